This is an optimization exercise on Yosys and OpenROAD, whose aim is small area and few clock cycles, not a production implementation. RTL that was checked went through simulation tests only; none was proved equivalent to the original. The runs stand in the order in which they began. Some may have run side by side, so a run need not build on the results above it, and the first need not be the original design. Not every run is shown, and edits may drop behaviour that the tests do not exercise. Only the layout flow was run in run 1; the RTL was not checked for function there. Power is estimated from default activity; no workload was simulated.

==> design/flow/design.v <==
`timescale 1ns/1ps
module Data_Road (
  input               clk,
  input               rst,
  output     [63:0]   pc,
  input      [31:0]   instruction,
  output     [63:0]   dmem_addr,
  output     [63:0]   dmem_wdata,
  output     [7:0]    dmem_wmask,
  output              dmem_we,
  input      [63:0]   dmem_rdata
);
  wire       [31:0]   inst;
  wire       [63:0]   inst_fetcher_pc_debug;
  wire       [3:0]    controller_1_aluCtr;
  wire                controller_1_aluSrc;
  wire                controller_1_shiftCtr;
  wire                controller_1_strip32;
  wire       [1:0]    controller_1_exRes;
  wire                controller_1_regWriteEnable;
  wire       [2:0]    controller_1_branch;
  wire                controller_1_jump;
  wire                controller_1_jalr;
  wire       [2:0]    controller_1_load;
  wire       [2:0]    controller_1_store;
  wire                controller_1_memWriteEnable;
  wire       [4:0]    controller_1_rs1;
  wire       [4:0]    controller_1_rs2;
  wire       [4:0]    controller_1_rd;
  wire       [63:0]   reg_1_readData1;
  wire       [63:0]   reg_1_readData2;
  wire       [63:0]   reg_1_writeData;
  wire                alu_1_Zero;
  wire                alu_1_Less;
  wire                alu_1_LessU;
  wire       [63:0]   alu_1_aluResult;
  wire       [11:0]   branchAddr;
  wire       [19:0]   jumpAddr;
  reg                 branch;
  reg        [63:0]   data1;
  reg        [63:0]   immediate;
  reg        [63:0]   data2;
  wire       [63:0]   exResult;
  wire       [63:0]   upper_immediate;
  reg        [63:0]   write_data;
  wire       [2:0]    byteOffset;
  wire       [63:0]   load_lane;
  reg        [63:0]   load_data;
  reg        [7:0]    store_mask;
  Instruction_Fetcher inst_fetcher (
    .clk           (clk                   ),  
    .rst           (rst                   ),  
    .branch        (branch                ),  
    .jump          (controller_1_jump     ),  
    .jalr          (controller_1_jalr     ),  
    .enable        (1'b1                  ),  
    .branchAddr    (branchAddr            ),  
    .jumpAddr      (jumpAddr              ),  
    .jalrAddr      (alu_1_aluResult       ),  
    .romData       (instruction           ),  
    .instruction   (inst                  ),  
    .pc_debug      (inst_fetcher_pc_debug )   
  );
  Controller controller_1 (
    .instruction    (inst                       ),  
    .aluCtr         (controller_1_aluCtr        ),  
    .aluSrc         (controller_1_aluSrc        ),  
    .shiftCtr       (controller_1_shiftCtr      ),  
    .strip32        (controller_1_strip32       ),  
    .exRes          (controller_1_exRes         ),  
    .regWriteEnable (controller_1_regWriteEnable),  
    .branch         (controller_1_branch        ),  
    .jump           (controller_1_jump          ),  
    .jalr           (controller_1_jalr          ),  
    .load           (controller_1_load          ),  
    .store          (controller_1_store         ),  
    .memWriteEnable (controller_1_memWriteEnable),  
    .rs1            (controller_1_rs1           ),  
    .rs2            (controller_1_rs2           ),  
    .rd             (controller_1_rd            )   
  );
  Register_file reg_1 (
    .clk       (clk                        ),  
    .rst       (rst                        ),  
    .RegWrite  (controller_1_regWriteEnable),  
    .readReg1  (controller_1_rs1           ),  
    .readReg2  (controller_1_rs2           ),  
    .writeReg  (controller_1_rd            ),  
    .writeData (reg_1_writeData            ),  
    .readData1 (reg_1_readData1            ),  
    .readData2 (reg_1_readData2            )   
  );
  ALU alu_1 (
    .aluOp     (controller_1_aluCtr  ),  
    .word      (controller_1_strip32 ),  
    .data1     (data1                ),  
    .data2     (data2                ),  
    .Zero      (alu_1_Zero           ),  
    .Less      (alu_1_Less           ),  
    .LessU     (alu_1_LessU          ),  
    .aluResult (alu_1_aluResult      )   
  );
  assign pc = inst_fetcher_pc_debug;
  always @(*) begin
    if(controller_1_store != 3'b000) begin
      immediate = {{52{inst[31]}},inst[31 : 25],inst[11 : 7]};
    end else begin
      immediate = {{52{inst[31]}},inst[31 : 20]};
    end
  end
  assign branchAddr = {inst[31],inst[7],inst[30 : 25],inst[11 : 8]};
  assign jumpAddr = {inst[31],inst[19 : 12],inst[20],inst[30 : 21]};
  always @(*) begin
    data1 = reg_1_readData1;
    if(controller_1_strip32) begin
      data1[63 : 32] = (controller_1_aluCtr == 4'b1001) ? {32{reg_1_readData1[31]}} : 32'h0;
    end
  end
  always @(*) begin
    data2 = (controller_1_aluSrc ? reg_1_readData2 : immediate);
    if(controller_1_strip32) begin
      data2[63 : 32] = 32'h0;
    end
  end
  always @(*) begin
    case(controller_1_branch)
      3'b001 : branch = alu_1_Zero;
      3'b010 : branch = (! alu_1_Zero);
      3'b011 : branch = alu_1_Less;
      3'b100 : branch = (! alu_1_Less);
      3'b101 : branch = alu_1_LessU;
      3'b110 : branch = (! alu_1_LessU);
      default : branch = 1'b0;
    endcase
  end
  assign exResult = (controller_1_strip32 ? {{32{alu_1_aluResult[31]}},alu_1_aluResult[31 : 0]} : alu_1_aluResult);
  assign upper_immediate = {{32{inst[31]}},inst[31 : 12],12'h0};
  always @(*) begin
    case(controller_1_exRes)
      2'b00 : write_data = exResult;
      2'b01 : write_data = (inst_fetcher_pc_debug + 64'h0000000000000004);
      2'b10 : write_data = upper_immediate;
      default : write_data = (upper_immediate + inst_fetcher_pc_debug);
    endcase
  end
  assign byteOffset = alu_1_aluResult[2 : 0];
  assign load_lane = (dmem_rdata >> {byteOffset,3'b000});
  always @(*) begin
    case(controller_1_load)
      3'b001 : load_data = {{56{load_lane[7]}},load_lane[7 : 0]};
      3'b010 : load_data = {{48{load_lane[15]}},load_lane[15 : 0]};
      3'b011 : load_data = {{32{load_lane[31]}},load_lane[31 : 0]};
      3'b101 : load_data = {56'h0,load_lane[7 : 0]};
      3'b110 : load_data = {48'h0,load_lane[15 : 0]};
      3'b111 : load_data = {32'h0,load_lane[31 : 0]};
      default : load_data = load_lane;
    endcase
  end
  assign reg_1_writeData = ((controller_1_load == 3'b000) ? write_data : load_data);
  always @(*) begin
    case(controller_1_store)
      3'b001 : store_mask = 8'h01;
      3'b010 : store_mask = 8'h03;
      3'b011 : store_mask = 8'h0f;
      default : store_mask = 8'hff;
    endcase
  end
  assign dmem_addr = alu_1_aluResult;
  assign dmem_wdata = (reg_1_readData2 << {byteOffset,3'b000});
  assign dmem_wmask = (store_mask << byteOffset);
  assign dmem_we = controller_1_memWriteEnable;
endmodule
module ALU (
  input      [3:0]    aluOp,
  input               word,
  input      [63:0]   data1,
  input      [63:0]   data2,
  output              Zero,
  output              Less,
  output              LessU,
  output     [63:0]   aluResult
);
  wire       [63:0]   adder_1_data2;
  wire                adder_1_carryOut;
  wire                adder_1_overflow;
  wire                adder_1_sign;
  wire                adder_1_zero;
  wire       [63:0]   adder_1_adderResult;
  wire       [63:0]   shifter_1_shiftResult;
  wire       [5:0]    shamt;
  reg        [1:0]    opCtr;
  reg                 signCtr;
  reg                 subCtr;
  reg        [1:0]    shiftCtr;
  reg        [1:0]    logicCtr;
  wire                sltLess;
  wire                sltuLess;
  wire       [63:0]   sltResult;
  reg        [63:0]   logicResult;
  reg        [63:0]   _zz_aluResult;
  Adder adder_1 (
    .data1       (data1              ),  
    .data2       (adder_1_data2      ),  
    .subCtr      (subCtr             ),  
    .carryOut    (adder_1_carryOut   ),  
    .overflow    (adder_1_overflow   ),  
    .sign        (adder_1_sign       ),  
    .zero        (adder_1_zero       ),  
    .adderResult (adder_1_adderResult)   
  );
  Shifter shifter_1 (
    .data        (data1                ),  
    .shamt       (shamt                ),  
    .shiftCtr    (shiftCtr             ),  
    .shiftResult (shifter_1_shiftResult)   
  );
  always @(*) begin
    case(aluOp)
      4'b0000, 4'b1000 : opCtr = 2'b00;
      4'b0001, 4'b0010 : opCtr = 2'b01;
      4'b0110, 4'b0111, 4'b1001 : opCtr = 2'b10;
      4'b0011, 4'b0100, 4'b0101 : opCtr = 2'b11;
      default : opCtr = 2'b00;
    endcase
  end
  always @(*) begin
    case(aluOp)
      4'b0010 : signCtr = 1'b0;
      default : signCtr = 1'b1;
    endcase
  end
  always @(*) begin
    case(aluOp)
      4'b0001, 4'b0010, 4'b1000 : subCtr = 1'b1;
      default : subCtr = 1'b0;
    endcase
  end
  always @(*) begin
    case(aluOp)
      4'b0110 : shiftCtr = 2'b00;
      4'b0111 : shiftCtr = 2'b10;
      4'b1001 : shiftCtr = 2'b01;
      default : shiftCtr = 2'b00;
    endcase
  end
  always @(*) begin
    case(aluOp)
      4'b0011 : logicCtr = 2'b00;
      4'b0100 : logicCtr = 2'b01;
      4'b0101 : logicCtr = 2'b10;
      default : logicCtr = 2'b00;
    endcase
  end
  assign shamt = {(data2[5] && (! word)),data2[4 : 0]};
  assign adder_1_data2 = (subCtr ? (~ data2) : data2);
  assign Zero = adder_1_zero;
  assign sltLess = (adder_1_sign ^ adder_1_overflow);
  assign sltuLess = (! adder_1_carryOut);
  assign Less = sltLess;
  assign LessU = sltuLess;
  assign sltResult = {63'h0,(signCtr ? sltLess : sltuLess)};
  always @(*) begin
    case(logicCtr)
      2'b00 : logicResult = (data1 & data2);
      2'b01 : logicResult = (data1 | data2);
      2'b10 : logicResult = (data1 ^ data2);
      default : logicResult = 64'h0;
    endcase
  end
  always @(*) begin
    case(opCtr)
      2'b00 : _zz_aluResult = adder_1_adderResult;
      2'b01 : _zz_aluResult = sltResult;
      2'b10 : _zz_aluResult = shifter_1_shiftResult;
      default : _zz_aluResult = logicResult;
    endcase
  end
  assign aluResult = _zz_aluResult;
endmodule
module Adder (
  input      [63:0]   data1,
  input      [63:0]   data2,
  input               subCtr,
  output              carryOut,
  output              overflow,
  output              sign,
  output              zero,
  output     [63:0]   adderResult
);
  wire       [64:0]   tempResult;
  assign tempResult = (({1'b0,data1} + {1'b0,data2}) + {64'h0,subCtr});
  assign zero = (tempResult[63 : 0] == 64'h0);
  assign overflow = (((data1[63] && data2[63]) && (! tempResult[63])) || (((! data1[63]) && (! data2[63])) && tempResult[63]));
  assign sign = tempResult[63];
  assign carryOut = tempResult[64];
  assign adderResult = tempResult[63 : 0];
endmodule
module Shifter (
  input      [63:0]   data,
  input      [5:0]    shamt,
  input      [1:0]    shiftCtr,
  output     [63:0]   shiftResult
);
  reg        [63:0]   reversed;
  wire       [63:0]   tempShift;
  reg        [63:0]   leftShiftResult;
  wire       [63:0]   sraMask;
  reg        [63:0]   _zz_shiftResult;
  integer             i;
  always @(*) begin
    for(i = 0; i < 64; i = i + 1) begin
      reversed[i] = data[63 - i];
    end
  end
  assign tempShift = (((shiftCtr == 2'b00) ? reversed : data) >> shamt);
  always @(*) begin
    for(i = 0; i < 64; i = i + 1) begin
      leftShiftResult[i] = tempShift[63 - i];
    end
  end
  assign sraMask = (~ (64'hffffffffffffffff >> shamt));
  always @(*) begin
    case(shiftCtr)
      2'b00 : _zz_shiftResult = leftShiftResult;
      2'b01 : _zz_shiftResult = (tempShift | (sraMask & {64{data[63]}}));
      2'b10 : _zz_shiftResult = tempShift;
      default : _zz_shiftResult = 64'h0;
    endcase
  end
  assign shiftResult = _zz_shiftResult;
endmodule
module Register_file (
  input               clk,
  input               rst,
  input               RegWrite,
  input      [4:0]    readReg1,
  input      [4:0]    readReg2,
  input      [4:0]    writeReg,
  input      [63:0]   writeData,
  output     [63:0]   readData1,
  output     [63:0]   readData2
);
  reg        [63:0]   coreArea_Regs [1:31];
  integer             i;
  assign readData1 = ((readReg1 == 5'b00000) ? 64'h0 : coreArea_Regs[readReg1]);
  assign readData2 = ((readReg2 == 5'b00000) ? 64'h0 : coreArea_Regs[readReg2]);
  always @(posedge clk or posedge rst) begin
    if(rst) begin
      for(i = 1; i < 32; i = i + 1) begin
        coreArea_Regs[i] <= 64'h0;
      end
    end else begin
      if(RegWrite && (writeReg != 5'b00000)) begin
        coreArea_Regs[writeReg] <= writeData;
      end
    end
  end
endmodule
module Instruction_Fetcher (
  input               clk,
  input               rst,
  input               branch,
  input               jump,
  input               jalr,
  input               enable,
  input      [11:0]   branchAddr,
  input      [19:0]   jumpAddr,
  input      [63:0]   jalrAddr,
  input      [31:0]   romData,
  output     [31:0]   instruction,
  output     [63:0]   pc_debug
);
  reg        [63:0]   coreArea_pc;
  reg        [63:0]   coreArea_pc_reg;
  wire       [63:0]   coreArea_pc_add_4;
  wire       [63:0]   coreArea_jumpAddr;
  wire       [63:0]   coreArea_branchAddr;
  reg        [63:0]   coreArea_next_pc;
  assign pc_debug = coreArea_pc;
  assign coreArea_pc_add_4 = (coreArea_pc + 64'h0000000000000004);
  assign coreArea_jumpAddr = (coreArea_pc + {{43{jumpAddr[19]}},jumpAddr,1'b0});
  assign coreArea_branchAddr = (coreArea_pc + {{51{branchAddr[11]}},branchAddr,1'b0});
  always @(*) begin
    if(jalr) begin
      coreArea_next_pc = {jalrAddr[63 : 1],1'b0};
    end else if(jump) begin
      coreArea_next_pc = coreArea_jumpAddr;
    end else if(branch) begin
      coreArea_next_pc = coreArea_branchAddr;
    end else begin
      coreArea_next_pc = coreArea_pc_add_4;
    end
    if(rst) begin
      coreArea_next_pc = 64'h0;
    end
  end
  assign instruction = (rst ? 32'h0 : romData);
  always @(*) begin
    coreArea_pc = coreArea_pc_reg;
    if(rst) begin
      coreArea_pc = 64'h0;
    end
  end
  always @(posedge clk or posedge rst) begin
    if(rst) begin
      coreArea_pc_reg <= 64'h0;
    end else begin
      if(enable) begin
        coreArea_pc_reg <= coreArea_next_pc;
      end
    end
  end
endmodule
module Controller (
  input      [31:0]   instruction,
  output reg [3:0]    aluCtr,
  output reg          aluSrc,
  output reg          shiftCtr,
  output reg          strip32,
  output reg [1:0]    exRes,
  output reg          regWriteEnable,
  output reg [2:0]    branch,
  output reg          jump,
  output reg          jalr,
  output reg [2:0]    load,
  output reg [2:0]    store,
  output reg          memWriteEnable,
  output     [4:0]    rs1,
  output     [4:0]    rs2,
  output     [4:0]    rd
);
  wire       [6:0]    funct7;
  wire       [2:0]    funct3;
  wire       [6:0]    opcode;
  assign funct7 = instruction[31 : 25];
  assign funct3 = instruction[14 : 12];
  assign opcode = instruction[6 : 0];
  assign rs2 = instruction[24 : 20];
  assign rs1 = instruction[19 : 15];
  assign rd = instruction[11 : 7];
  always @(*) begin
    aluCtr = 4'b0000;
    aluSrc = 1'b0;
    shiftCtr = 1'b0;
    strip32 = 1'b0;
    exRes = 2'b00;
    regWriteEnable = 1'b0;
    branch = 3'b000;
    jump = 1'b0;
    jalr = 1'b0;
    load = 3'b000;
    store = 3'b000;
    memWriteEnable = 1'b0;
    case(opcode)
      7'b0000011 : begin
        regWriteEnable = 1'b1;
        case(funct3)
          3'b000 : load = 3'b001;
          3'b001 : load = 3'b010;
          3'b010 : load = 3'b011;
          3'b011 : load = 3'b100;
          3'b100 : load = 3'b101;
          3'b101 : load = 3'b110;
          3'b110 : load = 3'b111;
          default : load = 3'b100;
        endcase
      end
      7'b0010011, 7'b0011011, 7'b0110011, 7'b0111011 : begin
        regWriteEnable = 1'b1;
        aluSrc = opcode[5];
        strip32 = opcode[3];
        case(funct3)
          3'b000 : aluCtr = ((opcode[5] && funct7[5]) ? 4'b1000 : 4'b0000);
          3'b010 : aluCtr = 4'b0001;
          3'b011 : aluCtr = 4'b0010;
          3'b111 : aluCtr = 4'b0011;
          3'b110 : aluCtr = 4'b0100;
          3'b100 : aluCtr = 4'b0101;
          3'b001 : begin
            aluCtr = 4'b0110;
            shiftCtr = 1'b1;
          end
          default : begin
            aluCtr = (funct7[5] ? 4'b1001 : 4'b0111);
            shiftCtr = 1'b1;
          end
        endcase
      end
      7'b0100011 : begin
        memWriteEnable = 1'b1;
        case(funct3)
          3'b000 : store = 3'b001;
          3'b001 : store = 3'b010;
          3'b010 : store = 3'b011;
          default : store = 3'b100;
        endcase
      end
      7'b0110111 : begin
        regWriteEnable = 1'b1;
        exRes = 2'b10;
      end
      7'b0010111 : begin
        regWriteEnable = 1'b1;
        exRes = 2'b11;
      end
      7'b1100011 : begin
        aluCtr = 4'b1000;
        aluSrc = 1'b1;
        case(funct3)
          3'b000 : branch = 3'b001;
          3'b001 : branch = 3'b010;
          3'b100 : branch = 3'b011;
          3'b101 : branch = 3'b100;
          3'b110 : branch = 3'b101;
          3'b111 : branch = 3'b110;
          default : branch = 3'b000;
        endcase
      end
      7'b1100111 : begin
        regWriteEnable = 1'b1;
        jump = 1'b1;
        jalr = 1'b1;
        exRes = 2'b01;
      end
      7'b1101111 : begin
        regWriteEnable = 1'b1;
        jump = 1'b1;
        exRes = 2'b01;
      end
      default : begin
      end
    endcase
  end
endmodule
==> design/flow/run.sh <==
#!/bin/bash
# synth_recipe.tcl (not shown) runs the flow's synth.tcl, then flattens the netlist and writes it again
# the make line also repeats each setting of config.mk as NAME=value (left out here)
make -C /OpenROAD-flow-scripts/flow DESIGN_CONFIG=/design/flow/config.mk WORK_HOME=/design/flow/orfs CLKGATE_MAP_FILE= SYNTH_SCRIPT=/design/flow/synth_recipe.tcl finish
==> design/flow/config.mk <==
export PLATFORM = sky130hd
export DESIGN_NAME = Data_Road
export DESIGN_NICKNAME = Data_Road
export VERILOG_FILES = /design/flow/design.v
export SDC_FILE = /design/flow/constraint.sdc
export NUM_CORES = 8
export LEC_CHECK = 0
export CAP_MARGIN = 20
export CORE_MARGIN = 2
export CORE_UTILIZATION = 35
export MAX_ROUTING_LAYER = met4
export PLACE_DENSITY = 0.5
export SLEW_MARGIN = 20
==> design/flow/constraint.sdc <==
create_clock -name core_clock -period 18.0 [get_ports {clk}]
set_input_delay 3.6000 -clock core_clock [delete_from_list [all_inputs] [get_ports {clk}]]
set_output_delay 3.6000 -clock core_clock [all_outputs]
set_load 0.01 [all_outputs]
==> results.txt, run 1 <==
- The flow ran to the end and the layout has no timing, DRC or antenna violations.
- Clock-pin slew was measured on the worst setup and hold paths at about 60 ps.
- The filler cells instantiated in the layout total between 30000 and 40000.
- Yosys mapped a number of flops with a built-in enable equal to 0.
- The number of setup violations in the final report is 0.
- The top cell types in the final layout, fill and taps aside, are sky130_fd_sc_hd__nand2_1, sky130_fd_sc_hd__o21ai_0, sky130_fd_sc_hd__dfrtp_1.
- The number of H-tree branching levels is 4.
- The total number of vias is roughly 150k.
- The number of buffers inserted during clock tree synthesis is around 240.
- Data arrives at the worst endpoint at ~14000 ps.
- The register with the most flip-flops in the layout has between 1500 and 2000 of them.
- Once the clock tree was built, the resizer swapped 0 gates to a different size.
- STA classifies the critical path endpoint as a primary output.
- The starting DRC count in detailed routing is about 29000.
- The congestion estimate from routability-driven global placement came to ~1.1.
- Dividing the detail-routed wire length by the instance count gives 44.5 µm.
- The clock reaches the later pin of the worst-skew pair after around 1100 ps.
- In this run, synthesis produced a sequential element count of 2048.
- The final critical delay including setup and external delays is between 15000 and 20000 ps.
- After synthesis, flip-flops and latches occupy just under 40% of the total area.
- The initial utilization of the core area, before any placement, comes to 35.1%.
- The die covers 384000 µm².
- The most common library cell in the layout ignoring fill and taps is sky130_fd_sc_hd__nand2_1.
- IR analysis of the VDD net gives a maximum drop of around 0.092 mV.
- The top cell type by area accounts for 38.7% of the synthesized area.
- The measured slew at the worst slew-check pin is approximately 1400 ps.
- The simple-gate share of the synthesized area is between 20% and 30%.
- The multiplexer share of the synthesized area is under 10%.
- The height of the die is 619 µm.
- STA puts the critical path data required time at around 14000 ps.
- The final sum of negative setup slack is 0 ps.
- The global-route wire length before repair is between 1000 and 1500 mm.
- The row count is around 230.
- The fraction of layout instances using a drive strength above 1 is around 11%.
- The number of buffers inserted by port buffering is between 200 and 300.
- The class of the tightest hold or removal check is reg -> reg.
- The most used flip-flop cell after synthesis is sky130_fd_sc_hd__dfrtp_1.
- Clock tree synthesis selected as its root buffer the cell sky130_fd_sc_hd__clkbuf_16.
- The first-pass iteration count of the detailed router is 14.
- The final net count is 16399.
- The clock drives roughly 2000 sinks.
- Across the run, the number of max-cap violations was 0.
- The category of the worst setup path launch point is a primary input.
- The area added between synthesis and finish is 15.8%.
- On the final layout, the worst hold slack is between 500 and 600 ps.
- The final clock skew is roughly 170 ps.
- The detailed-route vias per instance is approximately 7.0.
- The worst register-to-register path begins at reg_1.coreArea_Regs[29][0]$_DFFE_PP0P_.
- The total count of max-transition violations in the final report was 0.
- For this run the aggregate overflow at the end of global routing stands at 0.
- The critical path is of the in -> out type.
- For this run, the number of Yosys warnings is 7.
- The number of remaining DRC errors is 0.
- In the synthesized netlist the async set-or-reset flop fraction comes to 100%.
- After technology mapping, the gate count stands at 16254.
- For this run, the total global-route usage over all layers was measured as 49.6%.
- The worst pin sits at a relative slew slack of slightly below 6%.
- In this run the remaining antenna-violating nets after routing total 0.
- The count of endpoints failing hold in the final timing report was 0.
- The synthesized design spends more area on one cell type than any other, namely sky130_fd_sc_hd__dfrtp_1.
- The count of boundary I/O pins is roughly 300.
- Static timing analysis puts the maximum clock frequency at 56.8 MHz.
- The average footprint of a synthesized cell is between 8 and 9 µm².
- The start point of the worst hold path is reg_1.coreArea_Regs[28][46]$_DFFE_PP0P_.
- In this run the post-CTS setup repair buffer count came out at 0.
- In this run the worst path has a maximum fanout of 26.
- The routed design has ~950 mm of wire.
- Power spread over the standard cell area amounts to 80.3 nW/µm².
- Detailed placement ended at an HPWL of ~660 mm.
- Counting stages on the worst path, the most repeated cell is sky130_fd_sc_hd__nand2_1.
- The initial antenna violation count is about 150.
- The via count of the first global-routing pass was about 140k.
- Yosys attributes the largest share of cell area to sky130_fd_sc_hd__dfrtp_1, sky130_fd_sc_hd__nand2_1, sky130_fd_sc_hd__o21ai_0, sky130_fd_sc_hd__a22oi_1, sky130_fd_sc_hd__and3_1.
- The post-synthesis xor/xnor area fraction is a little under 2%.
- The worst setup path startpoint is instruction[24].
- The clock passes through at most 4 buffers.
- The synthesized netlist devotes roughly 2.6% of its cell area to adder and majority cells.
- The die boundary width is 619 µm.
- The netlist uses 109 different library cells.
- The static leakage is roughly 68 nW.
- The final critical path takes up 97.8% of the cycle.
- The share of the synthesized area in compound gates (AO/OA/AOI/OAI) is 26.9%.
- The largest single stage delay on the critical path is about 900 ps.
- Setup repair after global routing left no endpoint under its margin.
- The total area inside the core boundary comes to around 380000 µm².
- After synthesis the cells add up to about 130000 µm².
- The pin count of the biggest net entering global routing is between 150 and 200.
- After clock tree synthesis, the flow added hold-fix buffers numbering 0.
- The largest individual stage delay along the critical path comes from the cell sky130_fd_sc_hd__clkdlybuf4s50_1.
- TritonCTS built the clock tree.
- The combinational family with the most area after synthesis is compound AO/OA/AOI/OAI gates.
## layout make-up
cell class	count	area [µm²]	area share (%)
Timing Repair Buffer	1146	10600	6.88
Clock buffer	347	6920	4.50
Clock inverter	91	1220	0.798
Tap cell	5016	6280	4.09
Multi-Input combinational cell	12357	75900	49.4
Sequential cell	2048	51200	33.4
Antenna cell	203	508	0.331
Inverter	239	907	0.591
## routing by layer
metal | global-route usage [%] | up-vias | part of all wire (%)
met3 | 18.8 | 4036 | 14
met1 | 60.9 | 74067 | 38
li1 | - | 59475 | -
met2 | 65.9 | 13147 | 39
met4 | 35.1 | 0 | 8.9
met5 | - | - | 0
## path summary, 6_finish.rpt
check	endpoint	slack (ps)	cells after the start
max	dmem_wdata[57]	400	32
min in group asynchronous	inst_fetcher.coreArea_pc_reg[39]$_DFF_PP0_	3040	2
max reg2reg	inst_fetcher.coreArea_pc_reg[46]$_DFF_PP0_	7450	26
min	reg_1.coreArea_Regs[28][46]$_DFFE_PP0P_	500	2
max in group asynchronous	reg_1.coreArea_Regs[7][10]$_DFFE_PP0P_	7300	12
min reg2reg	reg_1.coreArea_Regs[28][46]$_DFFE_PP0P_	500	2
## worst max-delay path: cells and delay by family
kind                       cells  cell delay (ps)
AOI/OAI and AO/OA             12             3640
xor gates and xnor gates       1              210
adders and majority gates      1              450
buffers and inverters          7             3210
muxes                          2              280
and+or+nand+nor                9             2500
## power by group
group / internal [mW] / switching [mW] / total [mW] / leakage [nW]
logic: 0.560 / 1.77 / 2.33 / 35.9
clock network: 2.98 / 2.26 / 5.23 / 4.00
registers: 4.68 / 0.0837 / 4.76 / 28.5
total: 8.22 / 4.11 / 12.3 / 68.4
## cells in the mapped netlist (96+ instances only)
library cell	number
sky130_fd_sc_hd__mux2i_1	244
sky130_fd_sc_hd__nand4_1	210
sky130_fd_sc_hd__o22ai_1	136
sky130_fd_sc_hd__o31ai_1	131
sky130_fd_sc_hd__nand3_1	316
sky130_fd_sc_hd__nor2_1	596
sky130_fd_sc_hd__xnor2_1	205
sky130_fd_sc_hd__a211oi_1	128
sky130_fd_sc_hd__ha_1	270
sky130_fd_sc_hd__dfrtp_1	2048
sky130_fd_sc_hd__a22oi_1	955
sky130_fd_sc_hd__clkbuf_1	1333
sky130_fd_sc_hd__and3_1	980
sky130_fd_sc_hd__buf_2	174
sky130_fd_sc_hd__nor3_1	214
sky130_fd_sc_hd__nand2_1	2850
sky130_fd_sc_hd__o21ai_0	2108
sky130_fd_sc_hd__a221oi_1	161
sky130_fd_sc_hd__a2111oi_0	291
sky130_fd_sc_hd__nor2b_1	112
sky130_fd_sc_hd__inv_1	231
sky130_fd_sc_hd__a21oi_1	642
sky130_fd_sc_hd__xor2_1	96
sky130_fd_sc_hd__o21ai_1	163
sky130_fd_sc_hd__a21o_1	96
sky130_fd_sc_hd__mux2_2	206
## cells by family after synthesis
kind of cell	count (synthesis)
simple gates	5765
mux	460
compound gates	5554
fa+ha+maj	277
buf+inv	1849
flops	2048
xor+xnor	301
## through the flow
stage	total power [mW]	instance area (µm²)	std cells	setup slack (ps)	utilization, %
final	12.3	154000	21447	400	40.6
after global routing	12.5	153000	21402	283	40.6
after CTS	12.2	153000	21240	900	40.4
after detailed placement	7.03	145000	20802	922	38.3
after global placement	7.04	145000	20802	863	38.3
after floorplan	5.80	133000	16254	4.70	-
## Run 2: large edit since run 1, in outline
design/flow/design.v: 534 -> 2951 lines; modules unchanged: 0
  c_a222oi: new, 3 lines
  c_a22o: new, 3 lines
  c_o22ai: new, 3 lines
  c_a21o: new, 3 lines
  c_and2: new, 3 lines
  c_or2: new, 3 lines
  c_or3: new, 3 lines
  c_nand2: new, 3 lines
  c_nand3: new, 3 lines
  c_nand4: new, 3 lines
  c_inv: new, 3 lines
  c_xor2: new, 3 lines
  c_ha: new, 4 lines
  c_fa: new, 4 lines
  c_wmux: new, 3 lines
  c_o21ai: new, 3 lines
  mux32: new, 17 lines
  mux31: new, 16 lines
  Data_Road: edited, 171 -> 2867 lines, shown in part
  removed: ALU, Adder, Shifter, Register_file, Instruction_Fetcher, Controller
==> module c_a222oi as of run 2 <==
module c_a222oi(input a0, input s0, input a1, input s1, input a2, input s2, output y);
  assign y = ~((a0 & s0) | (a1 & s1) | (a2 & s2));
endmodule
==> module c_a22o as of run 2 <==
module c_a22o(input a0, input s0, input a1, input s1, output y);
  assign y = (a0 & s0) | (a1 & s1);
endmodule
==> module c_o22ai as of run 2 <==
module c_o22ai(input x, input sn, input z, input s, output y);
  assign y = ~((x | sn) & (z | s));
endmodule
==> module c_a21o as of run 2 <==
module c_a21o(input a1, input a2, input b1, output y);
  assign y = (a1 & a2) | b1;
endmodule
==> module c_and2 as of run 2 <==
module c_and2(input a, input b, output y);
  assign y = a & b;
endmodule
==> module c_or2 as of run 2 <==
module c_or2(input a, input b, output y);
  assign y = a | b;
endmodule
==> module c_or3 as of run 2 <==
module c_or3(input a, input b, input c, output y);
  assign y = a | b | c;
endmodule
==> module c_nand2 as of run 2 <==
module c_nand2(input a, input b, output y);
  assign y = ~(a & b);
endmodule
==> module c_nand3 as of run 2 <==
module c_nand3(input a, input b, input c, output y);
  assign y = ~(a & b & c);
endmodule
==> module c_nand4 as of run 2 <==
module c_nand4(input a, input b, input c, input d, output y);
  assign y = ~(a & b & c & d);
endmodule
==> module c_inv as of run 2 <==
module c_inv(input a, output y);
  assign y = ~a;
endmodule
==> module c_xor2 as of run 2 <==
module c_xor2(input a, input b, output y);
  assign y = a ^ b;
endmodule
==> module c_ha as of run 2 <==
module c_ha(input a, input b, output s, output c);
  assign s = a ^ b;
  assign c = a & b;
endmodule
==> module c_fa as of run 2 <==
module c_fa(input a, input b, input ci, output s, output co);
  assign s = a ^ b ^ ci;
  assign co = (a & b) | (ci & (a ^ b));
endmodule
==> module c_wmux as of run 2 <==
module c_wmux(input q, input wen, input wd, input we, output y);
  assign y = (q & wen) | (wd & we);
endmodule
==> module c_o21ai as of run 2 <==
module c_o21ai(input a1, input a2, input b1, output y);
  assign y = ~((a1 | a2) & b1);
endmodule
==> module mux32 as of run 2 <==
module mux32(input [31:0] d, input [31:0] s, output y);
  wire [11:0] l;
  wire h0, h1, h2;
  genvar j;
  generate
    for (j = 0; j < 10; j = j + 1) begin : t
      c_a222oi u(.a0(d[3*j]), .s0(s[3*j]), .a1(d[3*j+1]), .s1(s[3*j+1]),
                 .a2(d[3*j+2]), .s2(s[3*j+2]), .y(l[j]));
    end
  endgenerate
  c_nand2 u10(.a(d[30]), .b(s[30]), .y(l[10]));
  c_nand2 u11(.a(d[31]), .b(s[31]), .y(l[11]));
  c_nand4 n0(.a(l[0]), .b(l[1]), .c(l[2]), .d(l[3]), .y(h0));
  c_nand4 n1(.a(l[4]), .b(l[5]), .c(l[6]), .d(l[7]), .y(h1));
  c_nand4 n2(.a(l[8]), .b(l[9]), .c(l[10]), .d(l[11]), .y(h2));
  c_or3 o(.a(h0), .b(h1), .c(h2), .y(y));
endmodule
==> module mux31 as of run 2 <==
module mux31(input [30:0] d, input [30:0] s, output y);
  wire [10:0] l;
  wire h0, h1, h2;
  genvar j;
  generate
    for (j = 0; j < 10; j = j + 1) begin : t
      c_a222oi u(.a0(d[3*j]), .s0(s[3*j]), .a1(d[3*j+1]), .s1(s[3*j+1]),
                 .a2(d[3*j+2]), .s2(s[3*j+2]), .y(l[j]));
    end
  endgenerate
  c_nand2 u10(.a(d[30]), .b(s[30]), .y(l[10]));
  c_nand4 n0(.a(l[0]), .b(l[1]), .c(l[2]), .d(l[3]), .y(h0));
  c_nand4 n1(.a(l[4]), .b(l[5]), .c(l[6]), .d(l[7]), .y(h1));
  c_nand3 n2(.a(l[8]), .b(l[9]), .c(l[10]), .y(h2));
  c_or3 o(.a(h0), .b(h1), .c(h2), .y(y));
endmodule
==> module Data_Road as of run 2, first 57 of 2867 lines <==
module Data_Road (
  input               clk,
  input               rst,
  output     [63:0]   pc,
  input      [31:0]   instruction,
  output     [63:0]   dmem_addr,
  output     [63:0]   dmem_wdata,
  output     [7:0]    dmem_wmask,
  output              dmem_we,
  input      [63:0]   dmem_rdata
);
  wire [31:0] i = instruction;
  wire op2 = i[2];
  wire op3 = i[3];
  wire op4 = i[4];
  wire op5 = i[5];
  wire op6 = i[6];
  wire [2:0] f3 = i[14:12];
  wire is_load   = ~op6 & ~op5 & ~op4;
  wire is_store  = ~op6 &  op5 & ~op4;
  wire is_branch =  op6 & ~op2;
  wire is_jal    =  op6 &  op3;
  wire is_jump   =  op6 &  op2;           
  wire not_jump  = ~is_jump;
  wire is_lui    = ~op6 &  op5 & op4 & op2;
  wire is_auipc  = ~op6 & ~op5 & op4 & op2;
  wire is_alu    = ~op6 &  op4 & ~op2;    
  wire is_word   = is_alu & op3;
  wire use_rs2   = is_branch | (is_alu & op5);
  wire use_imm   = ~use_rs2;
  wire reg_wen   = ~is_store & ~is_branch;
  wire sub       = is_branch | (is_alu & ((op5 & i[30] & (f3 == 3'b000)) | (f3[2:1] == 2'b01)));
  wire [4:0] rs1 = i[19:15];
  wire [4:0] rs2 = i[24:20];
  wire [4:0] rd  = i[11:7];
  reg  [63:2] pc_q;
  assign pc = {pc_q, 2'b00};
  wire [63:0] wd;
  wire [63:0] a;
  wire [63:0] r2;
  wire [31:1] wsel;
  wire [31:1] wseln;
  wire [31:0] s1;
  wire [31:1] s2;
  wire use_pc = is_auipc | is_jal;
  wire rs1_en = ~use_pc & ~is_lui;
  assign s1[0] = use_pc;
  genvar gi, gb;
  generate
    for (gi = 1; gi < 32; gi = gi + 1) begin : regs
      reg  [63:0] q;
      wire [63:0] d;
      assign wsel[gi]  = rst | (reg_wen & (rd == gi));
      assign wseln[gi] = ~wsel[gi];
      assign s1[gi] = rs1_en & (rs1 == gi);
      assign s2[gi] = rs2 == gi;
      for (gb = 0; gb < 64; gb = gb + 1) begin : b
removed: design/flow/run.sh
==> design/flow/flow/run.sh (new file) <==
#!/bin/bash
# Layout flow: the standard ORFS flow (standard.sh, step by step), with
#  - port buffers made of the smallest buffer cell (buf_1), which repair
#    resizes where timing needs it
#  - a clock tree of clkbuf_8 cells with clusters of at most 16 sinks and
#    no dummy loads
# Each step's full output goes to its own log file in this folder.
set -euo pipefail
export BUFFER_PORTS_ARGS="-buffer_cell sky130_fd_sc_hd__buf_1"
export CTS_ARGS="-sink_clustering_enable -repair_clock_nets -dont_use_dummy_load -buf_list sky130_fd_sc_hd__clkbuf_8 -sink_clustering_size 16 -sink_clustering_max_diameter 50"
for step in synth floorplan place cts route finish; do
  bash standard.sh "$step" > "log_$step.txt" 2>&1
done
test -f out/final.def
==> design/flow/standard.sh (new file) <==
#!/bin/bash
# synth_recipe.tcl (not shown) runs the flow's synth.tcl, then flattens the netlist and writes it again
# the make line also repeats each setting of config.mk as NAME=value (left out here)
make -C /OpenROAD-flow-scripts/flow DESIGN_CONFIG=/design/flow/config.mk WORK_HOME=/design/flow/orfs CLKGATE_MAP_FILE= SYNTH_SCRIPT=/design/flow/synth_recipe.tcl "${@:-finish}"
--- a/design/flow/config.mk
+++ b/design/flow/config.mk
@@ -7,7 +7,8 @@
 export LEC_CHECK = 0
 export CAP_MARGIN = 20
 export CORE_MARGIN = 2
-export CORE_UTILIZATION = 35
-export MAX_ROUTING_LAYER = met4
+export CORE_UTILIZATION = 40
+export MAX_ROUTING_LAYER = met5
 export PLACE_DENSITY = 0.5
 export SLEW_MARGIN = 20
+export SYNTH_HIERARCHICAL = 1
==> run 2 against run 1 <==
  * Critical endpoint is now dmem_addr[55]
  * Register-to-register slack got worse by 3600 ps
  * Critical path depth decreased by 8
  * Worst setup slack improved by 1700 ps
  * First-iteration DRC count is 12% higher
  * Worst hold slack better by 12 ps
==> results.txt, run 2 <==
- The run finished with no timing, DRC or antenna violations.
- The fraction of layout instances using a drive strength above 1 is 9.24% (-2.1 points).
- The power per cell area is 138 nW/µm² (+72%).
- The quantity of gates resized following cts is 0 (unchanged).
- The length in cells of the worst reg-to-reg path came to 55 (+110%).
- The endpoint required time on the critical path is 14400 ps (about the same).
- The signal arrival time at the worst endpoint is 12300 ps (-1700 ps).
- The final wirelength is 665 mm (-30%).
- The number of remaining DRC errors is 0 (unchanged).
- The sequential cell area was 41300 µm² (-19%).
- The detailed-route vias per instance was 8.88 (+26%).
- The count of flip-flops with a built-in enable after synthesis is 0 (unchanged).
- The total global-route track usage is 54.6% (+5.0 points).
- Leaving out fill and tap cells, the most frequent cell in the layout is sky130_fd_sc_hd__a22o_1.
- The number of maximum-capacitance constraint violations came to 0 (unchanged).
- The global-route wire length before repair came to 867 mm (-32%).
- The average wire length per cell after detail routing was 54.9 µm (+23%).
- The total number of vias is 107557 (-29%).
- The final critical delay including setup and external delays is 15900 ps (-1700 ps).
- The worst hold path cell count was 1 (-1).
- The area occupied by multi-input gates was 49200 µm² (-35%).
- The static leakage was 39.5 nW (-42%).
- The post-synthesis instance area is 90500 µm² (-32%).
- The register area share after synthesis came to 45.6% (+6.9 points).
- The post-CTS repair timing setup buffer count is 0 (unchanged).
- The highest attainable clock frequency is 62.9 MHz (+11%).
- The post-detailed-route count of antenna-violating nets came to 0 (unchanged).
- The insertion delay to the later sink of the worst-skew pair came to 1100 ps (+50 ps).
- The highest ir drop seen on vdd came to 0.0732 mV (-20%).
- The height of the die is 480 µm (-23%).
- The total count of max-transition violations in the final report is 0 (unchanged).
- The signal on the critical path passes through buf_1 -> nand2b_1 -> nor2_4 -> buf_4 -> a222oi_1 -> nand4_1 -> or3_1 -> buf_4 -> xor2_1 -> a22o_1 -> ha_1 -> a21o_1 -> a21o_1 -> a21o_1 -> a21o_1 -> a21o_1 -> a21o_1 -> buf_4 -> a21o_1 -> a21o_1 -> a21o_1 -> a21o_1 -> xor2_1 -> buf_1.
- The number of buffers inserted during clock tree synthesis is 227 (-3.8%).
- The maximum root-to-sink buffer count was 3 (-1).
- The worst setup path is of the in -> out kind.
- The worst reg2reg path startpoint is pc_q[14]$_DFF_PP0_.
- The register ranked first by flip-flop count is regs.q.
- The die boundary width is 480 µm (-23%).
- The detailed placer's ending HPWL came to 415 mm (-38%).
- The via count of the first global-routing pass came to 97693 (-29%).
- The final net count is 9247 (-44%).
- The number of filler instances in the final layout is 21344 (-45%).
- The first-pass iteration count of the detailed router is 22 (+8).
- The count of endpoints failing hold in the final timing report is 0 (unchanged).
- The measured slew at the worst slew-check pin is 1390 ps (-23.5 ps).
- The fraction of registers with async set/reset is 3.03% (-97 points).
- The class of the tightest hold or removal check is reg -> reg.
- The initial antenna violation count was 91 (-40%).
- The fraction of post-synthesis cell area in the top cell type by area is 43.9% (+5.2 points).
- Setup repair after global routing left no endpoint under its margin.
- The average footprint of a synthesized cell was 11.0 µm² (+35%).
- The area added between synthesis and finish is 13.4%.
- The number of H-tree branching levels is 4 (unchanged).
- The die area is 230000 µm² (-40%).
- The number of synthesized register bits is 2046 (-0.098%).
- The top cell types in the final layout, fill and taps aside, are sky130_fd_sc_hd__a22o_1, sky130_fd_sc_hd__dfxtp_1, sky130_fd_sc_hd__a222oi_1.
- The flip-flop count of the largest register, all copies and words added is 1984 (unchanged).
- The distinct cell type count after synthesis came to 58 (-47%).
- The starting DRC count in detailed routing came to 32143 (+12%).
- The terminus of the critical flop-to-flop path is regs[25].q[63]$_DFF_P_.
- The slowest library cell on the worst path is sky130_fd_sc_hd__nor2_4.
- The count of boundary I/O pins is 299 (unchanged).
- Summed over all instances, the cell type with the most area after synthesis is sky130_fd_sc_hd__dfxtp_1.
- The post-route fraction of the period consumed by the critical path is 88.4% (-9.4 points).
- The number of clock sinks seen by CTS is 2046 (-0.098%).
- The critical-path maximum fanout is 20 (-23%).
- The type of element capturing the critical path is a primary output.
- Yosys attributes the largest share of cell area to sky130_fd_sc_hd__dfxtp_1, sky130_fd_sc_hd__a22o_1, sky130_fd_sc_hd__a222oi_1, sky130_fd_sc_hd__o22ai_1, sky130_fd_sc_hd__nand4_1.
- The most prevalent standard cell on the critical path is sky130_fd_sc_hd__a21o_1.
- The number of setup violations in the final report is 0 (unchanged).
- TritonCTS built the clock tree.
- The number of buffer and inverter stages on the critical path came to 5 (-2).
- The effective utilization at floorplan is 40.2% (+5.2 points).
- Sorting the synthesized cells by how often they occur yields sky130_fd_sc_hd__a22o_1, sky130_fd_sc_hd__dfxtp_1, sky130_fd_sc_hd__a222oi_1, sky130_fd_sc_hd__nand2_1, sky130_fd_sc_hd__o22ai_1.
- The clock transition at the registers of the reported paths came to 70 ps (about the same).
- The final global-route overflow total was 0 (unchanged).
- The cell at the root of the clock tree is sky130_fd_sc_hd__clkbuf_8.
- The kind of cell with the highest combined delay on the critical path is compound AO/OA/AOI/OAI gates.
- The final sum of negative setup slack is 0 ps (unchanged).
- The core box area is 225000 µm² (-41%).
- The number of buffers inserted by port buffering was 294 (-1.3%).
- The pin count of the biggest net entering global routing is 66 (-56%).
- The last weighted congestion value of the routability-driven placer is 1.16 (+6.5%).
- For this run, the leading register cell type out of synthesis is sky130_fd_sc_hd__dfxtp_1.
- The count of yosys warnings during synthesis is 8 (+1).
- The row count is 174 (-23%).
- The headroom to the max-slew limit is 7.23% (+1.3 points).
- The setup slack of the worst register-to-register path was 3900 ps (-3550 ps).
- The start point of the worst hold path is regs[31].q[6]$_DFF_P_.
- The hold buffer count at cts came to 0 (unchanged).
- The final clock skew was 168 ps (+1.38 ps).
- The largest incremental delay on the critical path was 1210 ps (+310 ps).
- The core utilization of the finished layout is 45.6% (+5.0 points).
- The most used standard cell by instance count after synthesis is sky130_fd_sc_hd__a22o_1.
- The worst setup path is launched from a primary input.
- The number of instances in the synthesized netlist is 8225 (-49%).
- The worst hold path terminates at regs[31].q[6]$_DFF_P_.
run 2: report_power, final:
part	total, mW	internal (mW)	switching [mW]	leakage (nW)
clock network	2.81	1.11	1.71	1.63
logic	4.88	1.51	3.37	20.9
registers	6.49	5.49	0.997	17.0
total	14.2	8.11	6.08	39.5
run 2: kinds of logic after synthesis:
group | after synthesis | synth area share, %
AOI/OAI and AO/OA | 4302 | 42.0
DFF | 2046 | 45.6
and+or+nand+nor | 1354 | 7.70
buffers and inverters | 217 | 1.26
xor gates and xnor gates | 195 | 1.89
adders and majority gates | 92 | 1.36
muxes | 17 | 0.194
other | 2 | 0.00830
run 2: layout make-up:
class,instances,share of cell area [%]
diodes,71,0.173
multi-input cells,5966,48.0
flip-flops and latches,2046,40.2
repair buffers,716,4.51
well taps,2992,3.65
clock buffers,227,3.04
inverters,101,0.433
run 2: how the worst max path moves through the flow:
| stage | start | slack [ps] | to | cells past startpoint |
|---|---|---|---|---|
| finish | instruction[23] | 2100 | dmem_addr[55] | 24 |
| global route | instruction[23] | 2540 | dmem_addr[55] | 24 |
| CTS | instruction[3] | 3100 | dmem_addr[55] | 23 |
| detailed placement | instruction[3] | 3130 | dmem_addr[55] | 23 |
| global placement | instruction[3] | 3190 | dmem_addr[55] | 23 |
| floorplan | instruction[20] | 660 | regs[29].q[32]$_DFF_P_ | 22 |
run 2: worst reg2reg max path: cells and delay by family, from the launching register on:
family	cells	cell delay (ps)
and+or+nand+nor	51	12600
DFF	1	590
AOI/OAI and AO/OA	2	350
buffers and inverters	1	350
xor gates and xnor gates	1	200
run 2: per-layer routing:
metal	share of wire, %	global-route usage (%)
met1	34	63.2
met2	38	73.0
met4	10	44.6
met5	0.22	3.40
met3	17	29.4
run 2: per-module statistics from Yosys (local to each module, per instance), a selection:
module     area [µm²]  cells inside  copies in the design  flip-flops and latches
c_o21ai          5.00             1                    50                       0
c_inv            3.75             1                    56                       0
c_and2           6.26             1                   112                       0
c_or3            6.26             1                   128                       0
c_or2            6.26             1                    50                       0
c_nand2          3.75             1                   419                       0
c_nand4          6.26             1                   352                       0
c_wmux           8.76             1                  1984                       0
Data_Road       44100          2550                     1                    2046
c_xor2           8.76             1                   179                       0
c_a222oi         10.0             1                  1503                       0
run 2: through the flow:
step | power [mW] | instances | setup slack [ps] | hold slack, ps | cell area, µm²
final | 14.2 | 12119 | 2100 | 514 | 103000
after global routing | 14.3 | 12058 | 2540 | 523 | 102000
after CTS | 13.7 | 12043 | 3100 | 510 | 102000
after detailed placement | 11.0 | 11816 | 3130 | 494 | 99200
after global placement | 10.9 | 11815 | 3190 | 489 | 99200
after floorplan | 8.72 | 8229 | 655 | 478 | 90500
Testbench counts for the RTL of run 2, summed over its fixed seeds: cycles 87,125.
## Run 3: large edit since run 2, in outline
design/flow/design.v: 2951 -> 2715 lines; modules unchanged: 18
  Data_Road: edited, 2867 -> 2631 lines, shown in part
==> module Data_Road, changes in run 3, first 96 of 3569 lines <==
@@ -106,6 +106,7 @@
   wire fillw  = arith & a[31];
   wire fill   = sright & arith & (op3 ? a[31] : a[63]);
   wire filln  = ~fill;
+  wire fwn    = ~(fillw & srw);
   wire [5:0] sh  = is_load ? {sum[2:0], 3'b000} : {bx[5] & ~op3, bx[4:0]};
   wire [5:0] shn = ~sh;
   wire [63:0] sl0, sl1, sl2, sl3, sl4, sl5, sl6;
@@ -139,6 +140,9 @@
                (sz == 2'd1) ? dmem_rdata[{off[2:1], 4'b1111}] :
                               dmem_rdata[{off[2], 5'b11111}];
   wire lext = ~f3[2] & lsign;
+  wire ext1n = ~(lext & lde1);
+  wire ext2n = ~(lext & lde2);
+  wire ext4n = ~(lext & lde4 | wsign & s_w);
   wire sz0   = (sz == 2'd0);
   wire sz1   = (sz == 2'd1);
   wire sz2   = (sz == 2'd2);
@@ -391,654 +395,534 @@
   wire l714;
   wire l717;
   wire l720;
-  wire l722;
-  wire h724;
-  wire l726;
+  wire h722;
+  wire l724;
+  wire h726;
   wire l728;
   wire h730;
   wire l732;
-  wire l734;
-  wire h736;
-  wire l738;
+  wire h734;
+  wire l736;
+  wire h738;
   wire l740;
   wire h742;
   wire l744;
-  wire l746;
-  wire h748;
-  wire l750;
+  wire h746;
+  wire l748;
+  wire h750;
   wire l752;
   wire h754;
   wire l756;
-  wire l758;
-  wire h760;
-  wire l762;
+  wire h758;
+  wire l760;
+  wire h762;
   wire l764;
   wire h766;
   wire l768;
-  wire l770;
-  wire h772;
-  wire l774;
+  wire h770;
+  wire l772;
+  wire h774;
   wire l776;
   wire h778;
   wire l780;
-  wire l782;
-  wire h784;
-  wire l786;
+  wire h782;
+  wire l784;
+  wire h786;
   wire l788;
   wire h790;
   wire l792;
-  wire l794;
-  wire h796;
-  wire l798;
+  wire h794;
+  wire l796;
+  wire h798;
   wire l800;
   wire h802;
   wire l804;
-  wire l806;
-  wire h808;
-  wire l810;
+  wire h806;
+  wire l808;
+  wire h810;
   wire l812;
   wire h814;
   wire l816;
-  wire l818;
-  wire h820;
==> run 3 against run 2 <==
  * Sequential power down 2%
  * Non-clock buffer count fell by 9
  * Routed wire length shrank 5.3%
  * Worst setup slack worse by 260 ps
  * Critical endpoint is now dmem_addr[63]
  * Worst hold slack lost 3.7 ps
  * Largest cell class unchanged
  * Synthesized area decreased by 0.38%
  * Clock power is essentially flat
  * First-iteration DRC count fell by 10%
  * Critical path depth did not move
==> results.txt, run 3 <==
- The core box area was 224000 µm² (-0.19%).
- The worst setup path is captured at a primary output.
- The critical-path maximum fanout is 27 (+35%).
- Yosys instantiated no cell more often than sky130_fd_sc_hd__a22o_1.
- The hold buffer count at cts is 0 (unchanged).
- In the layout the commonest cells are sky130_fd_sc_hd__a22o_1, sky130_fd_sc_hd__dfxtp_1, sky130_fd_sc_hd__a222oi_1.
- The number of maximum-capacitance constraint violations is 0 (unchanged).
- The insertion delay to the later sink of the worst-skew pair is 1090 ps (about the same).
- The cell type contributing the most total cell area after synthesis is sky130_fd_sc_hd__dfxtp_1.
- The signal arrival time at the worst endpoint was 12560 ps (+260 ps).
- The die area is 229000 µm² (-0.38%).
- The run finished with no timing, DRC or antenna violations.
- The final critical delay including setup and external delays came to 16160 ps (+258 ps).
- The highest ir drop seen on vdd is 0.0697 mV (-4.9%).
- The area occupied by multi-input gates was 49100 µm² (-0.29%).
- The final global-route overflow total was 0 (unchanged).
- The number of instances in the synthesized netlist is 8104 (-1.5%).
- Setup repair after global routing left no endpoint under its margin.
- The clock transition at the registers of the reported paths was 50 ps (-20 ps).
- The path class of the tightest hold or removal check is reg -> reg.
- The last weighted congestion value of the routability-driven placer came to 1.14 (-1.6%).
- The total number of vias is 103927 (-3.4%).
- The fraction of layout instances using a drive strength above 1 is 9.27% (+0.026 points).
- The most common library cell in the layout ignoring fill and taps is sky130_fd_sc_hd__a22o_1.
- The starting DRC count in detailed routing is 28810 (-10%).
- The total global-route track usage was 51.7% (-2.9 points).
- The number of synthesized register bits is 2046 (unchanged).
- After synthesis, the cell types taking the most area are sky130_fd_sc_hd__dfxtp_1, sky130_fd_sc_hd__a22o_1, sky130_fd_sc_hd__a222oi_1, sky130_fd_sc_hd__o22ai_1, sky130_fd_sc_hd__nand4_1.
- The flip-flop cell with the highest count after synthesis is sky130_fd_sc_hd__dfxtp_1.
- The final clock skew is 183 ps (+15.7 ps).
- The count of endpoints failing hold in the final timing report is 0 (unchanged).
- The core utilization of the finished layout is 45.4% (-0.19 points).
- The row count came to 174 (unchanged).
- The post-route fraction of the period consumed by the critical path was 89.8% (+1.4 points).
- The detailed placer's ending HPWL came to 400 mm (-3.5%).
- The CTS tree is built.
- The final net count is 9102 (-1.6%).
- The pin count of the biggest net entering global routing is 71 (+7.6%).
- The average wire length per cell after detail routing came to 52.8 µm (-3.9%).
- The number of setup violations in the final report is 0 (unchanged).
- The register area share after synthesis is 45.8% (+0.17 points).
- Counting instances in the post-synthesis netlist gives the leading cell types as sky130_fd_sc_hd__a22o_1, sky130_fd_sc_hd__dfxtp_1, sky130_fd_sc_hd__a222oi_1, sky130_fd_sc_hd__o22ai_1, sky130_fd_sc_hd__nand2_1.
- The final cell area excluding filler cells came to 102000 µm² (-0.61%).
- The highest attainable clock frequency is 61.9 MHz (-1.6%).
- The count of yosys warnings during synthesis was 8 (unchanged).
- The measured slew at the worst slew-check pin is 1370 ps (-18.8 ps).
- The effective utilization at floorplan is 40.2% (-0.075 points).
- The total count of max-transition violations in the final report was 0 (unchanged).
- The detailed-route vias per instance was 8.70 (-1.9%).
- The area of placed instances is 98800 µm² (-0.43%).
- The final wirelength is 630 mm (-5.3%).
- The count of flip-flops with a built-in enable after synthesis is 0 (unchanged).
- The average footprint of a synthesized cell was 11.1 µm² (+1.1%).
- The distinct cell type count after synthesis is 64 (+10%).
- The number of filler instances in the final layout is 21373 (+0.14%).
- The maximum root-to-sink buffer count is 3 (unchanged).
- The setup slack of the worst register-to-register path is 3760 ps (-140 ps).
- The fraction of post-synthesis cell area in the top cell type by area is 44.1% (+0.17 points).
- The endpoint required time on the critical path was 14400 ps (about the same).
- The post-synthesis instance area is 90200 µm² (-0.38%).
- The fraction of registers with async set/reset is 3.03% (unchanged).
- The via count of the first global-routing pass came to 95099 (-2.7%).
- The flip-flop count of the largest register, all copies and words added is 1984 (unchanged).
- The number of remaining DRC errors was 0 (unchanged).
- The first-pass iteration count of the detailed router was 21 (-4.5%).
- The sequential cell area is 41300 µm² (unchanged).
- The initial antenna violation count came to 96 (+5.5%).
- The number of H-tree branching levels is 4 (unchanged).
- The height of the die came to 479 µm (-0.19%).
- The quantity of gates resized following cts came to 0 (unchanged).
- The cell at the root of the clock tree is sky130_fd_sc_hd__clkbuf_8.
- The die boundary width is 479 µm (-0.19%).
- The final sum of negative setup slack came to 0 ps (unchanged).
- The headroom to the max-slew limit is 8.50% (+1.3 points).
- The static leakage is 39.4 nW (-0.41%).
- The number of buffers inserted during clock tree synthesis is 223 (-1.8%).
- The count of boundary I/O pins was 299 (unchanged).
- The area added between synthesis and finish is 13.1%.
- The post-CTS repair timing setup buffer count came to 0 (unchanged).
- By startpoint and endpoint, the worst setup path is classified as in -> out.
- The power per cell area is 135 nW/µm² (-2.5%).
- The register with the most flip-flops in the final layout is regs.q.
- The number of clock sinks seen by CTS is 2046 (unchanged).
- The global-route wire length before repair is 825 mm (-4.9%).
- The number of buffers inserted by port buffering came to 294 (unchanged).
- The category of the worst setup path launch point is a primary input.
- The post-detailed-route count of antenna-violating nets came to 0 (unchanged).
==> run 3: changes by cell type in the layout (fill, tap and decap cells not counted), sizes merged, moves of 15 or more <==
cell,previous run,this run
a21o,130,152
a21oi,51,66
diode,71,35
inv,97,74
nand2,467,337
nand3,98,131
nand4,352,324
==> run 3: area by class of cell <==
type                            instances  area share, %
Multi-Input combinational cell       5859           48.1
Sequential cell                      2046           40.5
Clock buffer                          223           3.01
Timing Repair Buffer                  707           4.34
Inverter                               77          0.294
Antenna cell                           35         0.0859
Tap cell                             2992           3.67
==> run 3: routing by layer <==
metal / track usage (%) / part of all wire [%] / vias up
met4: 41.6 / 9.5 / 76
met1: 60.7 / 35 / 51197
li1: - / - / 38472
met3: 23.8 / 16 / 3099
met5: 2.20 / 0.16 / -
met2: 71.6 / 40 / 11083
==> run 3: kinds of logic after synthesis <==
group                    synth area share, %
AO/OA/AOI/OAI                           42.4
flip-flops                              45.8
AND/OR/NAND/NOR                         7.18
XOR/XNOR                                1.98
buffers and inverters                   1.23
adder cells (fa/ha/maj)                 1.35
multiplexers                          0.0805
other                                0.00833
==> run 3: final timing paths <==
path                                       startpoint                endpoint  cells after the start
worst max-delay path                   instruction[6]           dmem_addr[63]                     24
worst min-delay path            regs[26].q[0]$_DFF_P_   regs[26].q[0]$_DFF_P_                      1
worst max register to register     pc_q[13]$_DFF_PP0_  regs[19].q[63]$_DFF_P_                     55
worst min register to register  regs[26].q[0]$_DFF_P_   regs[26].q[0]$_DFF_P_                      1
max in group asynchronous                         rst      pc_q[63]$_DFF_PP0_                      4
min in group asynchronous                         rst       pc_q[4]$_DFF_PP0_                      3
==> run 3: modules after synthesis, one instance, submodules excluded, a selection <==
module	copies in the design	cells	area, µm²	flip-flops and latches
c_or2	50	1	6.26	0
c_nand4	320	1	6.26	0
c_o21ai	50	1	5.00	0
Data_Road	1	2549	44300	2046
c_nand2	299	1	3.75	0
c_or3	128	1	6.26	0
c_a22o	161	1	8.76	0
c_a222oi	1503	1	10.0	0
c_a21o	121	1	7.51	0
c_wmux	1984	1	8.76	0
==> run 3: worst max-delay path, cell delays in order <==
cell                       delay, ps
sky130_fd_sc_hd__buf_1           730
sky130_fd_sc_hd__nand3b_1        390
sky130_fd_sc_hd__and3b_1         290
sky130_fd_sc_hd__nand2_1         210
sky130_fd_sc_hd__nor2_4          870
sky130_fd_sc_hd__buf_4           520
sky130_fd_sc_hd__buf_4           580
sky130_fd_sc_hd__a222oi_1        240
sky130_fd_sc_hd__nand4_1         290
sky130_fd_sc_hd__or3_1           480
sky130_fd_sc_hd__ha_1            370
sky130_fd_sc_hd__and2_1          190
sky130_fd_sc_hd__a21o_1          230
sky130_fd_sc_hd__a21o_1          290
sky130_fd_sc_hd__a21o_1          370
sky130_fd_sc_hd__a21o_1          260
sky130_fd_sc_hd__buf_4           190
sky130_fd_sc_hd__a21o_1          250
sky130_fd_sc_hd__a21o_1          240
sky130_fd_sc_hd__a21o_1          210
sky130_fd_sc_hd__a21o_1          190
sky130_fd_sc_hd__a21o_1          160
sky130_fd_sc_hd__xor2_1          870
sky130_fd_sc_hd__buf_1           230
==> run 3: power breakdown <==
part	switching [mW]	internal (mW)
clock	1.70	1.09
combinational	3.14	1.43
sequential	0.955	5.43
==> run 3: through the flow <==
step / instances / hold slack [ps] / setup slack, ps / total power, mW
3_5_place_dp: 11678 / 494 / 2480 / 10.7
4_1_cts: 11901 / 510 / 2460 / 13.3
5_1_grt: 11910 / 523 / 2150 / 13.9
6_report: 11939 / 511 / 1840 / 13.7
3_3_place_gp: 11675 / 489 / 2170 / 10.6
2_1_floorplan: 8108 / 478 / 432 / 8.52
Testbench counts for the RTL of run 3, summed over its fixed seeds: cycles 87,125.
--- run 4: outline of the changes from run 3 ---
design/flow/design.v: 2715 -> 2803 lines; modules unchanged: 18
  Data_Road: edited, 2631 -> 2719 lines, shown in part
==> module Data_Road, changes in run 4, first 77 of 3686 lines <==
@@ -98,8 +98,9 @@
   wire taken  = is_branch & (cond ^ f3[0]);
   wire ntaken = ~taken;
   wire shld   = is_load;
-  wire sleft  = ~f3[2] & ~is_load;
-  wire sright = f3[2] & ~is_load;
+  wire shst   = is_store;
+  wire sleft  = ~f3[2] & ~is_load & ~is_store;
+  wire sright = f3[2] & ~is_load & ~is_store;
   wire arith  = i[30];
   wire srn    = sright & ~op3;
   wire srw    = sright & op3;
@@ -107,7 +108,7 @@
   wire fill   = sright & arith & (op3 ? a[31] : a[63]);
   wire filln  = ~fill;
   wire fwn    = ~(fillw & srw);
-  wire [5:0] sh  = is_load ? {sum[2:0], 3'b000} : {bx[5] & ~op3, bx[4:0]};
+  wire [5:0] sh  = (is_load | is_store) ? {sum[2:0], 3'b000} : {bx[5] & ~op3, bx[4:0]};
   wire [5:0] shn = ~sh;
   wire [63:0] sl0, sl1, sl2, sl3, sl4, sl5, sl6;
   wire wb_en  = ~rst;
@@ -143,15 +144,6 @@
   wire ext1n = ~(lext & lde1);
   wire ext2n = ~(lext & lde2);
   wire ext4n = ~(lext & lde4 | wsign & s_w);
-  wire sz0   = (sz == 2'd0);
-  wire sz1   = (sz == 2'd1);
-  wire sz2   = (sz == 2'd2);
-  wire sz3   = (sz == 2'd3);
-  wire szn0  = ~sz0;
-  wire szn3  = ~sz3;
-  wire szlt2 = ~sz[1];
-  wire szge2 = sz[1];
-  wire sz12  = sz1 | sz2;
   reg [7:0] smask;
   always @(*) begin
     case (sz)
@@ -363,566 +355,614 @@
   wire G556;
   wire G558;
   wire l624;
-  wire l627;
+  wire l626;
+  wire h628;
   wire l630;
-  wire l633;
+  wire l632;
+  wire h634;
   wire l636;
-  wire l639;
+  wire l638;
+  wire h640;
   wire l642;
-  wire l645;
+  wire l644;
+  wire h646;
   wire l648;
-  wire l651;
+  wire l650;
+  wire h652;
   wire l654;
-  wire l657;
+  wire l656;
+  wire h658;
   wire l660;
-  wire l663;
+  wire l662;
+  wire h664;
   wire l666;
-  wire l669;
+  wire l668;
+  wire h670;
   wire l672;
-  wire l675;
+  wire l674;
+  wire h676;
   wire l678;
==> design/flow/flow/run.sh (replaced) <==
#!/bin/bash
# Layout flow: the standard ORFS flow, step by step, with
#  - port buffers made of the smallest buffer cell (buf_1), which repair
#    resizes where timing needs it
#  - a clock tree of clkbuf_8 cells, clusters of at most 14 sinks within
#    60 um, and no dummy loads
#  - ORFS's power recovery after global routing (RECOVER_POWER), which
#    downsizes cells off the critical paths
# The synthesis is the standard one (standard.sh synth), unchanged.
# Each step's full output goes to its own log file in this folder.
set -euo pipefail
here=$(pwd)
export BUFFER_PORTS_ARGS="-buffer_cell sky130_fd_sc_hd__buf_1"
export CTS_ARGS="-sink_clustering_enable -repair_clock_nets -dont_use_dummy_load -buf_list sky130_fd_sc_hd__clkbuf_8 -sink_clustering_size 14 -sink_clustering_max_diameter 60"
# The standard flow's config with the power recovery setting added
printf 'include %s/config.mk\nexport RECOVER_POWER = 100\n' "$here" > "$here/flow_config.mk"
sed "s#DESIGN_CONFIG=[^ ]*#DESIGN_CONFIG=$here/flow_config.mk#" standard.sh > flow_standard.sh
bash standard.sh synth > log_synth.txt 2>&1
for step in floorplan place cts route finish; do
  bash flow_standard.sh "$step" > "log_$step.txt" 2>&1
done
test -f out/final.def
==> run 4 against run 3 <==
  * The layout now fails its checks (max-capacitance violations, max-slew violations)
  * Worst hold slack better by 6.2 ps
  * Sequential power up 2%
  * Final cell count down 0.22%
  * Utilization about the same
  * Global-route usage up 2.7 points
  * Non-clock buffer count up 33
  * Clock power down 6%
  * Synthesized area down 0.64%
  * Synthesized cell count down 0.39%
==> results.txt, run 4 <==
- The run finished, with violations left.
- The violated checks flagged are max-capacitance violations, max-slew violations.
- The maximum root-to-sink buffer count came to 3 (unchanged).
- The height of the die was 477 µm (-0.32%).
- Ranked by total cell area, the synthesized netlist is headed by sky130_fd_sc_hd__dfxtp_1, sky130_fd_sc_hd__a22o_1, sky130_fd_sc_hd__a222oi_1, sky130_fd_sc_hd__o22ai_1, sky130_fd_sc_hd__nand4_1.
- The least setup slack across all paths after layout is 1250 ps (-584 ps).
- The starting DRC count in detailed routing is 33839 (+17%).
- The die boundary width is 477 µm (-0.32%).
- The via count of the first global-routing pass came to 95913 (+0.86%).
- The detailed-route vias per instance came to 8.93 (+2.6%).
- The CTS tree is built.
- The flip-flop count of the largest register, all copies and words added was 1984 (unchanged).
- The final wirelength is 659 mm (+4.5%).
- The number of synthesized register bits is 2046 (unchanged).
- The final net count came to 9073 (-0.32%).
- The portion of total power attributed to the clock network is 18.6% (-1.7 points).
- Leaving out fill and tap cells, the most frequent cell in the layout is sky130_fd_sc_hd__a22o_1.
- The clock transition at the registers of the reported paths came to 90 ps (+40 ps).
- By count the netlist is led by sky130_fd_sc_hd__a22o_1, sky130_fd_sc_hd__dfxtp_1, sky130_fd_sc_hd__a222oi_1, sky130_fd_sc_hd__nand2_1, sky130_fd_sc_hd__o22ai_1.
- The hold buffer count at cts is 0 (unchanged).
- The fraction of layout instances using a drive strength above 1 is 8.14% (-1.1 points).
- The largest total area in the synthesized netlist belongs to sky130_fd_sc_hd__dfxtp_1.
- The first-pass iteration count of the detailed router is 17 (-19%).
- The final global-route overflow total is 0 (unchanged).
- The class of the tightest hold or removal check is reg -> reg.
- The number of buffers inserted during clock tree synthesis was 188 (-16%).
- The endpoint required time on the critical path is 18930 ps (+4530 ps).
- The total count of max-transition violations in the final report came to 862 (+862).
- The average wire length per cell after detail routing was 55.3 µm (+4.8%).
- The global-route wire length before repair was 859 mm (+4.2%).
- The effective utilization at floorplan came to 40.3% (+0.093 points).
- The post-route fraction of the period consumed by the critical path is 93.0% (+3.2 points).
- The sequential cell area came to 41300 µm² (unchanged).
- The power per cell area is 138 nW/µm² (+2.3%).
- The critical path is of the in -> reg type.
- The placed cell count is 11669 (-0.077%).
- The critical-path maximum fanout was 50 (+85%).
- The area of placed instances is 98600 µm² (-0.19%).
- The final sum of negative setup slack is 0 ps (unchanged).
- The number of maximum-capacitance constraint violations is 30 (+30).
- The measured slew at the worst slew-check pin came to 3060 ps (+1690 ps).
- The total number of vias is 106350 (+2.3%).
- The row count was 173 (-0.57%).
- Among cell families on the critical path, the largest total delay comes from buffers and inverters.
- The internal power summed over all cells is 7.91 mW (-0.54%).
- The insertion delay to the later sink of the worst-skew pair is 1090 ps (about the same).
- The count of yosys warnings during synthesis was 8 (unchanged).
- The fraction of post-synthesis cell area in the top cell type by area came to 44.3% (+0.28 points).
- The net load switching power is 6.03 mW (+4.1%).
- The final total power is 13.9 mW (+1.4%).
- Among all flip-flop cells after synthesis, the most frequent one is sky130_fd_sc_hd__dfxtp_1.
- The number of filler instances in the final layout is 21265 (-0.51%).
- The cell sitting at the root of the clock tree is a sky130_fd_sc_hd__clkbuf_8.
- The worst hold margin is 517 ps (+6.17 ps).
- The highest attainable clock frequency is 59.7 MHz (-3.5%).
- The distinct cell type count after synthesis was 61 (-4.7%).
- The area added between synthesis and finish is 12.9%.
- The number of clock sinks seen by CTS came to 2046 (unchanged).
- The signal arrival time at the worst endpoint is 17680 ps (+5120 ps).
- The largest individual stage delay along the critical path comes from the cell sky130_fd_sc_hd__clkinvlp_2.
- The final instance count without filler cells is 11913 (-0.22%).
- The part of the total power dissipated in combinational logic is 34.8% (+1.5 points).
- The post-CTS repair timing setup buffer count was 0 (unchanged).
- The share of total power in sequential cells came to 46.6% (about the same).
- The number of buffer and inverter stages on the critical path is 6 (+1).
- The last weighted congestion value of the routability-driven placer is 1.04 (-8.9%).
- The number of instances in the synthesized netlist is 8072 (-0.39%).
- The net switching fraction of the power is 43.2% (+1.1 points).
- Leaving out fill and tap cells, the most frequent cells in the layout are sky130_fd_sc_hd__a22o_1, sky130_fd_sc_hd__dfxtp_1, sky130_fd_sc_hd__a222oi_1.
- The post-synthesis instance area is 89600 µm² (-0.64%).
- The number of buffers inserted by port buffering was 294 (unchanged).
- The fraction of registers with async set/reset is 3.03% (unchanged).
- The core utilization of the finished layout is 45.4% (about the same).
- The area occupied by multi-input gates is 48800 µm² (-0.60%).
- The type of element capturing the critical path is a flip-flop.
- The number of remaining DRC errors is 0 (unchanged).
- The final cell area excluding filler cells came to 101000 µm² (-0.89%).
- The register area share after synthesis came to 46.1% (+0.29 points).
- The quantity of gates resized following cts is 0 (unchanged).
- The average footprint of a synthesized cell was 11.1 µm² (-0.24%).
- The number of setup violations in the final report came to 0 (unchanged).
- The detailed placer's ending HPWL was 396 mm (-0.99%).
- The pin count of the biggest net entering global routing is 92 (+30%).
- The final clock skew is 168 ps (-15.5 ps).
- The number of H-tree branching levels was 4 (unchanged).
- The placement-stage worst setup slack is 2460 ps (-19.2 ps).
- The headroom to the max-slew limit came to -104% (-110 points).
- The initial antenna violation count is 65 (-32%).
- The total global-route track usage is 54.4% (+2.7 points).
- The core box area was 223000 µm² (-0.86%).
- The highest ir drop seen on vdd was 0.0798 mV (+15%).
- The most prevalent standard cell on the critical path is sky130_fd_sc_hd__a21o_1.
- The largest incremental delay on the critical path is 2130 ps (+1260 ps).
- The count of endpoints failing hold in the final timing report came to 0 (unchanged).
- The most used standard cell by instance count after synthesis is sky130_fd_sc_hd__a22o_1.
- The count of flip-flops with a built-in enable after synthesis came to 0 (unchanged).
- The die area is 228000 µm² (-0.63%).
- Ranked by flip-flop count, first place goes to regs.q.
- The static leakage is 38.5 nW (-2.2%).
- The count of boundary I/O pins is 299 (unchanged).
- Setup repair after global routing left no endpoint under its margin.
- The post-detailed-route count of antenna-violating nets was 0 (unchanged).
- The category of the worst setup path launch point is a primary input.
- The final critical delay including setup and external delays is 16750 ps (+584 ps).
run 4: cell type report:
class | count | area share [%]
Antenna cell | 51 | 0.126
Clock buffer | 188 | 2.56
Inverter | 19 | 0.0792
Multi-Input combinational cell | 5894 | 48.3
Sequential cell | 2046 | 40.8
Tap cell | 2975 | 3.68
Timing Repair Buffer | 740 | 4.45
run 4: per-layer routing:
| layer | vias up | share of wire [%] | GRT usage, % |
|---|---|---|---|
| li1 | 38336 | - | - |
| met3 | 3595 | 17 | 26.8 |
| met4 | 28 | 11 | 46.0 |
| met1 | 51753 | 34 | 63.9 |
| met2 | 12638 | 38 | 72.9 |
| met5 | - | 0.12 | 2.10 |
run 4: cells by family (layout without fill, tap and decap cells):
family	count (synthesis)	after routing	synth area share (%)
adder cells (fa/ha/maj)	86	86	1.29
AND/OR/NAND/NOR	1338	1338	7.79
AO/OA/AOI/OAI	4255	4255	41.9
multiplexers	9	9	0.103
other	2	57	0.00838
buffers and inverters	136	947	0.872
flip-flops	2046	2046	46.1
XOR/XNOR	200	200	1.96
run 4: worst paths after layout:
path                                        start  slack [ps]  cells past startpoint                endpoint
min in group asynchronous                     rst        5080                      2       pc_q[2]$_DFF_PP0_
hold reg to reg            regs[31].q[52]$_DFF_P_         520                      1  regs[31].q[52]$_DFF_P_
setup / recovery                   instruction[4]        1250                     31   regs[4].q[35]$_DFF_P_
hold / removal             regs[31].q[52]$_DFF_P_         520                      1  regs[31].q[52]$_DFF_P_
max in group asynchronous                     rst        9170                      3      pc_q[23]$_DFF_PP0_
setup reg to reg               pc_q[13]$_DFF_PP0_        3650                     56  regs[23].q[63]$_DFF_P_
run 4: power groups by stage:
stage          sequential (mW)  clock [mW]  combinational [mW]
3_3_place_gp              6.47           0                4.55
4_1_cts                   6.40        2.54                4.60
3_5_place_dp              6.49           0                4.58
2_1_floorplan             6.16           0                2.55
5_1_grt                   6.55        2.70                4.83
6_report                  6.49        2.60                4.85
run 4: per-module statistics from Yosys, one instance, submodules excluded, a selection:
module     cells  times used  flops+latches
c_or2          1          50              0
c_a22o         1         137              0
c_fa           1          11              0
Data_Road   2549           1           2046
c_ha           1          75              0
c_or3          1         128              0
c_nand2        1         347              0
c_o22ai        1         384              0
c_o21ai        1          50              0
c_a21o         1         121              0
Testbench counts for the RTL of run 4, summed over its fixed seeds: cycles 87,125.
==> run 5, diff against run 4 <==
==> design/flow/flow/run.sh (replaced) <==
#!/bin/bash
# Layout flow: the standard ORFS flow (standard.sh, step by step), with
#  - port buffers made of the smallest buffer cell (buf_1), which repair
#    resizes where timing needs it
#  - a clock tree of clkbuf_8 cells, clusters of at most 14 sinks within
#    60 um, and no dummy loads
# Each step's full output goes to its own log file in this folder.
set -euo pipefail
export BUFFER_PORTS_ARGS="-buffer_cell sky130_fd_sc_hd__buf_1"
export CTS_ARGS="-sink_clustering_enable -repair_clock_nets -dont_use_dummy_load -buf_list sky130_fd_sc_hd__clkbuf_8 -sink_clustering_size 14 -sink_clustering_max_diameter 60"
for step in synth floorplan place cts route finish; do
  bash standard.sh "$step" > "log_$step.txt" 2>&1
done
test -f out/final.def
==> run 5 against run 4 <==
  * Largest cell class unchanged
  * Critical endpoint is now dmem_addr[59]
  * Via count increased by 0.58%
  * Largest power group unchanged
  * Clock skew decreased by 1.4 ps
  * Now clean on timing, DRC and antenna
  * Sequential share of layout area decreased by 0.19 points
  * Sequential power about the same
  * Synthesized cell count unchanged
  * Maximum frequency increased by 5.0%
==> results.txt, run 5 <==
- The flow ran to the end and the layout has no timing, DRC or antenna violations.
- The number of clock sinks seen by CTS came to 2046 (unchanged).
- The most common cell in the synthesized netlist is sky130_fd_sc_hd__a22o_1.
- The share of total power in sequential cells was 46.3% (-0.3 points).
- The fraction of layout instances using a drive strength above 1 came to 9.28% (+1.1 points).
- The final sum of negative setup slack came to 0 ps (unchanged).
- The quantity of gates resized following cts came to 0 (unchanged).
- The CTS tree is built.
- Counting instances in the post-synthesis netlist gives the leading cell types as sky130_fd_sc_hd__a22o_1, sky130_fd_sc_hd__dfxtp_1, sky130_fd_sc_hd__a222oi_1, sky130_fd_sc_hd__nand2_1, sky130_fd_sc_hd__o22ai_1.
- The pin count of the biggest net entering global routing is 92 (unchanged).
- The total count of max-transition violations in the final report is 0 (-100%).
- The critical-path maximum fanout was 20 (-60%).
- The total global-route track usage is 54.4% (unchanged).
- The worst reg2reg path startpoint is pc_q[14]$_DFF_PP0_.
- The starting DRC count in detailed routing is 34206 (+1.1%).
- The routed length on met3 is 110 mm (-0.51%).
- The signal arrival time at the worst endpoint is 12350 ps (-5330 ps).
- The cell at the root of the clock tree is sky130_fd_sc_hd__clkbuf_8.
- The worst hold path belongs to the class reg -> reg.
- The count of yosys warnings during synthesis is 8 (unchanged).
- The part of the total power dissipated in combinational logic is 35.2% (+0.4 points).
- The flip-flop count of the largest register, all copies and words added is 1984 (unchanged).
- The number of maximum-capacitance constraint violations is 0 (-100%).
- The via count of the first global-routing pass is 95913 (unchanged).
- The final clock skew is 166 ps (-1.44 ps).
- The post-CTS repair timing setup buffer count was 0 (unchanged).
- The highest layer used for signal routing is met5.
- The number of buffers inserted during clock tree synthesis came to 188 (unchanged).
- The final wirelength is 659 mm (about the same).
- The hold buffer count at cts is 0 (unchanged).
- Setup repair after global routing left no endpoint under its margin.
- The least setup slack across all paths after layout came to 2050 ps (+793 ps).
- The fraction of post-synthesis cell area in the top cell type by area is 44.3% (unchanged).
- The worst setup path is launched from a primary input.
- The row count is 173 (unchanged).
- The height of the die is 477 µm (unchanged).
- The final net count is 9073 (unchanged).
- The number of remaining DRC errors is 0 (unchanged).
- The effective utilization at floorplan came to 40.3% (unchanged).
- The measured slew at the worst slew-check pin came to 1360 ps (-1700 ps).
- The highest attainable clock frequency is 62.7 MHz (+5.0%).
- The library cells used most frequently in the layout, excluding fill and tap cells, are sky130_fd_sc_hd__a22o_1, sky130_fd_sc_hd__dfxtp_1, sky130_fd_sc_hd__a222oi_1.
- The final critical delay including setup and external delays is 15950 ps (-793 ps).
- The register ranked first by flip-flop count is regs.q.
- The critical path goes through buf_1 -> nand2b_1 -> nor2_4 -> buf_4 -> a222oi_1 -> nand4_1 -> or3_1 -> xor2_1 -> a22o_1 -> ha_1 -> a21o_1 -> a21o_1 -> a21o_1 -> a21o_1 -> a21o_1 -> a21o_1 -> a21o_1 -> a21o_1 -> a21o_1 -> xor2_1 -> buf_1.
- The distinct cell type count after synthesis came to 61 (unchanged).
- The kind of cell with the highest combined delay along the critical path is compound AO/OA/AOI/OAI gates.
- Tracing the worst setup path back leads to its startpoint at instruction[22].
- The start point of the worst hold path is regs[22].q[9]$_DFF_P_.
- Sorting the synthesized cells by area gives the leading types as sky130_fd_sc_hd__dfxtp_1, sky130_fd_sc_hd__a22o_1, sky130_fd_sc_hd__a222oi_1, sky130_fd_sc_hd__o22ai_1, sky130_fd_sc_hd__nand4_1.
- The most common library cell in the layout ignoring fill and taps is sky130_fd_sc_hd__a22o_1.
- The insertion delay to the later sink of the worst-skew pair is 1080 ps (about the same).
- The largest total area in the synthesized netlist belongs to sky130_fd_sc_hd__dfxtp_1.
- The endpoint required time on the critical path is 14400 ps (-4530 ps).
- The core utilization of the finished layout came to 45.6% (+0.21 points).
- The number of buffers inserted by port buffering is 294 (unchanged).
- The placement-stage worst setup slack came to 2460 ps (unchanged).
- Relative to the synthesized area, the layout overhead comes to 13.4%.
- The initial antenna violation count is 67 (+3.1%).
- The count of flip-flops with a built-in enable after synthesis came to 0 (unchanged).
- The headroom to the max-slew limit is 9.05% (+110 points).
- The average footprint of a synthesized cell is 11.1 µm² (unchanged).
- In the synthesized netlist the dominant register cell turns out to be sky130_fd_sc_hd__dfxtp_1.
- The final total power is 14.0 mW (+0.48%).
- The core box area came to 223000 µm² (unchanged).
- The number of setup violations in the final report was 0 (unchanged).
- The number of synthesized register bits is 2046 (unchanged).
- The detailed placer's ending HPWL is 396 mm (unchanged).
- The worst setup path category is in -> out.
- The post-synthesis instance area is 89600 µm² (unchanged).
- The most numerous cell type found on the critical path is sky130_fd_sc_hd__a21o_1.
- The amount of wire on met2 after detailed routing is 253 mm (+0.42%).
- The die boundary width is 477 µm (unchanged).
- The number of buffer and inverter stages on the critical path is 3 (-3).
- The power per cell area is 138 nW/µm² (about the same).
- The global-route wire length before repair is 859 mm (unchanged).
- The number of instances in the synthesized netlist was 8072 (unchanged).
- The net switching fraction of the power is 43.1% (-0.13 points).
- The total number of vias is 106967 (+0.58%).
- The last weighted congestion value of the routability-driven placer was 1.04 (unchanged).
- The count of endpoints failing hold in the final timing report is 0 (unchanged).
- The fraction of registers with async set/reset is 3.03% (unchanged).
- The number of H-tree branching levels is 4 (unchanged).
- The die area is 228000 µm² (unchanged).
- The internal power summed over all cells was 7.97 mW (+0.71%).
- The static leakage came to 38.8 nW (+0.90%).
- The register area share after synthesis is 46.1% (unchanged).
- Among all stages on the critical path, the largest delay is contributed by sky130_fd_sc_hd__nor2_4.
- The count of boundary I/O pins is 299 (unchanged).
- The post-route fraction of the period consumed by the critical path is 88.6% (-4.4 points).
- The net load switching power was 6.04 mW (+0.18%).
- The highest ir drop seen on vdd is 0.0779 mV (-2.4%).
- STA classifies the critical path endpoint as a primary output.
- The clock transition at the registers of the reported paths is 50 ps (-40 ps).
- The post-detailed-route count of antenna-violating nets was 0 (unchanged).
- The first-pass iteration count of the detailed router came to 22 (+5).
- The wire length on met1 came to 226 mm (about the same).
- The portion of total power attributed to the clock network is 18.5% (about the same).
- The detailed-route vias per instance came to 8.96 (+0.37%).
- The maximum root-to-sink buffer count is 3 (unchanged).
- The final global-route overflow total is 0 (unchanged).
- The worst hold margin is 519 ps (+1.86 ps).
- The largest incremental delay on the critical path is 1160 ps (-970 ps).
- The average wire length per cell after detail routing was 55.2 µm (-0.19%).
run 5: cell types whose count changed in the layout (fill, tap and decap cells not counted), moves of 12 or more:
| cell | previous run | this run |
|---|---|---|
| sky130_fd_sc_hd__clkbuf_1 | 93 | 0 |
| sky130_fd_sc_hd__buf_4 | 338 | 417 |
| sky130_fd_sc_hd__o21ai_0 | 55 | 8 |
| sky130_fd_sc_hd__o21ai_1 | 3 | 50 |
| sky130_fd_sc_hd__diode_2 | 51 | 76 |
| sky130_fd_sc_hd__buf_1 | 281 | 293 |
run 5: kinds of logic (layout without fill, tap and decap cells):
| family | Yosys count | after routing | synth area share, % |
|---|---|---|---|
| flip-flops | 2046 | 2046 | 46.1 |
| AND/OR/NAND/NOR | 1338 | 1338 | 7.79 |
| other | 2 | 82 | 0.00838 |
| buffers and inverters | 136 | 947 | 0.872 |
| adder cells (fa/ha/maj) | 86 | 86 | 1.29 |
| AO/OA/AOI/OAI | 4255 | 4255 | 41.9 |
| XOR/XNOR | 200 | 200 | 1.96 |
| multiplexers | 9 | 9 | 0.103 |
run 5: worst reg2reg max path, delay by kind of cell, from the launching register on:
kind                      cells  cell delay, ps
and+or+nand+nor              50           12530
AOI/OAI and AO/OA             3             930
DFF                           1             590
buffers and inverters         1             270
xor gates and xnor gates      1             130
run 5: modules after synthesis, one instance, submodules excluded, a selection:
module | flip-flops and latches | cells
c_nand3 | 0 | 1
c_a222oi | 0 | 1
c_o21ai | 0 | 1
c_and2 | 0 | 1
c_a21o | 0 | 1
c_or3 | 0 | 1
c_a22o | 0 | 1
c_o22ai | 0 | 1
c_fa | 0 | 1
run 5: metal layers:
layer | vias up | GRT usage (%)
met2 | 12668 | 72.9
met4 | 34 | 46.0
li1 | 38375 | -
met3 | 3629 | 26.8
met5 | - | 2.10
met1 | 52261 | 63.9
run 5: final timing paths:
kind | to | slack [ps] | depth (start not counted)
worst max register to register | regs[23].q[63]$_DFF_P_ | 3550 | 55
worst min register to register | regs[22].q[9]$_DFF_P_ | 520 | 1
worst max-delay path | dmem_addr[59] | 2050 | 21
max in group asynchronous | pc_q[23]$_DFF_PP0_ | 13350 | 3
worst min-delay path | regs[22].q[9]$_DFF_P_ | 520 | 1
min in group asynchronous | pc_q[2]$_DFF_PP0_ | 3270 | 2
run 5: through the flow:
step | instance area [µm²] | std cells
CTS | 101000 | 11857
global placement | 98500 | 11666
detailed placement | 98600 | 11669
finish | 102000 | 11938
global route | 101000 | 11872
floorplan | 89600 | 8076
run 5: power groups by stage:
stage / combinational (mW) / clock (mW) / sequential, mW
6_report: 4.92 / 2.60 / 6.49
5_1_grt: 4.89 / 2.70 / 6.55
4_1_cts: 4.60 / 2.54 / 6.40
3_5_place_dp: 4.58 / 0 / 6.49
3_3_place_gp: 4.55 / 0 / 6.47
2_1_floorplan: 2.55 / 0 / 6.16
run 5: final cells by class:
type / count / area, µm²
multi-input cells: 5894 / 48900
diodes: 76 / 190
fillers: 21186 / 121000
flip-flops and latches: 2046 / 41300
inverters: 19 / 82.6
well taps: 2975 / 3720
repair buffers: 740 / 4810
clock buffers: 188 / 2590
==> run 6, diff against run 5 <==
--- a/design/flow/config.mk
+++ b/design/flow/config.mk
@@ -7,8 +7,8 @@
 export LEC_CHECK = 0
 export CAP_MARGIN = 20
 export CORE_MARGIN = 2
-export CORE_UTILIZATION = 40
+export CORE_UTILIZATION = 50
 export MAX_ROUTING_LAYER = met5
-export PLACE_DENSITY = 0.5
+export PLACE_DENSITY = 0.6
 export SLEW_MARGIN = 20
 export SYNTH_HIERARCHICAL = 1
==> run 6 against run 5 <==
  * Still clean on timing, DRC and antenna
  * Count of clock-buffer cells in the layout down 8
  * Non-clock buffer count fell by 26
  * Worst setup slack lost 820 ps
  * Final area fell by 1.2%
  * Maximum frequency decreased by 4.9%
  * Clock power fell by 4%
  * Sequential power about the same
  * First-iteration DRC count is 8.1% higher
  * Die area down 20%
  * Critical path depth grew 3
  * Register-to-register slack got worse by 180 ps
  * Total power is 1.5% lower
  * Largest power group unchanged
  * Highest routed layer unchanged
==> results.txt, run 6 <==
- The final net count was 9039 (-0.37%).
- The run finished with no timing, DRC or antenna violations.
- The critical-path maximum fanout is 26 (+30%).
- The initial antenna violation count came to 48 (-28%).
- The most used standard cell by instance count after synthesis is sky130_fd_sc_hd__a22o_1.
- The final total power was 13.8 mW (-1.5%).
- The detailed-route vias per instance is 9.46 (+5.5%).
- The fraction of post-synthesis cell area in the top cell type by area was 44.3% (unchanged).
- The post-synthesis instance area is 89600 µm² (unchanged).
- The cell type contributing the most total cell area after synthesis is sky130_fd_sc_hd__dfxtp_1.
- The worst hold margin is 517 ps (-1.93 ps).
- The starting DRC count in detailed routing was 36963 (+8.1%).
- The die boundary width is 427 µm (-10%).
- The area added between synthesis and finish is 12.0%.
- The measured slew at the worst slew-check pin is 1440 ps (+71.3 ps).
- The number of clock sinks seen by CTS came to 2046 (unchanged).
- The final sum of negative setup slack is 0 ps (unchanged).
- The fraction of registers with async set/reset is 3.03% (unchanged).
- The placement-stage worst setup slack is 2390 ps (-64.4 ps).
- The count of yosys warnings during synthesis is 8 (unchanged).
- The least setup slack across all paths after layout was 1230 ps (-820 ps).
- The core utilization of the finished layout is 56.3% (+11 points).
- The simple-gate share of the synthesized area is 7.79% (unchanged).
- The number of H-tree branching levels came to 4 (unchanged).
- The share of the synthesized area in compound gates (AO/OA/AOI/OAI) is 41.9% (unchanged).
- The effective utilization at floorplan was 50.3% (+10 points).
- The number of maximum-capacitance constraint violations came to 0 (unchanged).
- The area of placed instances came to 97600 µm² (-1.1%).
- The number of buffers inserted during clock tree synthesis came to 180 (-4.3%).
- The maximum root-to-sink buffer count is 3 (unchanged).
- The signal arrival time at the worst endpoint is 13170 ps (+820 ps).
- The multiplexer share of the synthesized area is 0.103% (unchanged).
- The number of buffers inserted by port buffering is 294 (unchanged).
- The via count of the first global-routing pass is 95900 (-0.014%).
- The total count of max-transition violations in the final report is 0 (unchanged).
- The clock transition at the registers of the reported paths is 60 ps (about the same).
- The post-CTS repair timing setup buffer count is 0 (unchanged).
- The distinct cell type count after synthesis is 61 (unchanged).
- The die area is 183000 µm² (-20%).
- The number of synthesized register bits is 2046 (unchanged).
- After synthesis, the cell types taking the most area are sky130_fd_sc_hd__dfxtp_1, sky130_fd_sc_hd__a22o_1, sky130_fd_sc_hd__a222oi_1, sky130_fd_sc_hd__o22ai_1, sky130_fd_sc_hd__nand4_1.
- The height of the die is 427 µm (-10%).
- The number of remaining DRC errors is 0 (unchanged).
- The worst setup path category is in -> out.
- The type of element capturing the critical path is a primary output.
- The endpoint required time on the critical path is 14400 ps (about the same).
- The fraction of layout instances using a drive strength above 1 came to 8.91% (-0.37 points).
- The count of boundary I/O pins is 299 (unchanged).
- The flip-flop count of the largest register, all copies and words added is 1984 (unchanged).
- TritonCTS built the clock tree.
- The number of instances in the synthesized netlist is 8072 (unchanged).
- The average wire length per cell after detail routing was 52.6 µm (-4.7%).
- Sorting the synthesized cells by how often they occur yields sky130_fd_sc_hd__a22o_1, sky130_fd_sc_hd__dfxtp_1, sky130_fd_sc_hd__a222oi_1, sky130_fd_sc_hd__nand2_1, sky130_fd_sc_hd__o22ai_1.
- For this run, the leading register cell type out of synthesis is sky130_fd_sc_hd__dfxtp_1.
- CTS placed an instance of sky130_fd_sc_hd__clkbuf_8 at the clock tree root.
- The combinational family with the most area after synthesis is compound AO/OA/AOI/OAI gates.
- The final cell area excluding filler cells came to 100000 µm² (-1.2%).
- The most common library cell in the layout ignoring fill and taps is sky130_fd_sc_hd__a22o_1.
- The number of setup violations in the final report came to 0 (unchanged).
- The count of flip-flops with a built-in enable after synthesis is 0 (unchanged).
- The highest attainable clock frequency came to 59.6 MHz (-4.9%).
- The detailed placer's ending HPWL is 369 mm (-6.8%).
- The quantity of gates resized following cts came to 0 (unchanged).
- The count of endpoints failing hold in the final timing report came to 0 (unchanged).
- The placed cell count is 11024 (-5.5%).
- The register area share after synthesis is 46.1% (unchanged).
- The insertion delay to the later sink of the worst-skew pair came to 1090 ps (about the same).
- Setup repair after global routing left no endpoint under its margin.
- The final clock skew came to 122 ps (-43.8 ps).
- The final global-route overflow total is 0 (unchanged).
- The hold buffer count at cts is 0 (unchanged).
- The row count came to 155 (-10%).
- The last weighted congestion value of the routability-driven placer is 1.13 (+8.2%).
- The register ranked first by flip-flop count is regs.q.
- The post-route fraction of the period consumed by the critical path is 93.2% (+4.6 points).
- The first-pass iteration count of the detailed router is 33 (+50%).
- The final critical delay including setup and external delays is 16770 ps (+820 ps).
- The power per cell area is 138 nW/µm² (-0.30%).
- The final wirelength is 593 mm (-9.9%).
- The post-detailed-route count of antenna-violating nets is 0 (unchanged).
- The headroom to the max-slew limit is 4.29% (-4.8 points).
- The fraction of the mapped netlist area in adder cells is 1.29% (unchanged).
- The average footprint of a synthesized cell is 11.1 µm² (unchanged).
- The static leakage was 38.6 nW (-0.56%).
- The post-synthesis xor/xnor area fraction is 1.96% (unchanged).
- The global-route wire length before repair is 787 mm (-8.5%).
- The path class of the tightest hold or removal check is reg -> reg.
- The total global-route track usage is 61.7% (+7.3 points).
- The highest ir drop seen on vdd is 0.0889 mV (+14%).
- The category of the worst setup path launch point is a primary input.
- The core box area is 178000 µm² (-20%).
- The total number of vias is 106699 (-0.25%).
- The pin count of the biggest net entering global routing is 66 (-28%).
- Leaving out fill and tap cells, the most frequent cells in the layout are sky130_fd_sc_hd__a22o_1, sky130_fd_sc_hd__dfxtp_1, sky130_fd_sc_hd__a222oi_1.
- The final instance count without filler cells is 11282 (-5.5%).
run 6: path summary, 6_finish.rpt:
path | from | endpoint | slack (ps) | cells after the start
worst max register to register | pc_q[14]$_DFF_PP0_ | regs[22].q[63]$_DFF_P_ | 3370 | 55
worst max-delay path | instruction[2] | dmem_addr[63] | 1230 | 24
min in group asynchronous | rst | pc_q[51]$_DFF_PP0_ | 2960 | 2
max in group asynchronous | rst | pc_q[24]$_DFF_PP0_ | 13730 | 3
worst min-delay path | regs[8].q[7]$_DFF_P_ | regs[8].q[7]$_DFF_P_ | 520 | 1
worst min register to register | regs[8].q[7]$_DFF_P_ | regs[8].q[7]$_DFF_P_ | 520 | 1
run 6: power breakdown:
group / internal, mW / switching (mW)
sequential: 5.49 / 1.02
combinational: 1.53 / 3.27
clock: 0.887 / 1.61
run 6: worst max-delay path, cell delays in order:
cell and delay (ps):
sky130_fd_sc_hd__buf_1 460, sky130_fd_sc_hd__nand2_1 450, sky130_fd_sc_hd__o21ai_0 1100, sky130_fd_sc_hd__nor2_1 370
sky130_fd_sc_hd__nand2_1 420, sky130_fd_sc_hd__nor2_4 290, sky130_fd_sc_hd__buf_4 510, sky130_fd_sc_hd__buf_4 410
sky130_fd_sc_hd__a222oi_1 400, sky130_fd_sc_hd__nand4_1 420, sky130_fd_sc_hd__or3_1 730, sky130_fd_sc_hd__ha_1 470
sky130_fd_sc_hd__and2_1 170, sky130_fd_sc_hd__and2_1 140, sky130_fd_sc_hd__and2_1 240, sky130_fd_sc_hd__and2_1 530
sky130_fd_sc_hd__a21o_1 400, sky130_fd_sc_hd__a21o_1 640, sky130_fd_sc_hd__a21o_1 290, sky130_fd_sc_hd__a21o_1 210
sky130_fd_sc_hd__a21o_1 180, sky130_fd_sc_hd__a21o_1 130, sky130_fd_sc_hd__xor2_1 290, sky130_fd_sc_hd__buf_1 190
run 6: layout make-up:
type / instances / area (µm²)
Sequential cell: 2046 / 41300
Fill cell: 15712 / 77900
Inverter: 19 / 80.1
Clock buffer: 180 / 2480
Multi-Input combinational cell: 5894 / 48900
Timing Repair Buffer: 714 / 4480
Antenna cell: 74 / 185
Tap cell: 2355 / 2950
run 6: logic make-up (layout without fill, tap and decap cells):
logic type / count (synthesis) / after routing
compound gates: 4255 / 4255
flops: 2046 / 2046
simple gates: 1338 / 1338
xor+xnor: 200 / 200
buf+inv: 136 / 913
fa+ha+maj: 86 / 86
mux: 9 / 9
other cells: 2 / 80
run 6: layer usage:
| layer | GRT usage (%) | share of wire [%] | vias up |
|---|---|---|---|
| met2 | 77.5 | 36 | 13379 |
| met3 | 38.1 | 19 | 4331 |
| met1 | 70.2 | 32 | 50707 |
| li1 | - | - | 38234 |
| met5 | 5.74 | 0.21 | - |
| met4 | 56.6 | 13 | 48 |
run 6: per-module statistics from Yosys, one instance, submodules excluded, a selection:
module / cells / copies in the design / flops+latches
c_or3: 1 / 128 / 0
c_a21o: 1 / 121 / 0
c_a222oi: 1 / 1471 / 0
c_and2: 1 / 112 / 0
c_nand2: 1 / 347 / 0
c_xor2: 1 / 179 / 0
c_a22o: 1 / 137 / 0
c_nand4: 1 / 320 / 0
c_nand3: 1 / 154 / 0

[separate check: timing with driven ports]
Ports are ideal in the flow. The routed layouts listed here were re-timed in OpenROAD.
Step 1 assumes that a clkbuf_16 drives the clock port and a buf_2 every other input.
Step 2 moves the port delays by t, midway between the first and last clock arrival at a register: inputs arrive t later, outputs are due t later. That takes back most of the time a late clock gives input paths.
Three values: ideal, step 1, step 2; two values: the first two.
run	shift t [ns]	setup WS [ns]	hold WS [ns]	latest minus earliest clock arrival (ns)
run 1	1.090	0.400 / 0.348 / 0.348	0.502 / 0.502 / 0.502	0.166 / 0.166
run 2	1.107	2.097 / 1.994 / 1.994	0.514 / 0.514 / 0.514	0.168 / 0.167
run 3	1.108	1.838 / 1.801 / 1.801	0.511 / 0.511 / 0.511	0.183 / 0.183
run 4	1.107	1.254 / 1.316 / 0.209	0.517 / 0.517 / 0.517	0.167 / 0.168
run 5	1.092	2.047 / 1.961 / 1.961	0.519 / 0.519 / 0.519	0.167 / 0.166
run 6	1.132	1.227 / 1.202 / 1.202	0.517 / 0.517 / 0.517	0.123 / 0.122
The setup slack of run 4, which loses most, moves by +0.062 ns with the drivers and by -1.045 ns with both steps.
